Background: an optimization exercise with open tools, aiming at small area. Do not read the settings as production practice. RTL that was checked went through simulation tests only; none was proved equivalent to the original. The runs stand in the order in which they began. Some may have run side by side, so a run need not build on the results above it, and the first need not be the original design. Some runs may be left out. An edit can pass the tests and still lose a function that they never use. Function not checked in runs 3 and 4: the RTL went through the layout flow alone. The clock cells of runs 9, 11, 12, 14 and 15 come from the design's own scripts or RTL, not from TritonCTS. No driver is modelled on the clock port, so clock power and skew are understated where the tree is cut down; a real chip needs a root buffer or a tree. No activity file was given, so power comes from the tool's default toggle rates.

==> flow/design.v <==
module LCDTestor
(
	clk,rst_n,key_in,
	vga_r,vga_g,vga_b,
	vga_hsy,vga_vsy,vga_clk,vga_de,
	led,led1
);
input clk;
input rst_n, key_in;
output [7:0] vga_r;
output [7:0] vga_g;
output [7:0] vga_b;
output vga_hsy, vga_vsy;
output vga_clk, vga_de;
output reg led;
output reg led1;
reg [23:0] cyc;
wire cyc_z = ~|cyc[22:0];
always @(posedge clk or negedge rst_n)
	if (!rst_n) begin
		cyc  <= 24'd1;
		led1 <= 1'b0;
	end else begin
		cyc  <= {cyc[22:0], cyc[23]^cyc[22]^cyc[21]^cyc[16]^cyc_z};
		if (cyc_z & ~cyc[23]) led1 <= ~led1;
	end
localparam [31:0] T0  = 32'hc6f68ac0;
localparam [31:0] POL = 32'haaaaaaaa;
reg key_now, key_pre;
wire key_neg = ~key_now & key_pre;
reg [31:0] tq;
wire [31:0] tb = tq ^ POL;
wire t_z = ~|tb[30:0];
wire t_fb = tb[31]^tb[21]^tb[1]^tb[0]^t_z;
reg ko, ko_d;
reg [3:0] sw;		 
always @(posedge clk or negedge rst_n)
	if (!rst_n) begin
		key_now <= 1'b1;
		key_pre <= 1'b1;
		tq <= T0 ^ POL;
		ko <= 1'b0;
		ko_d <= 1'b0;
		led <= 1'b1;
		sw <= 4'd15;
	end else begin
		key_now <= key_in;
		key_pre <= key_now;
		tq <= key_neg ? (T0 ^ POL) : ({tb[30:0], t_fb} ^ POL);
		ko <= t_z & ~tb[31] & ~key_in;
		ko_d <= ko;
		if (ko) led <= ~led;
		if (ko_d | (&sw)) sw <= (sw == 4'd8) ? 4'd0 : sw + 4'd1;
	end
reg [11:0] r;
reg [9:0] v;
reg [1:0] band;		 
wire [12:0] r_inc = {1'b0, r} + 13'd1;
wire line_end = (r == 12'd1454);
wire v_last = v[9] & v[8] & v[5] & v[2] & v[0];	 
wire v_act = (v >= 10'd35) && (v < 10'd635);
wire [1:0] v_band = (v < 10'd185) ? 2'd0 : (v < 10'd335) ? 2'd1 : (v < 10'd485) ? 2'd2 : 2'd3;
always @(posedge clk or negedge rst_n)
	if (!rst_n) begin
		r <= 12'd1454;
		v <= 10'd805;
	end else begin
		r <= r_inc[11:0] | (r_inc[12] ? 12'd1408 : 12'd0);
		if (line_end) v <= v_last ? 10'd0 : v + 10'd1;
	end
always @(posedge clk)
	if (r == 12'd2047 && v_act) band <= v_band;
assign vga_clk = r[0];
assign vga_hsy = (r >= 12'd1455) && (r <= 12'd1726);
assign vga_vsy = (v < 10'd6);
assign vga_de  = r_inc[11] & v_act;
wire ld = r[11] & v_act;
wire [7:0] xv = ld ? r[10:3] : 8'hff;
wire [7:0] gv = {band, (ld ? r[10:8] : 3'b111), 3'b000};
reg [7:0] vr, vg, vb;
always @* begin
	case (sw)
	4'd0: begin vr = 8'hff; vg = 8'h00; vb = 8'h00; end
	4'd1: begin vr = 8'h00; vg = 8'hff; vb = 8'h00; end
	4'd2: begin vr = 8'h00; vg = 8'h00; vb = 8'hff; end
	4'd4: begin vr = 8'hff; vg = 8'hff; vb = 8'hff; end
	4'd5: begin vr = xv;    vg = 8'h00; vb = 8'h00; end
	4'd6: begin vr = 8'h00; vg = xv;    vb = 8'h00; end
	4'd7: begin vr = 8'h00; vg = 8'h00; vb = xv;    end
	4'd8: begin vr = gv;    vg = gv;    vb = gv;    end
	default: begin vr = 8'h00; vg = 8'h00; vb = 8'h00; end
	endcase
end
assign vga_r = vr;
assign vga_g = vg;
assign vga_b = vb;
endmodule
==> flow/run.sh <==
#!/bin/bash
# synth_recipe.tcl (not shown) runs the flow's synth.tcl, then flattens the netlist and writes it again
# the make line also repeats each setting of config.mk as NAME=value (left out here)
make -C /OpenROAD-flow-scripts/flow DESIGN_CONFIG=/design/flow/config.mk WORK_HOME=/design/flow/orfs CLKGATE_MAP_FILE= SYNTH_SCRIPT=/design/flow/synth_recipe.tcl finish
==> flow/config.mk <==
export PLATFORM = sky130hd
export DESIGN_NAME = LCDTestor
export DESIGN_NICKNAME = LCDTestor
export VERILOG_FILES = /design/flow/design.v
export SDC_FILE = /design/flow/constraint.sdc
export NUM_CORES = 4
export LEC_CHECK = 0
export CAP_MARGIN = 20
export CORE_MARGIN = 2
export CORE_UTILIZATION = 40
export SLEW_MARGIN = 20
==> flow/constraint.sdc <==
create_clock -name core_clock -period 8.0 [get_ports {clk}]
set_input_delay 1.6000 -clock core_clock [delete_from_list [all_inputs] [get_ports {clk}]]
set_output_delay 1.6000 -clock core_clock [all_outputs]
set_load 0.01 [all_outputs]
==> reports/results.txt, run 1 <==
Status: timing/DRC/antenna clean
Post-synth EDFFs: 2
Unrepaired setup endpoints after global routing: no
Fin cells: 545
Largest net degree at the start of global routing: 82
Crit-path max cell delay: 0.57 ns
CTS root buffer: clkbuf_8
First-pass GRT wire length: 13320 um
Post-layout util: 47.88%
Worst hold stages: 0
Sink Count: 90
Post-CTS Hold Fix Bufs: 0
Global route overflow: 0
Critical R2R Launch: v[0]
Leading area contributor after synthesis: dfrtp_1
Max cap viols: 0
Grt met1 use: 20.39%
RD Place Congestion: 0.8224
Worst setup SP type: flip-flop
Overall die height: 105.0 um
DR vias: 2895
Initial Util: 41.54%
Post-synthesis instance total: 382
Ys async rst share: 97.78%
DR DRC count: 0
Max Clock Freq: 213.7 MHz
Vias in the first global route: 2777
Final Slew Violations: 0
Worst-skew pair later-pin latency: 0.35 ns
Multi-input logic area: 1637 sq um
Fill cells: 912
FF/Latch Area: 2303 sq um
Final hold vios: 0
Worst setup endpoint: vga_b[4]
Port buffer count: 32
Post-Syn Area: 4079 sq um
CP Cell Sequence: ha_1 > o41a_1 > o221ai_2 > o21ai_0 > o21ai_1 > clkdlybuf4s50_1
WP buf/inv: 1
Post-synth top area share: 33.74%
Met2 usage: 22.36%
HPWL Detailed: 5240 um
IO Pins: 33
Final setup fails: 0
TNS Setup: 0 ns
CP Capture Type: output pin
Die area: 11020 sq um
Aggregate global-route resource usage: 14.75%
Critical path class: flip-flop to output pin
Area delta synth->final: 15.28%
Final Instance Area: 4702 sq um
CP Launch Point: v[1]
Critical-path top delay cell: o221ai_2
Rows: 36
DR WL/cell: 14.06 um
Number of CTS-inserted buffers: 9
Max Root-Sink Buffers: 2
Syn_nets: 393
Routed Antenna Nets: 0
P_leak: 1.858 nW
Reg2Reg Capture Point: band[0]
1st-iter DRT viols: 99
Period utilization: 58.50%
Initial antenna violation count: 0
Hold Worst Slack: 0.3772 ns
Inst Count DP: 529
Post-layout min period: 4.680 ns
Routed wire length: 7663 um
Top Usage Layer GRT: met2
VDD IR max: 91.18 uV
Clk_skew: 0.01353 ns
Number of diodes: 0
Worst min path class: flip-flop to flip-flop
Avg Cell Area, Syn: 10.68 sq um
H-tree lvl count: 3
Clock-pin slew on the worst setup and hold paths: 0.09 ns
Post-synthesis sequential element count: 90
Req. time, crit path: 6.40 ns
Yosys cell types: 54
Seq/Total Area, Yosys: 56.47%
Worst rel slew slack: 51.77%
Clock tree from TritonCTS: done
Fin nets: 418
Synth Flop Type: dfrtp_1
Crit path max fanout: 17
Reg2Reg Setup Slack: 5.72 ns
Worst path depth: 6
Postcts setup bufs: 0
Area after DPL: 4473 sq um
Synth area leaders: dfrtp_1, dfstp_2, a21oi_1
Share of cells above drive strength 1: 15.05%
Core area: 9819 sq um
Met3 GRT Util: 3.743%
Pwr Density: 189.3 nW/um^2
Drt first pass iters: 4
R2r worst-path depth: 4
YS warnings: 1
Die Wd: 105.0 um
Post-cts repair resize count: 0
Arrival time worst endpoint: 3.08 ns
Vias per cell: 5.312
Critical path's top delay family: compound AO/OA/AOI/OAI gates
Worst slew pin tran: 0.7180 ns
==> cell type report <==
type	instances	share of cell area, %
well taps	133	3.539
repair buffers	34	7.158
flip-flops and latches	90	48.99
clock buffers	10	2.927
clock inverters	6	1.863
multi-input cells	263	34.81
inverters	9	0.7185
==> power by group <==
group,switching (mW),internal (mW)
sequential,0.0146,0.488
combinational,0.0245,0.0192
clock,0.158,0.186
total,0.197,0.693
==> cell usage after synthesis, types with 6 or more instances <==
| cell | instances |
|---|---|
| nand3_1 | 16 |
| o21ai_1 | 8 |
| nand2b_1 | 7 |
| nor2b_1 | 9 |
| clkbuf_1 | 14 |
| and3_1 | 6 |
| nor2_1 | 30 |
| ha_1 | 8 |
| nor4_1 | 7 |
| xor2_1 | 7 |
| xnor2_1 | 11 |
| nand2_1 | 30 |
| nor4bb_1 | 6 |
| nand4_1 | 6 |
| o21ai_0 | 16 |
| inv_1 | 9 |
| a21oi_1 | 27 |
| dfrtp_1 | 55 |
| nor3_1 | 14 |
| dfstp_2 | 33 |
==> layer usage <==
| layer | vias up | part of all wire (%) |
|---|---|---|
| met5 | - | 0 |
| met4 | 0 | 1.7 |
| met3 | 12 | 4.3 |
| met2 | 65 | 45 |
| met1 | 1416 | 48 |
| li1 | 1402 | - |
==> stage by stage <==
stage	power, mW	setup WS, ns
6_report	0.8900	3.320
3_5_place_dp	0.5557	3.699
3_3_place_gp	0.5541	3.785
5_1_grt	0.9314	3.056
4_1_cts	0.9030	3.301
2_1_floorplan	0.5359	4.580
==> registers in the layout (all words and copies together), names as in the netlist <==
signal / flops
band: 2
cyc: 24
key_now: 1
key_pre: 1
ko: 1
ko_d: 1
led: 1
led1: 1
r: 12
sw: 4
tq: 32
v: 10
==> cells in the final DEF (no fill, tap or decap), types with 9 or more instances in the layout <==
cell type	netlist	routed
xnor2_1	11	11
o21ai_0	16	16
inv_1	9	9
dfrtp_1	55	55
nor2_1	30	30
nor3_1	14	14
dfstp_2	33	33
clkbuf_8	0	10
nand3_1	16	16
clkdlybuf4s50_1	0	31
nand2_1	30	30
nor2b_1	9	9
a21oi_1	27	27
==> kinds of logic (layout without fill, tap and decap cells) <==
family	Yosys count	count (layout)	share of synthesized area (%)
adders and majority gates	8	8	2.454
muxes	6	6	1.534
AOI/OAI and AO/OA	76	76	11.38
xor gates and xnor gates	18	18	3.865
DFF	90	90	56.47
buffers and inverters	29	59	3.405
and+or+nand+nor	155	155	20.89
==> worst min path at each step <==
| stage | from | endpoint | slack [ns] |
|---|---|---|---|
| 2_1_floorplan | cyc[10] | cyc[11] | 0.35 |
| 3_3_place_gp | cyc[20] | cyc[21] | 0.36 |
| 3_5_place_dp | cyc[7] | cyc[8] | 0.36 |
| 4_1_cts | key_now | key_pre | 0.38 |
| 5_1_grt | key_now | key_pre | 0.39 |
| 6_report | key_now | key_pre | 0.38 |
==> run 2, diff against run 1 <==
--- a/flow/config.mk
+++ b/flow/config.mk
@@ -8,4 +8,6 @@
 export CAP_MARGIN = 20
 export CORE_MARGIN = 2
 export CORE_UTILIZATION = 40
+export CTS_CLUSTER_DIAMETER = 400
+export CTS_CLUSTER_SIZE = 100
 export SLEW_MARGIN = 20
==> reports/results.txt, run 2 <==
Status: timing/DRC/antenna clean
Worst-skew pair later-pin latency: 0.35 ns (about the same)
Ys async rst share: 97.78% (unchanged)
Routed Antenna Nets: 0 (unchanged)
Final setup fails: 0 (unchanged)
Number of diodes: 0 (unchanged)
Vias per cell: 5.312 (unchanged)
Worst slew pin tran: 0.7180 ns (unchanged)
Vias in the first global route: 2777 (unchanged)
Power share of the clock group: 38.6% (about the same)
Fill cells: 912 (unchanged)
Worst rel slew slack: 51.77% (unchanged)
Drt first pass iters: 4 (unchanged)
DR WL/cell: 14.06 um (unchanged)
Syn_nets: 393 (unchanged)
Synth top cells by count: dfrtp_1, dfstp_2, nand2_1, nor2_1, a21oi_1
Unrepaired setup endpoints after global routing: no
Largest Register: tq
Internal: 692.8 uW (unchanged)
RD Place Congestion: 0.8224 (unchanged)
Port buffer count: 32 (unchanged)
Area delta synth->final: 15.28% (unchanged)
Critical-path top delay cell: o221ai_2
Compound-Gate Fraction of Synth Area: 11.38% (unchanged)
Final hold vios: 0 (unchanged)
TNS Setup: 0 ns (unchanged)
Post-synth EDFFs: 2 (unchanged)
First-pass GRT wire length: 13320 um (unchanged)
Post-Synth Adder-Cell Area: 2.454% (unchanged)
Die Wd: 105.0 um (unchanged)
CTS root buffer: clkbuf_8
Crit-path max cell delay: 0.57 ns (about the same)
Crit path max fanout: 17 (unchanged)
Hold Worst Slack: 0.3772 ns (unchanged)
WP buf/inv: 1 (unchanged)
Avg Cell Area, Syn: 10.68 sq um (unchanged)
Post-synthesis sequential element count: 90 (unchanged)
Yosys cell types: 54 (unchanged)
Routed wire length: 7663 um (unchanged)
Critical path's top delay family: compound AO/OA/AOI/OAI gates
Final worst slack: 3.320 ns (unchanged)
DR DRC count: 0 (unchanged)
Most frequent cells in the layout: dfrtp_1, dfstp_2, clkdlybuf4s50_1
1st-iter DRT viols: 99 (unchanged)
Share of cells above drive strength 1: 15.05% (unchanged)
XOR/XNOR share of the synthesized area: 3.865% (unchanged)
Top Registers: tq (32), cyc (24), r (12)
YS warnings: 1 (unchanged)
Synth area leaders: dfrtp_1, dfstp_2, a21oi_1
Max Root-Sink Buffers: 2 (unchanged)
Combinational power share: 4.9% (about the same)
Synth Flop Type: dfrtp_1
Arrival time worst endpoint: 3.08 ns (about the same)
P_leak: 1.858 nW (unchanged)
Largest net degree at the start of global routing: 82 (unchanged)
VDD IR max: 91.18 uV (unchanged)
Power share of the sequential group: 56.5% (about the same)
Switch share: 22.16% (unchanged)
DR vias: 2895 (unchanged)
Clock tree from TritonCTS: done
Initial Util: 41.54% (unchanged)
CP Cell Sequence: ha_1 > o41a_1 > o221ai_2 > o21ai_0 > o21ai_1 > clkdlybuf4s50_1
HPWL Detailed: 5240 um (unchanged)
Simple-gate share of the synthesized area: 20.89% (unchanged)
Max Clock Freq: 213.7 MHz (unchanged)
Worst slack, placed: 3.699 ns (unchanged)
Post-synthesis instance total: 382 (unchanged)
Final Slew Violations: 0 (unchanged)
Seq/Total Area, Yosys: 56.47% (unchanged)
Multi-input logic area: 1637 sq um (unchanged)
Fin nets: 418 (unchanged)
Switching power: 197.2 uW (unchanged)
Clk_skew: 0.01353 ns (unchanged)
Postcts setup bufs: 0 (unchanged)
Post-synth top area share: 33.74% (unchanged)
Initial antenna violation count: 0 (unchanged)
Post-layout min period: 4.680 ns (unchanged)
Most common cell after layout, fill and taps aside: dfrtp_1
Clock-pin slew on the worst setup and hold paths: 0.09 ns (about the same)
Post-synthesis mux area share: 1.534% (unchanged)
Aggregate global-route resource usage: 14.75% (unchanged)
Post-Syn Area: 4079 sq um (unchanged)
IO Pins: 33 (unchanged)
Overall die height: 105.0 um (unchanged)
Most frequent cell after synthesis: dfrtp_1
Core area: 9819 sq um (unchanged)
Post-layout util: 47.88% (unchanged)
Post-CTS Hold Fix Bufs: 0 (unchanged)
Worst setup SP type: flip-flop
Global route overflow: 0 (unchanged)
Worst min path class: flip-flop to flip-flop
CP Capture Type: output pin
Req. time, crit path: 6.40 ns (about the same)
Critical path class: flip-flop to output pin
Pwr Density: 189.3 nW/um^2 (unchanged)
Rows: 36 (unchanged)
Sink Count: 90 (unchanged)
Largest family of logic cells by synthesized area: simple AND/OR/NAND/NOR gates
Number of CTS-inserted buffers: 9 (unchanged)
Post-cts repair resize count: 0 (unchanged)
Max FFs per register: 32 (unchanged)
Period utilization: 58.50% (unchanged)
Max cap viols: 0 (unchanged)
Die area: 11020 sq um (unchanged)
FF/Latch Area: 2303 sq um (unchanged)
H-tree lvl count: 3 (unchanged)
Leading area contributor after synthesis: dfrtp_1
[run 2: cell counts in the layout (fill, tap and decap cells not counted)]
Identical to the previous run, type by type.
[run 2: final timing paths]
check / endpoint / slack (ns) / start / depth (start not counted)
hold reg to reg: key_pre / 0.38 / key_now / 0
setup / recovery: vga_b[4] / 3.32 / v[1] / 6
hold / removal: key_pre / 0.38 / key_now / 0
setup reg to reg: band[0] / 5.72 / v[0] / 4
min in group asynchronous: cyc[17] / 1.05 / rst_n / 1
max in group asynchronous: r[9] / 6.06 / rst_n / 2
[run 2: power by group through the flow]
stage          Combinational (mW)  Clock (mW)  Sequential, mW
2_1_floorplan              0.0295           0           0.506
3_3_place_gp               0.0437           0           0.510
3_5_place_dp               0.0446           0           0.511
4_1_cts                    0.0450       0.355           0.503
5_1_grt                    0.0511       0.374           0.506
6_report                   0.0436       0.344           0.502
[run 2: logic make-up (layout without fill, tap and decap cells)]
| family | after synthesis | after routing |
|---|---|---|
| fa+ha+maj | 8 | 8 |
| mux | 6 | 6 |
| xor+xnor | 18 | 18 |
| compound gates | 76 | 76 |
| buf+inv | 29 | 59 |
| simple gates | 155 | 155 |
| flops | 90 | 90 |
[run 2: layout make-up]
type | count | share of cell area (%)
clock buffers | 10 | 2.927
multi-input cells | 263 | 34.81
well taps | 133 | 3.539
clock inverters | 6 | 1.863
flip-flops and latches | 90 | 48.99
inverters | 9 | 0.7185
repair buffers | 34 | 7.158
[run 2: worst register-to-register path, cell delays in order, from the launching register on]
cell,delay (ns)
dfstp_2,0.60
ha_1,0.29
o41a_1,0.20
o221ai_2,0.29
nor4_1,0.54
[run 2: through the flow]
step                      std cells  total power, mW  area, sq um
after floorplan                 382           0.5359         4079
after global placement          529           0.5541         4473
after detailed placement        529           0.5557         4473
after CTS                       545           0.9030         4698
after global routing            545           0.9314         4702
final                           545           0.8900         4702
[run 2: routing by layer]
layer / track usage, % / part of all wire [%]
met2: 22.36 / 45
met4: 5.524 / 1.7
met5: 0 / 0
met1: 20.39 / 48
met3: 3.743 / 4.3
==> run 3, diff against run 2 <==
==> flow/design.v (replaced) <==
module LCDTestor
(
	clk,rst_n,key_in,
	vga_r,vga_g,vga_b,
	vga_hsy,vga_vsy,vga_clk,vga_de,
	led,led1
);
input clk;
input rst_n, key_in;
output [7:0] vga_r;
output [7:0] vga_g;
output [7:0] vga_b;
output vga_hsy, vga_vsy;
output vga_clk, vga_de;
output reg led;
output reg led1;
reg run;
reg [23:0] cq;		 
localparam [23:0] CPOL = 24'haaaaaa;
wire [23:0] cyc = run ? (cq ^ CPOL) : 24'd1;
wire cyc_z = ~|cyc[22:0];
always @(posedge clk)
	cq <= {cyc[22:0], cyc[23]^cyc[22]^cyc[21]^cyc[16]^cyc_z} ^ CPOL;
always @(posedge clk or negedge rst_n)
	if (!rst_n) led1 <= 1'b0;
	else if (cyc_z & ~cyc[23]) led1 <= ~led1;
localparam [31:0] T0  = 32'hc6f68ac0;
localparam [31:0] POL = 32'haaaaaaaa;
reg key_now, key_pre;
wire key_neg = ~key_now & key_pre;
reg [31:0] tq;
wire [31:0] tb = run ? (tq ^ POL) : T0;
wire t_z = ~|tb[30:0];
wire t_fb = tb[31]^tb[21]^tb[1]^tb[0]^t_z;
reg ko, ko_d;
reg [3:0] sw;		 
always @(posedge clk)
	tq <= key_neg ? (T0 ^ POL) : ({tb[30:0], t_fb} ^ POL);
always @(posedge clk or negedge rst_n)
	if (!rst_n) begin
		run <= 1'b0;
		key_now <= 1'b1;
		key_pre <= 1'b1;
		ko <= 1'b0;
		ko_d <= 1'b0;
		led <= 1'b1;
		sw <= 4'd15;
	end else begin
		run <= 1'b1;
		key_now <= key_in;
		key_pre <= key_now;
		ko <= t_z & ~tb[31] & ~key_in;
		ko_d <= ko;
		if (ko) led <= ~led;
		if (ko_d | (&sw)) sw <= (sw == 4'd8) ? 4'd0 : sw + 4'd1;
	end
reg [11:0] r;
reg [9:0] v;
reg [1:0] band;		 
wire [12:0] r_inc = {1'b0, r} + 13'd1;
wire line_end = (r == 12'd1454);
wire v_last = v[9] & v[8] & v[5] & v[2] & v[0];	 
wire v_act = (v >= 10'd35) && (v < 10'd635);
wire [1:0] v_band = (v < 10'd185) ? 2'd0 : (v < 10'd335) ? 2'd1 : (v < 10'd485) ? 2'd2 : 2'd3;
always @(posedge clk or negedge rst_n)
	if (!rst_n) begin
		r <= 12'd1454;
		v <= 10'd805;
	end else begin
		r <= r_inc[11:0] | (r_inc[12] ? 12'd1408 : 12'd0);
		if (line_end) v <= v_last ? 10'd0 : v + 10'd1;
	end
always @(posedge clk)
	if (r == 12'd2047 && v_act) band <= v_band;
assign vga_clk = r[0];
assign vga_hsy = (r >= 12'd1455) && (r <= 12'd1726);
assign vga_vsy = (v < 10'd6);
assign vga_de  = r_inc[11] & v_act;
wire ld = r[11] & v_act;
wire [7:0] xv = ld ? r[10:3] : 8'hff;
wire s8 = (sw == 4'd8);
wire [7:0] m = s8 ? {band, xv[7:5], 3'b000} : xv;
wire a_r = (sw == 4'd0) | (sw == 4'd4);
wire a_g = (sw == 4'd1) | (sw == 4'd4);
wire a_b = (sw == 4'd2) | (sw == 4'd4);
wire y_r = (sw == 4'd5) | s8;
wire y_g = (sw == 4'd6) | s8;
wire y_b = (sw == 4'd7) | s8;
assign vga_r = {8{a_r}} | ({8{y_r}} & m);
assign vga_g = {8{a_g}} | ({8{y_g}} & m);
assign vga_b = {8{a_b}} | ({8{y_b}} & m);
endmodule
==> flow/flow/run.sh (new file) <==
#!/bin/bash
# The standard layout (standard.sh), with two changes:
#  - port buffers are buf_1 instead of the buffer buffer_ports picks;
#  - CTS inserts no dummy loads.
# make's output goes to standard.log; ORFS writes each step's log under orfs/logs.
set -euo pipefail
export BUFFER_PORTS_ARGS="-buffer_cell sky130_fd_sc_hd__buf_1"
export CTS_ARGS="-sink_clustering_enable -repair_clock_nets -dont_use_dummy_load"
bash standard.sh > standard.log 2>&1
==> flow/standard.sh (new file) <==
#!/bin/bash
# synth_recipe.tcl (not shown) runs the flow's synth.tcl, then flattens the netlist and writes it again
# the make line also repeats each setting of config.mk as NAME=value (left out here)
make -C /OpenROAD-flow-scripts/flow DESIGN_CONFIG=/design/flow/config.mk WORK_HOME=/design/flow/orfs CLKGATE_MAP_FILE= SYNTH_SCRIPT=/design/flow/synth_recipe.tcl "${@:-finish}"
--- a/flow/config.mk
+++ b/flow/config.mk
@@ -8,6 +8,4 @@
 export CAP_MARGIN = 20
 export CORE_MARGIN = 2
 export CORE_UTILIZATION = 40
-export CTS_CLUSTER_DIAMETER = 400
-export CTS_CLUSTER_SIZE = 100
 export SLEW_MARGIN = 20
removed: flow/run.sh
==> reports/results.txt, run 3 <==
Status: timing/DRC/antenna clean
Arrival time worst endpoint: 2.51 ns (-0.57 ns)
Worst hold stages: 0 (unchanged)
Critical path's top delay family: compound AO/OA/AOI/OAI gates
VDD IR max: 142.4 uV (+56%)
Critical R2R Launch: r[11]
Max FFs per register: 32 (unchanged)
Share of cells above drive strength 1: 8.969% (-6.1 points)
TNS Setup: 0 ns (unchanged)
Synth Flop Type: dfxtp_1
CP Cell Sequence: ha_1 > o41a_1 > o221ai_4 > or3_1 > a221o_1 > buf_1
Clk_skew: 0.02825 ns (+0.01472 ns)
H-tree lvl count: 3 (unchanged)
Final Slew Violations: 0 (unchanged)
First-pass GRT wire length: 14680 um (+10%)
Syn_nets: 436 (+11%)
Top Registers: tq (32), cq (24), r (12)
Fin cells: 579 (+6.2%)
Crit path max fanout: 9 (-8)
Worst path depth: 6 (unchanged)
Reg2Reg Setup Slack: 5.85 ns (+0.13 ns)
Post-route total power: 769.0 uW (-14%)
Area after DPL: 4220 sq um (-5.7%)
CP Launch Point: v[0]
Post-synthesis instance total: 425 (+11%)
Postcts setup bufs: 0 (unchanged)
RD Place Congestion: 0.8604 (+4.6%)
Area delta synth->final: 8.487%
Number of diodes: 0 (unchanged)
Post-Syn Area: 4010 sq um (-1.7%)
DR vias: 3170 (+9.5%)
Max Clock Freq: 243.4 MHz (+14%)
Post-cts repair resize count: 0 (unchanged)
Period utilization: 51.36% (-7.1 points)
Worst rel slew slack: 41.97% (-9.8 points)
Post-CTS Hold Fix Bufs: 0 (unchanged)
Largest net degree at the start of global routing: 34 (-59%)
Global route overflow: 0 (unchanged)
Vias per cell: 5.475 (+3.1%)
HPWL Detailed: 5987 um (+14%)
Post-layout util: 44.51% (-3.4 points)
Post-synth top area share: 27.96% (-5.8 points)
Final worst slack: 3.891 ns (+0.5711 ns)
Min-Delay Startpoint: key_now
Rows: 36 (unchanged)
Most common cell after layout, fill and taps aside: dfxtp_1
Final Instance Area: 4350 sq um (-7.5%)
Avg Cell Area, Syn: 9.436 sq um (-12%)
Die area: 10840 sq um (-1.6%)
Inst Count DP: 570 (+7.8%)
P_leak: 1.660 nW (-11%)
Reg2Reg Capture Point: v[6]
Initial antenna violation count: 0 (unchanged)
Number of CTS-inserted buffers: 9 (unchanged)
Drt first pass iters: 4 (unchanged)
Overall die height: 104.1 um (-0.81%)
Worst setup SP type: flip-flop
Worst slew pin tran: 0.8687 ns (+0.1507 ns)
Port buffer count: 32 (unchanged)
Post-synthesis sequential element count: 91 (+1.1%)
Sink Count: 91 (+1.1%)
CP Capture Type: output pin
Req. time, crit path: 6.40 ns (about the same)
DR DRC count: 0 (unchanged)
Final setup fails: 0 (unchanged)
Max cap viols: 0 (unchanged)
Seq/Total Area, Yosys: 50.64% (-5.8 points)
Routed wire length: 8564 um (+12%)
Worst slack, placed: 4.256 ns (+0.5570 ns)
WP buf/inv: 1 (unchanged)
Synth top cells by count: dfxtp_1, nand2_1, nor2_1
Initial Util: 41.03% (-0.51 points)
Clock tree from TritonCTS: done
Leading area contributor after synthesis: dfxtp_1
Critical-path top delay cell: dfstp_2
Worst setup endpoint: vga_b[7]
Unrepaired setup endpoints after global routing: no
Ys async rst share: 36.26% (-62 points)
Final hold vios: 0 (unchanged)
Most frequent cells in the layout: dfxtp_1, nand2_1, nor2_1
Core area: 9774 sq um (-0.46%)
Die Wd: 104.1 um (-0.81%)
Worst min path class: flip-flop to flip-flop
Pwr Density: 176.8 nW/um^2 (-6.6%)
YS warnings: 1 (unchanged)
Aggregate global-route resource usage: 16.29% (+1.5 points)
Fin nets: 459 (+9.8%)
Post-layout min period: 4.109 ns (-0.5711 ns)
IO Pins: 33 (unchanged)
Fill cells: 979 (+7.3%)
Largest Register: tq
1st-iter DRT viols: 132 (+33%)
Vias in the first global route: 3033 (+9.2%)
Max Root-Sink Buffers: 2 (unchanged)
Worst-skew pair later-pin latency: 0.35 ns (about the same)
Post-synth EDFFs: 2 (unchanged)
Crit-path max cell delay: 0.56 ns (about the same)
DR WL/cell: 14.79 um (+5.2%)
CTS root buffer: clkbuf_8
Hold Worst Slack: 0.3625 ns (-0.01476 ns)
Synth area leaders: dfxtp_1, dfstp_2, dfrtp_1
Routed Antenna Nets: 0 (unchanged)
Clock-pin slew on the worst setup and hold paths: 0.08 ns (about the same)
R2r worst-path depth: 4 (unchanged)
Yosys cell types: 64 (+19%)
Most frequent cell after synthesis: dfxtp_1
Critical path class: flip-flop to output pin
==> run 3: cell types whose count changed after synthesis, sizes merged, moves of 4 or more <==
cell / delta
a21o: +5
dfxtp: +56
a221o: +6
nand2: +16
o21ai: +6
inv: +4
nor4bb: -5
nor2b: -4
dfrtp: -41
nor3: -5
dfstp: -14
==> run 3: worst min path at each step <==
| stage | slack (ns) | end |
|---|---|---|
| 6_report | 0.36 | key_pre |
| 4_1_cts | 0.36 | key_pre |
| 2_1_floorplan | 0.35 | tq[29] |
| 3_5_place_dp | 0.36 | tq[29] |
| 5_1_grt | 0.37 | key_pre |
| 3_3_place_gp | 0.36 | key_pre |
==> run 3: kinds of logic (layout without fill, tap and decap cells) <==
logic type | after synthesis | after routing | synth area share, %
muxes | 2 | 2 | 0.5304
and+or+nand+nor | 173 | 173 | 22.75
other | 1 | 1 | 0.09351
xor gates and xnor gates | 17 | 17 | 3.713
adders and majority gates | 8 | 8 | 2.496
DFF | 91 | 91 | 50.64
AOI/OAI and AO/OA | 97 | 97 | 16.26
buffers and inverters | 36 | 57 | 3.526
==> run 3: layout make-up <==
type | instances | area [sq um] | share of cell area (%)
timing repair buffer | 33 | 128.9 | 2.962
multi-input combinational | 298 | 1844 | 42.39
tap | 133 | 166.4 | 3.825
clock buffer | 9 | 123.9 | 2.847
sequential | 91 | 2031 | 46.68
inverter | 15 | 56.30 | 1.294
==> run 3: power breakdown <==
group	internal [mW]	switching, mW	total [mW]
logic	0.0171	0.0279	0.0450
registers	0.475	0.00990	0.485
clock network	0.101	0.138	0.239
total	0.593	0.176	0.769
==> run 3: routing by layer <==
metal / up-vias / routed length, um / global-route usage [%]
met5: - / 0 / 0
met4: 0 / 80 / 5.019
li1: 1565 / - / -
met1: 1519 / 4096 / 22.08
met3: 7 / 385 / 3.509
met2: 79 / 4000 / 26.08
==> run 4, diff against run 3 <==
--- a/flow/config.mk
+++ b/flow/config.mk
@@ -5,6 +5,7 @@
 export SDC_FILE = /design/flow/constraint.sdc
 export NUM_CORES = 4
 export LEC_CHECK = 0
+export ABC_AREA = 1
 export CAP_MARGIN = 20
 export CORE_MARGIN = 2
 export CORE_UTILIZATION = 40
==> reports/results.txt, run 4 <==
Worst slack, placed: 4.533 ns (+0.2772 ns)
1st-iter DRT viols: 185 (+40%)
Yosys cell types: 38 (-41%)
Crit-path max cell delay: 0.57 ns (about the same)
R2r worst-path depth: 6 (+2)
Top Registers: tq (32), cq (24), r (12)
TNS Setup: 0 ns (unchanged)
Post-synthesis sequential element count: 91 (unchanged)
Postcts setup bufs: 0 (unchanged)
DR DRC count: 0 (unchanged)
Sink Count: 91 (unchanged)
Ys async rst share: 36.26% (unchanged)
Worst min path class: flip-flop to flip-flop
IO Pins: 33 (unchanged)
Most frequent cells in the layout: nand2_1, nor2_1, inv_1
H-tree lvl count: 3 (unchanged)
Initial antenna violation count: 0 (unchanged)
Largest net degree at the start of global routing: 34 (unchanged)
Clk_skew: 0.03112 ns (+0.002868 ns)
Max cap viols: 0 (unchanged)
Leading area contributor after synthesis: dfxtp_1
Most frequent CP cell: inv_1
Number of CTS-inserted buffers: 9 (unchanged)
Die Wd: 105.5 um (+1.3%)
Post-cts repair resize count: 0 (unchanged)
Fill cells: 1036 (+5.8%)
CP Cell Sequence: inv_1 > ha_1 > nand3_2 > inv_1 > nor2_1 > nand4_1 > nand3_1 > nand2_1 > buf_1
Vias per cell: 4.851 (-11%)
Final Slew Violations: 0 (unchanged)
Power share of the clock group: 30.8% (-0.3 points)
DR WL/cell: 11.84 um (-20%)
Post-route total power: 761.0 uW (-1.0%)
VDD IR max: 83.56 uV (-41%)
Period utilization: 48.16% (-3.2 points)
P_leak: 2.013 nW (+21%)
Post-layout min period: 3.853 ns (-0.2556 ns)
Combinational power share: 5.3% (-0.6 points)
Status: timing/DRC/antenna clean
Worst slew pin tran: 0.9973 ns (+0.1286 ns)
DR vias: 3299 (+4.1%)
Critical-path top delay cell: dfstp_2
Initial Util: 40.64% (-0.39 points)
Clock tree from TritonCTS: done
Area delta synth->final: 8.078%
Most frequent cell after synthesis: nand2_1
Hold Worst Slack: 0.3721 ns (+0.009662 ns)
Multi-input logic area: 1778 sq um (-3.6%)
CTS root buffer: clkbuf_8
Unrepaired setup endpoints after global routing: no
Inst Count DP: 671 (+18%)
Max FFs per register: 32 (unchanged)
FF/Latch Area: 2031 sq um (unchanged)
Most common cell after layout, fill and taps aside: nand2_1
HPWL Detailed: 5881 um (-1.8%)
Reg2Reg Setup Slack: 5.78 ns (-0.07 ns)
Switching power: 171.3 uW (-2.6%)
Worst rel slew slack: 33.27% (-8.7 points)
Vias in the first global route: 3140 (+3.5%)
Routed Antenna Nets: 0 (unchanged)
Post-synth EDFFs: 2 (unchanged)
Req. time, crit path: 6.40 ns (about the same)
Critical path class: flip-flop to output pin
Synth top cells by count: nand2_1, nor2_1, inv_1
Power share of the sequential group: 63.9% (+0.9 points)
Max Clock Freq: 259.5 MHz (+6.6%)
Final worst slack: 4.147 ns (+0.2556 ns)
Largest Register: tq
Fin cells: 680 (+17%)
Fin nets: 557 (+21%)
Syn_nets: 527 (+21%)
Worst-skew pair later-pin latency: 0.35 ns (about the same)
Synth Flop Type: dfxtp_1
Crit path max fanout: 23 (+14)
Post-synthesis instance total: 516 (+21%)
Post-Syn Area: 4120 sq um (+2.7%)
Worst setup SP type: flip-flop
Final setup fails: 0 (unchanged)
Pwr Density: 170.9 nW/um^2 (-3.3%)
Synth area leaders: dfxtp_1, dfstp_2, nand2_1
Final hold vios: 0 (unchanged)
Rows: 37 (+2.8%)
Share of cells above drive strength 1: 9.007% (+0.039 points)
YS warnings: 1 (unchanged)
Global route overflow: 0 (unchanged)
Worst hold stages: 0 (unchanged)
First-pass GRT wire length: 13990 um (-4.7%)
Aggregate global-route resource usage: 15.28% (-1.0 points)
Routed wire length: 8052 um (-6.0%)
CP Capture Type: output pin
Post-CTS Hold Fix Bufs: 0 (unchanged)
Avg Cell Area, Syn: 7.985 sq um (-15%)
Seq/Total Area, Yosys: 49.29% (-1.4 points)
Number of diodes: 0 (unchanged)
Post-synth top area share: 27.21% (-0.75 points)
Die area: 11130 sq um (+2.6%)
Overall die height: 105.5 um (+1.3%)
Clock-pin slew on the worst setup and hold paths: 0.09 ns (about the same)
Core area: 10140 sq um (+3.7%)
Port buffer count: 32 (unchanged)
Arrival time worst endpoint: 2.25 ns (-0.26 ns)
Drt first pass iters: 5 (+1)
Switch share: 22.52% (-0.37 points)
Internal: 589.6 uW (-0.57%)
RD Place Congestion: 0.9004 (+4.6%)
Max Root-Sink Buffers: 2 (unchanged)
==> run 4: changes by cell type after synthesis, sizes merged, moves of 6 or more <==
cell    change
buf         +6
a221o       -6
and3        -9
nand3      +25
nand4      +19
nor2       +31
nand2      +75
xor2        +6
clkbuf     -14
a21oi       -6
nor4        -9
inv        +48
or3         -7
==> run 4: per-layer routing <==
layer	GRT usage (%)	vias to the layer above	routed length [um]
met5	0	-	0
met4	4.699	0	94
met3	4.082	11	325
met2	25.02	77	3741
met1	19.76	1500	3891
li1	-	1711	-
==> run 4: critical path: cells and delay by family (launching register included) <==
| kind | cells | cell delay, ns |
|---|---|---|
| flops | 1 | 0.57 |
| fa+ha+maj | 1 | 0.24 |
| simple gates | 5 | 0.76 |
| buf+inv | 3 | 0.34 |
==> run 4: worst paths after layout <==
kind                          from       end
setup reg to reg               run     cq[0]
hold / removal             key_now   key_pre
min in group asynchronous    rst_n      ko_d
hold reg to reg            key_now   key_pre
max in group asynchronous    rst_n      r[0]
setup / recovery             sw[0]  vga_g[7]
==> run 4: area by class of cell <==
cell class	count	area share, %
sequential	91	45.60
multi-input combinational	351	39.93
tap	136	3.821
timing repair buffer	32	2.725
inverter	61	5.142
clock buffer	9	2.782
==> run 4: logic make-up (layout without fill, tap and decap cells) <==
logic type	Yosys count	after routing	synth area share [%]
AOI/OAI and AO/OA	53	53	6.924
other	1	1	0.09101
and+or+nand+nor	270	270	29.67
xor gates and xnor gates	19	19	4.039
DFF	91	91	49.29
adders and majority gates	8	8	2.429
buffers and inverters	74	102	7.562
==> run 4: power groups by stage <==
| stage | combinational [mW] | clock (mW) | sequential, mW |
|---|---|---|---|
| after floorplan | 0.0293 | 0 | 0.492 |
| after global placement | 0.0400 | 0 | 0.495 |
| after detailed placement | 0.0412 | 0 | 0.495 |
| after CTS | 0.0411 | 0.246 | 0.486 |
| after global routing | 0.0461 | 0.266 | 0.489 |
| final | 0.0402 | 0.234 | 0.486 |
==> run 4: through the flow <==
| step | util, % | instance area (sq um) |
|---|---|---|
| 5_1_grt | 43.92 | 4453 |
| 4_1_cts | 43.92 | 4453 |
| 2_1_floorplan | - | 4120 |
| 3_3_place_gp | 42.70 | 4329 |
| 6_report | 43.92 | 4453 |
| 3_5_place_dp | 42.70 | 4329 |
==> run 5, diff against run 4 <==
--- a/flow/design.v
+++ b/flow/design.v
@@ -78,15 +78,22 @@
 assign vga_de  = r_inc[11] & v_act;
 wire ld = r[11] & v_act;
 wire [7:0] xv = ld ? r[10:3] : 8'hff;
-wire s8 = (sw == 4'd8);
-wire [7:0] m = s8 ? {band, xv[7:5], 3'b000} : xv;
-wire a_r = (sw == 4'd0) | (sw == 4'd4);
-wire a_g = (sw == 4'd1) | (sw == 4'd4);
-wire a_b = (sw == 4'd2) | (sw == 4'd4);
-wire y_r = (sw == 4'd5) | s8;
-wire y_g = (sw == 4'd6) | s8;
-wire y_b = (sw == 4'd7) | s8;
-assign vga_r = {8{a_r}} | ({8{y_r}} & m);
-assign vga_g = {8{a_g}} | ({8{y_g}} & m);
-assign vga_b = {8{a_b}} | ({8{y_b}} & m);
+wire [7:0] gv = {band, (ld ? r[10:8] : 3'b111), 3'b000};
+reg [7:0] vr, vg, vb;
+always @* begin
+	case (sw)
+	4'd0: begin vr = 8'hff; vg = 8'h00; vb = 8'h00; end
+	4'd1: begin vr = 8'h00; vg = 8'hff; vb = 8'h00; end
+	4'd2: begin vr = 8'h00; vg = 8'h00; vb = 8'hff; end
+	4'd4: begin vr = 8'hff; vg = 8'hff; vb = 8'hff; end
+	4'd5: begin vr = xv;    vg = 8'h00; vb = 8'h00; end
+	4'd6: begin vr = 8'h00; vg = xv;    vb = 8'h00; end
+	4'd7: begin vr = 8'h00; vg = 8'h00; vb = xv;    end
+	4'd8: begin vr = gv;    vg = gv;    vb = gv;    end
+	default: begin vr = 8'h00; vg = 8'h00; vb = 8'h00; end
+	endcase
+end
+assign vga_r = vr;
+assign vga_g = vg;
+assign vga_b = vb;
 endmodule
--- a/flow/config.mk
+++ b/flow/config.mk
@@ -5,7 +5,6 @@
 export SDC_FILE = /design/flow/constraint.sdc
 export NUM_CORES = 4
 export LEC_CHECK = 0
-export ABC_AREA = 1
 export CAP_MARGIN = 20
 export CORE_MARGIN = 2
 export CORE_UTILIZATION = 40
==> reports/results.txt, run 5 <==
Post-route total power: 759.6 uW (-0.18%)
HPWL Detailed: 5530 um (-6.0%)
CP Launch Point: v[1]
Vias in the first global route: 2904 (-7.5%)
Initial antenna violation count: 0 (unchanged)
Fill cells: 953 (-8.0%)
Post-CTS Hold Fix Bufs: 0 (unchanged)
Yosys cell types: 58 (+53%)
Max FFs per register: 32 (unchanged)
Worst rel slew slack: 38.73% (+5.5 points)
CTS root buffer: clkbuf_8
Crit-path max cell delay: 0.54 ns (-0.03 ns)
Max Root-Sink Buffers: 2 (unchanged)
Initial Util: 40.58% (-0.055 points)
Inst Count DP: 547 (-18%)
Number of diodes: 0 (unchanged)
Avg Cell Area, Syn: 9.638 sq um (+21%)
Worst min path class: flip-flop to flip-flop
Leading area contributor after synthesis: dfxtp_1
Critical-path top delay cell: a32oi_2
Overall die height: 102.7 um (-2.7%)
Largest net degree at the start of global routing: 34 (unchanged)
Aggregate global-route resource usage: 15.96% (+0.68 points)
RD Place Congestion: 0.8319 (-7.6%)
Area delta synth->final: 8.001% (about the same)
VDD IR max: 62.91 uV (-25%)
Post-cts repair resize count: 0 (unchanged)
Worst hold stages: 0 (unchanged)
Most frequent cells in the layout: dfxtp_1, nand2_1, buf_1
Unrepaired setup endpoints after global routing: no
Rows: 36 (-2.7%)
R2r worst-path depth: 5 (-1)
Destination of the worst hold path: key_pre
Post-synthesis sequential element count: 91 (unchanged)
Most frequent cell after synthesis: dfxtp_1
Sink Count: 91 (unchanged)
DR DRC count: 0 (unchanged)
Period utilization: 53.60% (+5.4 points)
Reg2Reg Setup Slack: 5.61 ns (-0.17 ns)
Post-layout util: 43.83% (-0.090 points)
Synth area leaders: dfxtp_1, dfstp_2, dfrtp_1
Post-synth top area share: 28.79% (+1.6 points)
1st-iter DRT viols: 179 (-3.2%)
DR WL/cell: 14.02 um (+18%)
Seq/Total Area, Yosys: 52.15% (+2.9 points)
Routed Antenna Nets: 0 (unchanged)
Worst path depth: 6 (-3)
Worst slew pin tran: 0.9190 ns (-0.07827 ns)
Vias per cell: 5.338 (+10%)
Die Wd: 102.7 um (-2.7%)
Share of cells above drive strength 1: 8.511% (-0.50 points)
P_leak: 1.546 nW (-23%)
Post-synth EDFFs: 2 (unchanged)
First-pass GRT wire length: 13410 um (-4.1%)
CP Cell Sequence: ha_1 > or4_1 > a32oi_2 > nor3_1 > o211ai_1 > buf_1
Worst setup SP type: flip-flop
Postcts setup bufs: 0 (unchanged)
Reg2Reg Capture Point: band[1]
Clock-pin slew on the worst setup and hold paths: 0.08 ns (about the same)
IO Pins: 33 (unchanged)
Global route overflow: 0 (unchanged)
Post-synthesis instance total: 404 (-22%)
Fin cells: 556 (-18%)
Post-layout min period: 4.288 ns (+0.4350 ns)
YS warnings: 1 (unchanged)
Crit path max fanout: 13 (-43%)
Clock tree from TritonCTS: done
Max cap viols: 0 (unchanged)
Pwr Density: 180.6 nW/um^2 (+5.7%)
Critical path class: flip-flop to output pin
Ys async rst share: 36.26% (unchanged)
Synth Flop Type: dfxtp_1
Die area: 10540 sq um (-5.3%)
Min-Delay Startpoint: key_now
Status: timing/DRC/antenna clean
TNS Setup: 0 ns (unchanged)
Critical path's top delay family: compound AO/OA/AOI/OAI gates
Critical R2R Launch: v[0]
DR vias: 2968 (-10%)
Largest Register: tq
Syn_nets: 415 (-21%)
Synth top cells by count: dfxtp_1, nand2_1, nor2_1
Post-Syn Area: 3894 sq um (-5.5%)
Final hold vios: 0 (unchanged)
Port buffer count: 32 (unchanged)
Core area: 9594 sq um (-5.4%)
WP buf/inv: 1 (-2)
Final Slew Violations: 0 (unchanged)
Max Clock Freq: 233.2 MHz (-10%)
Final setup fails: 0 (unchanged)
Arrival time worst endpoint: 2.69 ns (+0.44 ns)
CP Capture Type: output pin
Number of CTS-inserted buffers: 9 (unchanged)
Routed wire length: 7796 um (-3.2%)
Most common cell after layout, fill and taps aside: dfxtp_1
Worst-skew pair later-pin latency: 0.34 ns (about the same)
Clk_skew: 0.02008 ns (-0.01104 ns)
H-tree lvl count: 3 (unchanged)
Fin nets: 436 (-22%)
Req. time, crit path: 6.40 ns (about the same)
Drt first pass iters: 5 (unchanged)
Top Registers: tq (32), cq (24), r (12)
[run 5: cells by family after synthesis]
family                   after synthesis  synth area share [%]
adder cells (fa/ha/maj)                8                 2.571
buffers and inverters                 35                 3.824
AO/OA/AOI/OAI                        101                 16.87
multiplexers                           3                0.8354
AND/OR/NAND/NOR                      148                 19.83
other                                  1               0.09631
XOR/XNOR                              17                 3.824
flip-flops                            91                 52.15
[run 5: how the worst max path moves through the flow]
stage | to | slack (ns)
6_report | vga_b[7] | 3.71
5_1_grt | vga_b[6] | 3.49
4_1_cts | vga_r[7] | 3.51
3_5_place_dp | vga_r[7] | 3.88
3_3_place_gp | vga_g[6] | 3.95
2_1_floorplan | vga_b[3] | 4.42
[run 5: power by group]
group          switching (mW)  internal, mW
Sequential             0.0131         0.475
Clock                   0.134         0.101
Combinational          0.0230        0.0141
Total                   0.170         0.590
[run 5: final cells by class]
class	count	area (sq um)	share of cell area, %
Multi-Input combinational cell	278	1714	40.76
Sequential cell	91	2031	48.29
Timing Repair Buffer	32	121.4	2.886
Clock buffer	9	123.9	2.946
Inverter	13	48.80	1.160
Tap cell	133	166.4	3.957
[run 5: stage by stage]
stage,hold WS [ns],instance area [sq um],setup slack (ns)
floorplan,0.3536,3894,4.415
global placement,0.3587,4081,3.952
detailed placement,0.3630,4081,3.879
CTS,0.3748,4205,3.509
global route,0.3787,4205,3.487
finish,0.3740,4205,3.712
[run 5: routing by layer]
metal	part of all wire, %	wire (um)	global-route usage (%)	vias up
met3	3.6	283	3.322	6
met4	0.94	73	5.949	0
met2	45	3528	25.54	55
met1	50	3911	21.38	1418
met5	0	0	0	-
li1	-	-	-	1489
==> run 6, diff against run 5 <==
==> flow/flow/run.sh (replaced) <==
#!/bin/bash
# The standard layout (standard.sh), with these changes:
#  - synthesis is synth_recipe.tcl unchanged, except that yosys's abc runs
#    flow/abc_deep.script (area-oriented) instead of ORFS's speed script;
#  - port buffers are buf_1 instead of the buffer buffer_ports picks;
#  - CTS inserts no dummy loads.
# make's output goes to standard.log; ORFS writes each step's log under orfs/logs.
set -euo pipefail
export FLOW_FLOW_DIR=$PWD/flow
cat flow/abc_override.tcl synth_recipe.tcl > my_synth.tcl
export BUFFER_PORTS_ARGS="-buffer_cell sky130_fd_sc_hd__buf_1"
export CTS_ARGS="-sink_clustering_enable -repair_clock_nets -dont_use_dummy_load"
bash standard.sh SYNTH_SCRIPT=$PWD/my_synth.tcl finish > standard.log 2>&1
==> flow/flow/abc_deep.script (new file) <==
strash
&get -n
&deepsyn -T 20
&put
dch -f
map -a
topo
==> flow/flow/abc_override.tcl (new file) <==
# Prepended to synth_recipe.tcl: run yosys's abc with flow/abc_deep.script
# (an area-oriented ABC script) in place of the script ORFS picks.
proc abc {args} {
  set i [lsearch -exact $args -script]
  if {$i >= 0} {
    set args [lreplace $args $i [expr {$i + 1}] -script $::env(FLOW_FLOW_DIR)/abc_deep.script]
  }
  yosys abc {*}$args
}
==> reports/results.txt, run 6 <==
Status: timing/DRC/antenna clean
Most frequent CP cell: nor2_1
Vias per cell: 4.958 (-7.1%)
Worst rel slew slack: 45.85% (+7.1 points)
Yosys cell types: 27 (-53%)
Final hold vios: 0 (unchanged)
Global route overflow: 0 (unchanged)
Post-synth top area share: 31.80% (+3.0 points)
Critical path's top delay family: compound AO/OA/AOI/OAI gates
DR DRC count: 0 (unchanged)
Synth top cells by count: nor2_1, dfxtp_1, nand2_1
Inst Count DP: 538 (-1.6%)
Post-cts repair resize count: 0 (unchanged)
Largest Register: tq
Worst min path class: flip-flop to flip-flop
RD Place Congestion: 0.8097 (-2.7%)
First-pass GRT wire length: 11630 um (-13%)
Rows: 34 (-5.6%)
Synth Flop Type: dfxtp_1
Port buffer count: 32 (unchanged)
Postcts setup bufs: 0 (unchanged)
Number of diodes: 0 (unchanged)
Critical-path top delay cell: dfstp_2
Final setup fails: 0 (unchanged)
R2r worst-path depth: 4 (-1)
Syn_nets: 409 (-1.4%)
Power share of the clock group: 31.4% (+0.5 points)
Max cap viols: 0 (unchanged)
Largest net degree at the start of global routing: 34 (unchanged)
Min-Delay Startpoint: key_now
Period utilization: 52.00% (-1.6 points)
Worst setup SP type: flip-flop
Clk_skew: 0.02228 ns (+0.002193 ns)
Synth area leaders: dfxtp_1, dfstp_2, dfrtp_1
Arrival time worst endpoint: 2.56 ns (-0.13 ns)
Max Clock Freq: 240.4 MHz (+3.1%)
Drt first pass iters: 4 (-1)
1st-iter DRT viols: 95 (-47%)
Ys async rst share: 36.26% (unchanged)
Post-synth EDFFs: 2 (unchanged)
Routed wire length: 6536 um (-16%)
Pwr Density: 190.2 nW/um^2 (+5.3%)
Worst slew pin tran: 0.8092 ns (-0.1098 ns)
Clock-pin slew on the worst setup and hold paths: 0.07 ns (about the same)
Fill cells: 857 (-10%)
Number of CTS-inserted buffers: 9 (unchanged)
Most frequent cell after synthesis: nor2_1
Final Slew Violations: 0 (unchanged)
Combinational power share: 3.4% (-1.5 points)
WP buf/inv: 1 (unchanged)
Post-Syn Area: 3526 sq um (-9.4%)
Unrepaired setup endpoints after global routing: no
Initial antenna violation count: 0 (unchanged)
Power share of the sequential group: 65.2% (+1.0 points)
Clock tree from TritonCTS: done
Seq/Total Area, Yosys: 57.59% (+5.4 points)
Vias in the first global route: 2682 (-7.6%)
Die area: 9581 sq um (-9.1%)
Avg Cell Area, Syn: 8.859 sq um (-8.1%)
Fin cells: 547 (-1.6%)
Critical path class: flip-flop to output pin
Top Registers: tq (32), cq (24), r (12)
Req. time, crit path: 6.40 ns (about the same)
Switch share: 21.44% (-0.89 points)
Most common cell after layout, fill and taps aside: nor2_1
Leading area contributor after synthesis: dfxtp_1
Internal: 583.6 uW (-1.1%)
Switching power: 159.2 uW (-6.1%)
Post-CTS Hold Fix Bufs: 0 (unchanged)
IO Pins: 33 (unchanged)
YS warnings: 1 (unchanged)
Hold Worst Slack: 0.3622 ns (-0.01177 ns)
Area delta synth->final: 10.79%
CP Cell Sequence: ha_1 > nor2_1 > o41ai_1 > nand2_1 > o21ai_0 > nor2_1 > nand2_1 > nor2_1 > o21ai_0 > buf_1
Share of cells above drive strength 1: 6.834% (-1.7 points)
Worst hold stages: 0 (unchanged)
TNS Setup: 0 ns (unchanged)
Initial Util: 40.83% (+0.24 points)
Most frequent cells in the layout: nor2_1, dfxtp_1, nand2_1
Core area: 8636 sq um (-10%)
Sink Count: 91 (unchanged)
Crit-path max cell delay: 0.55 ns (about the same)
Worst-skew pair later-pin latency: 0.36 ns (+0.02 ns)
Critical R2R Launch: run
DR vias: 2712 (-8.6%)
H-tree lvl count: 3 (unchanged)
CTS root buffer: clkbuf_8
Final Instance Area: 3906 sq um (-7.1%)
Worst path depth: 10 (+4)
Overall die height: 97.89 um (-4.7%)
Max FFs per register: 32 (unchanged)
Post-synthesis instance total: 398 (-1.5%)
CP Capture Type: output pin
Reg2Reg Capture Point: tq[0]
Crit path max fanout: 8 (-5)
Routed Antenna Nets: 0 (unchanged)
Reg2Reg Setup Slack: 5.02 ns (-0.59 ns)
Aggregate global-route resource usage: 14.54% (-1.4 points)
Fin nets: 452 (+3.7%)
VDD IR max: 105.8 uV (+68%)
Destination of the worst hold path: key_pre
Die Wd: 97.89 um (-4.7%)
Area after DPL: 3782 sq um (-7.3%)
DR WL/cell: 11.95 um (-15%)
P_leak: 1.490 nW (-3.7%)
Max Root-Sink Buffers: 2 (unchanged)
Post-layout min period: 4.160 ns (-0.1285 ns)
HPWL Detailed: 4775 um (-14%)
Post-synthesis sequential element count: 91 (unchanged)
[run 6: changes by cell type in the layout (fill, tap and decap cells not counted), moves of 7 or more]
cell      change
nand2b_1      -7
a21oi_1      +29
o31ai_1      -10
clkinv_1     +46
o211ai_1     -12
inv_1        -13
nor2_1       +50
nand2_1       +8
o21ai_1      -10
[run 6: cell families after synthesis]
group           share of synthesized area (%)
simple gates                            19.98
other cells                            0.1064
buf+inv                                 4.897
flops                                   57.59
compound gates                          11.85
xor+xnor                                2.732
fa+ha+maj                               2.839
[run 6: routing by layer]
| metal | vias up | track usage, % | wire length, um |
|---|---|---|---|
| met5 | - | 0 | 0 |
| met4 | 0 | 3.526 | 52 |
| met3 | 8 | 4.080 | 271 |
| met2 | 52 | 25.18 | 3021 |
| met1 | 1244 | 18.01 | 3191 |
| li1 | 1408 | - | - |
[run 6: how the worst max path moves through the flow]
stage / start / to / slack [ns]
floorplan: v[0] / vga_r[3] / 4.51
global placement: v[0] / vga_r[3] / 4.29
detailed placement: v[0] / vga_r[6] / 4.25
CTS: v[0] / vga_r[6] / 3.84
global route: v[0] / vga_r[6] / 3.56
finish: v[0] / vga_r[4] / 3.84
[run 6: power groups by stage]
stage / Clock (mW) / Combinational, mW / Sequential [mW]
detailed placement: 0 / 0.0262 / 0.493
finish: 0.233 / 0.0253 / 0.484
global placement: 0 / 0.0256 / 0.494
global route: 0.264 / 0.0299 / 0.486
floorplan: 0 / 0.0150 / 0.492
CTS: 0.245 / 0.0262 / 0.484
[run 6: per-stage QoR]
stage	total power [mW]	utilization (%)	setup WS [ns]
after detailed placement	0.5196	43.80	4.247
final	0.7428	45.23	3.840
after floorplan	0.5070	-	4.508
after global routing	0.7802	45.23	3.564
after global placement	0.5192	43.80	4.289
after CTS	0.7559	45.23	3.845
[run 6: cell type report]
type / instances / area [sq um] / area share, %
sequential: 91 / 2031 / 51.99
multi-input combinational: 261 / 1323 / 33.86
tap: 108 / 135.1 / 3.459
inverter: 46 / 172.7 / 4.420
timing repair buffer: 32 / 121.4 / 3.107
clock buffer: 9 / 123.9 / 3.171
==> run 7, diff against run 6 <==
==> flow/flow/abc_deep.script (replaced) <==
strash
&get -n
&deepsyn -J 200 -S 1
&put
dch -f
map -a
topo
==> reports/results.txt, run 7 <==
Hold Worst Slack: 0.3686 ns (+0.006363 ns)
TNS Setup: 0 ns (unchanged)
Synth top cells by count: nor2_1, dfxtp_1, nand2_1
IO Pins: 33 (unchanged)
Most frequent CP cell: nor2_1
Max FFs per register: 32 (unchanged)
Switch share: 21.45% (about the same)
CP Cell Sequence: clkinv_1 > nor2_1 > clkinv_1 > nor2_1 > clkinv_1 > o211ai_1 > nand2_1 > o21ai_0 > nor2_1 > nand2_1 > nor2_1 > o21ai_0 > buf_1
Status: timing/DRC/antenna clean
Period utilization: 51.83% (-0.17 points)
Post-Syn Area: 3535 sq um (+0.25%)
RD Place Congestion: 0.8583 (+6.0%)
First-pass GRT wire length: 12140 um (+4.5%)
Most frequent cell after synthesis: nor2_1
Crit path max fanout: 8 (unchanged)
Largest net degree at the start of global routing: 34 (unchanged)
Postcts setup bufs: 0 (unchanged)
Post-synthesis sequential element count: 91 (unchanged)
Fin cells: 550 (+0.55%)
Post-layout util: 45.33% (+0.10 points)
Number of diodes: 0 (unchanged)
Rows: 34 (unchanged)
Number of CTS-inserted buffers: 9 (unchanged)
Post-synth top area share: 31.72% (-0.079 points)
Clk_skew: 0.02712 ns (+0.004846 ns)
Max Clock Freq: 241.2 MHz (+0.33%)
Power share of the sequential group: 65.2% (about the same)
Aggregate global-route resource usage: 15.33% (+0.79 points)
Destination of the worst hold path: key_pre
Final hold vios: 0 (unchanged)
Clock-pin slew on the worst setup and hold paths: 0.08 ns (about the same)
Avg Cell Area, Syn: 8.815 sq um (-0.50%)
Top Registers: tq (32), cq (24), r (12)
Final setup fails: 0 (unchanged)
Reg2Reg Setup Slack: 5.11 ns (+0.09 ns)
Leading area contributor after synthesis: dfxtp_1
Initial antenna violation count: 0 (unchanged)
Critical path's top delay family: simple AND/OR/NAND/NOR gates
Inst Count DP: 541 (+0.56%)
Worst setup SP type: flip-flop
Worst slack, placed: 4.219 ns (-0.02763 ns)
Area delta synth->final: 10.76% (about the same)
Area after DPL: 3791 sq um (+0.23%)
Worst min path class: flip-flop to flip-flop
DR DRC count: 0 (unchanged)
Vias per cell: 5.076 (+2.4%)
1st-iter DRT viols: 113 (+19%)
Arrival time worst endpoint: 2.55 ns (about the same)
Crit-path max cell delay: 0.39 ns (-0.16 ns)
Max cap viols: 0 (unchanged)
Most common cell after layout, fill and taps aside: nor2_1
Seq/Total Area, Yosys: 57.45% (-0.14 points)
Switching power: 159.1 uW (about the same)
Drt first pass iters: 4 (unchanged)
Post-route total power: 741.8 uW (-0.14%)
Final Instance Area: 3915 sq um (+0.22%)
Sink Count: 91 (unchanged)
Synth area leaders: dfxtp_1, dfstp_2, dfrtp_1
Routed Antenna Nets: 0 (unchanged)
Critical-path top delay cell: dfrtp_1
Combinational power share: 3.3% (about the same)
Vias in the first global route: 2723 (+1.5%)
Largest Register: tq
P_leak: 1.485 nW (-0.30%)
Critical path class: flip-flop to output pin
Final Slew Violations: 0 (unchanged)
Ys async rst share: 36.26% (unchanged)
Share of cells above drive strength 1: 7.466% (+0.63 points)
Post-synth EDFFs: 2 (unchanged)
Routed wire length: 6845 um (+4.7%)
HPWL Detailed: 5061 um (+6.0%)
Worst hold stages: 0 (unchanged)
Die area: 9605 sq um (+0.25%)
Internal: 582.7 uW (-0.15%)
Post-cts repair resize count: 0 (unchanged)
Post-synthesis instance total: 401 (+0.75%)
Synth Flop Type: dfxtp_1
YS warnings: 1 (unchanged)
Initial Util: 40.93% (+0.10 points)
Worst path depth: 13 (+3)
Syn_nets: 412 (+0.73%)
Reg2Reg Capture Point: tq[7]
Fin nets: 455 (+0.66%)
Worst slew pin tran: 0.8474 ns (+0.03814 ns)
VDD IR max: 95.15 uV (-10%)
Req. time, crit path: 6.40 ns (about the same)
Unrepaired setup endpoints after global routing: no
Final worst slack: 3.854 ns (+0.01357 ns)
Critical R2R Launch: run
Fill cells: 852 (-0.58%)
Post-CTS Hold Fix Bufs: 0 (unchanged)
Overall die height: 98.01 um (+0.12%)
Pwr Density: 189.5 nW/um^2 (-0.36%)
Clock tree from TritonCTS: done
CTS root buffer: clkbuf_8
DR vias: 2792 (+2.9%)
Power share of the clock group: 31.5% (about the same)
DR WL/cell: 12.45 um (+4.2%)
R2r worst-path depth: 4 (unchanged)
Most frequent cells in the layout: nor2_1, dfxtp_1, nand2_1
H-tree lvl count: 3 (unchanged)
Worst-skew pair later-pin latency: 0.34 ns (-0.02 ns)
Yosys cell types: 32 (+19%)
Worst rel slew slack: 43.30% (-2.6 points)
Core area: 8636 sq um (unchanged)
Min-Delay Startpoint: key_now
Post-layout min period: 4.146 ns (-0.01357 ns)
Port buffer count: 32 (unchanged)
Die Wd: 98.01 um (+0.12%)
Max Root-Sink Buffers: 2 (unchanged)
Global route overflow: 0 (unchanged)
CP Capture Type: output pin
WP buf/inv: 4 (+3)
run 7: area by class of cell:
cell class	count	area (sq um)	area share [%]
inverters	42	157.7	4.027
flip-flops and latches	91	2031	51.87
repair buffers	32	121.4	3.100
well taps	108	135.1	3.452
clock buffers	9	123.9	3.164
multi-input cells	268	1346	34.39
run 7: routing by layer:
metal	up-vias	GRT usage, %	routed length, um
met1	1302	19.70	3264
met3	4	3.508	254
met5	-	0	0
met4	0	5.556	45
met2	52	25.40	3279
li1	1434	-	-
run 7: worst reg2reg max path, stage by stage, from the launching register on:
cell and delay [ns]:
dfrtp_1 0.86, clkinv_1 0.64, nor2_1 0.69, clkinv_1 0.44
nor2_1 0.20
run 7: cell families after synthesis:
| family | count (synthesis) | synth area share, % |
|---|---|---|
| fa+ha+maj | 8 | 2.832 |
| xor+xnor | 8 | 1.982 |
| other cells | 1 | 0.1061 |
| buf+inv | 42 | 4.460 |
| flops | 91 | 57.45 |
| compound gates | 80 | 12.25 |
| simple gates | 171 | 20.92 |
run 7: worst max-delay path by stage:
stage / slack (ns) / from / to
6_report: 3.85 / v[3] / vga_r[6]
5_1_grt: 3.52 / v[3] / vga_r[4]
3_5_place_dp: 4.22 / v[3] / vga_r[7]
3_3_place_gp: 4.28 / v[3] / vga_r[6]
2_1_floorplan: 4.49 / v[5] / vga_r[6]
4_1_cts: 3.82 / v[3] / vga_r[6]
run 7: power groups by stage:
stage          Sequential, mW  Combinational [mW]  Clock [mW]
3_3_place_gp            0.493              0.0245           0
6_report                0.484              0.0242       0.234
4_1_cts                 0.484              0.0250       0.245
5_1_grt                 0.486              0.0274       0.264
3_5_place_dp            0.493              0.0250           0
2_1_floorplan           0.492              0.0140           0
==> run 8, diff against run 7 <==
--- a/flow/design.v
+++ b/flow/design.v
@@ -55,26 +55,35 @@
 		if (ko_d | (&sw)) sw <= (sw == 4'd8) ? 4'd0 : sw + 4'd1;
 	end
 reg [11:0] r;
-reg [9:0] v;
-reg [1:0] band;		 
 wire [12:0] r_inc = {1'b0, r} + 13'd1;
 wire line_end = (r == 12'd1454);
-wire v_last = v[9] & v[8] & v[5] & v[2] & v[0];	 
-wire v_act = (v >= 10'd35) && (v < 10'd635);
-wire [1:0] v_band = (v < 10'd185) ? 2'd0 : (v < 10'd335) ? 2'd1 : (v < 10'd485) ? 2'd2 : 2'd3;
+reg [2:0] s;
+reg [7:0] c;
+wire c_end = (c == 8'd149);
+wire [2:0] s_nx = (s == 3'd6) ? 3'd0 : s + 3'd1;
+wire [7:0] c_start = (s_nx == 3'd4) ? 8'd235 : (s_nx == 3'd5) ? 8'd144 :
+                     (s_nx == 3'd6) ? 8'd121 : 8'd0;
 always @(posedge clk or negedge rst_n)
 	if (!rst_n) begin
 		r <= 12'd1454;
-		v <= 10'd805;
+		s <= 3'd4;
+		c <= 8'd149;
 	end else begin
 		r <= r_inc[11:0] | (r_inc[12] ? 12'd1408 : 12'd0);
-		if (line_end) v <= v_last ? 10'd0 : v + 10'd1;
+		if (line_end) begin
+			if (c_end) begin
+				s <= s_nx;
+				c <= c_start;
+			end else
+				c <= c + 8'd1;
+		end
 	end
-always @(posedge clk)
-	if (r == 12'd2047 && v_act) band <= v_band;
+wire v_act = ~s[2];
+wire first = (c == 8'd0) & ~r[11] & (r >= 12'd1455);
+wire [1:0] band = s[2] ? 2'd3 : first ? s[1:0] - 2'd1 : s[1:0];
 assign vga_clk = r[0];
 assign vga_hsy = (r >= 12'd1455) && (r <= 12'd1726);
-assign vga_vsy = (v < 10'd6);
+assign vga_vsy = (s == 3'd5);
 assign vga_de  = r_inc[11] & v_act;
 wire ld = r[11] & v_act;
 wire [7:0] xv = ld ? r[10:3] : 8'hff;
==> reports/results.txt, run 8 <==
Switching power: 161.3 uW (+1.4%)
Clock-pin slew on the worst setup and hold paths: 0.08 ns (about the same)
Worst path depth: 10 (-3)
First-pass GRT wire length: 12270 um (+1.0%)
Most frequent CP cell: o21ai_0
Max FFs per register: 32 (unchanged)
Synth top cells by count: nor2_1, dfxtp_1, nand2_1
Area after DPL: 3804 sq um (+0.33%)
Largest Register: tq
Ys async rst share: 37.78% (+1.5 points)
Post-layout min period: 4.577 ns (+0.4310 ns)
Worst slew pin tran: 0.8339 ns (-0.01351 ns)
Die area: 9637 sq um (+0.34%)
DR DRC count: 0 (unchanged)
CP Cell Sequence: ha_1 > nand2_1 > o21ai_0 > a21oi_1 > o31ai_1 > a21boi_0 > o21ai_0 > o21ai_0 > a21oi_1 > buf_1
Worst-skew pair later-pin latency: 0.35 ns (about the same)
P_leak: 1.514 nW (+1.9%)
Power share of the sequential group: 64.7% (-0.5 points)
H-tree lvl count: 3 (unchanged)
HPWL Detailed: 5242 um (+3.6%)
Fin cells: 549 (-0.18%)
1st-iter DRT viols: 63 (-44%)
Seq/Total Area, Yosys: 56.26% (-1.2 points)
Aggregate global-route resource usage: 15.71% (+0.38 points)
DR WL/cell: 13.28 um (+6.7%)
Reg2Reg Setup Slack: 5.07 ns (-0.04 ns)
Leading area contributor after synthesis: dfxtp_1
Reg2Reg Capture Point: tq[31]
Final hold vios: 0 (unchanged)
Max Clock Freq: 218.5 MHz (-9.4%)
Routed wire length: 7293 um (+6.5%)
Number of diodes: 0 (unchanged)
WP buf/inv: 1 (-3)
Req. time, crit path: 6.40 ns (about the same)
Synth Flop Type: dfxtp_1
Initial antenna violation count: 0 (unchanged)
Critical-path top delay cell: dfstp_2
Clock tree from TritonCTS: done
Rows: 34 (unchanged)
Crit-path max cell delay: 0.56 ns (+0.17 ns)
YS warnings: 1 (unchanged)
Max cap viols: 0 (unchanged)
Combinational power share: 3.4% (about the same)
Arrival time worst endpoint: 2.98 ns (+0.43 ns)
Clk_skew: 0.03306 ns (+0.005936 ns)
Most common cell after layout, fill and taps aside: nor2_1
Port buffer count: 32 (unchanged)
Post-synth top area share: 31.60% (-0.11 points)
Overall die height: 98.17 um (+0.17%)
Internal: 577.0 uW (-0.97%)
Worst setup endpoint: vga_r[6]
Inst Count DP: 540 (-0.18%)
Yosys cell types: 28 (-13%)
Critical path class: flip-flop to output pin
Switch share: 21.85% (+0.40 points)
Status: timing/DRC/antenna clean
CP Capture Type: output pin
Syn_nets: 415 (+0.73%)
Unrepaired setup endpoints after global routing: no
Post-synthesis sequential element count: 90 (-1.1%)
Final worst slack: 3.423 ns (-0.4310 ns)
Critical path's top delay family: compound AO/OA/AOI/OAI gates
Post-Syn Area: 3547 sq um (+0.35%)
Postcts setup bufs: 0 (unchanged)
Crit path max fanout: 4 (-4)
Vias in the first global route: 2679 (-1.6%)
Final Instance Area: 3928 sq um (+0.32%)
Post-cts repair resize count: 0 (unchanged)
Top Registers: tq (32), cq (24), r (12)
Post-CTS Hold Fix Bufs: 0 (unchanged)
Worst rel slew slack: 44.41% (+1.1 points)
Die Wd: 98.17 um (+0.17%)
Post-synth EDFFs: 0 (-2)
Vias per cell: 5.120 (+0.86%)
TNS Setup: 0 ns (unchanged)
Fin nets: 458 (+0.66%)
Avg Cell Area, Syn: 8.868 sq um (+0.60%)
Global route overflow: 0 (unchanged)
Post-synthesis instance total: 400 (-0.25%)
R2r worst-path depth: 4 (unchanged)
VDD IR max: 138.6 uV (+46%)
Core area: 8678 sq um (+0.49%)
Routed Antenna Nets: 0 (unchanged)
Synth area leaders: dfxtp_1, dfstp_2, dfrtp_1
CTS root buffer: clkbuf_8
DR vias: 2811 (+0.68%)
Max Root-Sink Buffers: 2 (unchanged)
Worst min path class: flip-flop to flip-flop
Power share of the clock group: 31.9% (+0.4 points)
Largest net degree at the start of global routing: 35 (+2.9%)
Pwr Density: 188.0 nW/um^2 (-0.78%)
CP Launch Point: r[1]
Worst slack, placed: 3.848 ns (-0.3712 ns)
Drt first pass iters: 5 (+1)
Initial Util: 40.87% (-0.056 points)
Fill cells: 881 (+3.4%)
Most frequent cells in the layout: nor2_1, nand2_1, dfxtp_1
Sink Count: 90 (-1.1%)
Final setup fails: 0 (unchanged)
Area delta synth->final: 10.72% (about the same)
Number of CTS-inserted buffers: 9 (unchanged)
Final Slew Violations: 0 (unchanged)
Most frequent cell after synthesis: nor2_1
RD Place Congestion: 0.8413 (-2.0%)
IO Pins: 33 (unchanged)
Critical R2R Launch: run
Period utilization: 57.21% (+5.4 points)
Worst setup SP type: flip-flop
Share of cells above drive strength 1: 6.803% (-0.66 points)
[run 8: changes by cell type after synthesis, moves of 3 or more]
| cell | change |
|---|---|
| ha_1 | +4 |
| nor2_1 | -8 |
| xor2_1 | +3 |
| nand3_1 | +7 |
| nor4_1 | +6 |
| nor3_1 | -9 |
[run 8: worst min path at each step]
stage / from / endpoint / cells past startpoint
finish: key_now / key_pre / 0
global route: key_now / key_pre / 0
CTS: key_now / key_pre / 0
detailed placement: key_now / key_pre / 0
global placement: key_now / key_pre / 0
floorplan: key_now / key_pre / 0
[run 8: layout make-up]
cell class | instances | area (sq um) | share of cell area (%)
clock buffers | 9 | 123.9 | 3.154
inverters | 44 | 165.2 | 4.205
multi-input cells | 266 | 1386 | 35.30
flip-flops and latches | 90 | 1996 | 50.81
well taps | 108 | 135.1 | 3.441
repair buffers | 32 | 121.4 | 3.090
[run 8: power by group through the flow]
stage	registers [mW]	clock network (mW)	logic [mW]
2_1_floorplan	0.486	0	0.0146
5_1_grt	0.480	0.262	0.0291
6_report	0.478	0.236	0.0249
3_5_place_dp	0.487	0	0.0255
3_3_place_gp	0.487	0	0.0252
4_1_cts	0.478	0.248	0.0257
[run 8: cell families (layout without fill, tap and decap cells)]
logic type	Yosys count	in the layout	synth area share, %
and+or+nand+nor	163	163	19.79
DFF	90	90	56.26
AOI/OAI and AO/OA	77	77	11.75
buffers and inverters	44	85	4.656
xor gates and xnor gates	13	13	3.210
adders and majority gates	12	12	4.233
other	1	1	0.1057
[run 8: metrics by stage]
stage	hold WS (ns)	power (mW)	util (%)
global route	0.3752	0.7711	45.26
detailed placement	0.3568	0.5124	43.83
floorplan	0.3541	0.5002	-
CTS	0.3712	0.7513	45.26
global placement	0.3563	0.5123	43.83
finish	0.3726	0.7383	45.26
[run 8: routing by layer]
layer  vias to the layer above  GRT usage [%]  wire length (um)
met5                         -              0                 0
met4                         0          5.374               119
met3                        11          4.080               261
met2                        40          25.71              3508
met1                      1344          20.32              3404
li1                       1416              -                 -
[run 8: worst register-to-register path, stage by stage, from the launching register on]
cell      delay [ns]
dfrtp_1         0.86
clkinv_1        0.66
nor2_1          0.73
clkinv_1        0.45
nor2_1          0.19
==> run 9, diff against run 8 <==
--- a/flow/design.v
+++ b/flow/design.v
@@ -55,35 +55,26 @@
 		if (ko_d | (&sw)) sw <= (sw == 4'd8) ? 4'd0 : sw + 4'd1;
 	end
 reg [11:0] r;
+reg [9:0] v;
+reg [1:0] band;		 
 wire [12:0] r_inc = {1'b0, r} + 13'd1;
 wire line_end = (r == 12'd1454);
-reg [2:0] s;
-reg [7:0] c;
-wire c_end = (c == 8'd149);
-wire [2:0] s_nx = (s == 3'd6) ? 3'd0 : s + 3'd1;
-wire [7:0] c_start = (s_nx == 3'd4) ? 8'd235 : (s_nx == 3'd5) ? 8'd144 :
-                     (s_nx == 3'd6) ? 8'd121 : 8'd0;
+wire v_last = v[9] & v[8] & v[5] & v[2] & v[0];	 
+wire v_act = (v >= 10'd35) && (v < 10'd635);
+wire [1:0] v_band = (v < 10'd185) ? 2'd0 : (v < 10'd335) ? 2'd1 : (v < 10'd485) ? 2'd2 : 2'd3;
 always @(posedge clk or negedge rst_n)
 	if (!rst_n) begin
 		r <= 12'd1454;
-		s <= 3'd4;
-		c <= 8'd149;
+		v <= 10'd805;
 	end else begin
 		r <= r_inc[11:0] | (r_inc[12] ? 12'd1408 : 12'd0);
-		if (line_end) begin
-			if (c_end) begin
-				s <= s_nx;
-				c <= c_start;
-			end else
-				c <= c + 8'd1;
-		end
+		if (line_end) v <= v_last ? 10'd0 : v + 10'd1;
 	end
-wire v_act = ~s[2];
-wire first = (c == 8'd0) & ~r[11] & (r >= 12'd1455);
-wire [1:0] band = s[2] ? 2'd3 : first ? s[1:0] - 2'd1 : s[1:0];
+always @(posedge clk)
+	if (r == 12'd2047 && v_act) band <= v_band;
 assign vga_clk = r[0];
 assign vga_hsy = (r >= 12'd1455) && (r <= 12'd1726);
-assign vga_vsy = (s == 3'd5);
+assign vga_vsy = (v < 10'd6);
 assign vga_de  = r_inc[11] & v_act;
 wire ld = r[11] & v_act;
 wire [7:0] xv = ld ? r[10:3] : 8'hff;
--- a/flow/flow/run.sh
+++ b/flow/flow/run.sh
@@ -10,4 +10,7 @@
 cat flow/abc_override.tcl synth_recipe.tcl > my_synth.tcl
 export BUFFER_PORTS_ARGS="-buffer_cell sky130_fd_sc_hd__buf_1"
 export CTS_ARGS="-sink_clustering_enable -repair_clock_nets -dont_use_dummy_load"
+export POST_CTS_TCL=$PWD/flow/post_cts.tcl
+export CLK_LEAVES=4
+export CLK_LEAF_BUF=sky130_fd_sc_hd__clkbuf_16
 bash standard.sh SYNTH_SCRIPT=$PWD/my_synth.tcl finish > standard.log 2>&1
==> flow/flow/collapse.tcl (new file) <==
# Rebuild the clock network as nleaf buffers of type buf, each driven
# straight from the clock port and each driving one cluster of clock
# sinks (k-means on the sink locations); the buffers CTS made are removed.
proc collapse_clock_tree { nleaf buf } {
  set block [ord::get_db_block]
  set master [[ord::get_db] findMaster $buf]
  set clknet [$block findNet clk]
  # CTS's buffers and dummy loads
  set old {}
  foreach inst [$block getInsts] {
    set n [$inst getName]
    if {[string match "clkbuf_*" $n] || [string match "clkload*" $n]} { lappend old $inst }
  }
  # clock sinks: every CLK pin
  set sinks {}
  foreach inst [$block getInsts] {
    set it [$inst findITerm CLK]
    if {$it != "NULL" && [$it getNet] != "NULL"} {
      set bb [$inst getBBox]
      lappend sinks [list [expr {([$bb xMin] + [$bb xMax]) / 2.0}] [expr {([$bb yMin] + [$bb yMax]) / 2.0}] $it]
    }
  }
  foreach b $old {
    set onet "NULL"
    set x [$b findITerm X]
    if {$x != "NULL"} { set onet [$x getNet] }
    foreach it [$b getITerms] { if {[$it getNet] != "NULL"} { $it disconnect } }
    odb::dbInst_destroy $b
    if {$onet != "NULL" && $onet != $clknet} { odb::dbNet_destroy $onet }
  }
  # k-means, centers seeded along x
  set s [lsort -real -index 0 $sinks]
  set n [llength $s]
  set cx {}; set cy {}
  for {set k 0} {$k < $nleaf} {incr k} {
    set p [lindex $s [expr {int(($k + 0.5) * $n / $nleaf)}]]
    lappend cx [lindex $p 0]; lappend cy [lindex $p 1]
  }
  for {set iter 0} {$iter < 30} {incr iter} {
    set asg {}
    foreach p $s {
      set best 0; set bd 1e30
      for {set k 0} {$k < $nleaf} {incr k} {
        set d [expr {abs([lindex $p 0] - [lindex $cx $k]) + abs([lindex $p 1] - [lindex $cy $k])}]
        if {$d < $bd} { set bd $d; set best $k }
      }
      lappend asg $best
    }
    set ncx {}; set ncy {}
    for {set k 0} {$k < $nleaf} {incr k} {
      set sx 0; set sy 0; set m 0
      foreach p $s a $asg { if {$a == $k} { set sx [expr {$sx + [lindex $p 0]}]; set sy [expr {$sy + [lindex $p 1]}]; incr m } }
      if {$m > 0} { lappend ncx [expr {$sx / $m}]; lappend ncy [expr {$sy / $m}] } else { lappend ncx [lindex $cx $k]; lappend ncy [lindex $cy $k] }
    }
    set cx $ncx; set cy $ncy
  }
  for {set k 0} {$k < $nleaf} {incr k} {
    set net [odb::dbNet_create $block "clknet_leaf_$k"]
    $net setSigType CLOCK
    set inst [odb::dbInst_create $block $master "clkbuf_leaf_$k"]
    [$inst findITerm A] connect $clknet
    [$inst findITerm X] connect $net
    set m 0
    foreach p $s a $asg {
      if {$a == $k} {
        set it [lindex $p 2]
        $it disconnect
        $it connect $net
        incr m
      }
    }
    $inst setLocation [expr {int([lindex $cx $k])}] [expr {int([lindex $cy $k])}]
    $inst setPlacementStatus PLACED
    puts "clock leaf $k: $m sinks"
  }
}
==> flow/flow/post_cts.tcl (new file) <==
# POST_CTS hook: replace the CTS tree by a few leaf buffers fed from the
# clock port, then legalize and repair hold.
source $::env(FLOW_FLOW_DIR)/collapse.tcl
collapse_clock_tree $::env(CLK_LEAVES) $::env(CLK_LEAF_BUF)
detailed_placement
estimate_parasitics -placement
repair_timing -hold -hold_margin 0.05
detailed_placement
check_placement -verbose
report_clock_skew
==> reports/results.txt, run 9 <==
Status: timing/DRC/antenna clean
Initial antenna violation count: 0 (unchanged)
Die area: 9605 sq um (-0.34%)
Rows: 34 (unchanged)
Clk_skew: 0.03688 ns (+0.003822 ns)
CP Capture Type: output pin
Largest net degree at the start of global routing: 35 (unchanged)
Syn_nets: 412 (-0.72%)
Routed Antenna Nets: 0 (unchanged)
Critical R2R Launch: run
VDD IR max: 144.9 uV (+4.5%)
Final Slew Violations: 0 (unchanged)
WP buf/inv: 4 (+3)
Most frequent cell after synthesis: nor2_1
Worst slack, placed: 4.219 ns (+0.3712 ns)
Post-synthesis instance total: 401 (+0.25%)
Reg2Reg Capture Point: tq[7]
Die Wd: 98.01 um (-0.17%)
Avg Cell Area, Syn: 8.815 sq um (-0.60%)
Max cap viols: 0 (unchanged)
Fin nets: 450 (-1.7%)
RD Place Congestion: 0.8583 (+2.0%)
Worst setup SP type: flip-flop
Sink Count: 91 (+1.1%)
Critical-path top delay cell: dfrtp_1
HPWL Detailed: 5061 um (-3.4%)
Arrival time worst endpoint: 2.39 ns (-0.59 ns)
Crit-path max cell delay: 0.41 ns (-0.15 ns)
Critical path class: flip-flop to output pin
Worst min path class: flip-flop to flip-flop
Pwr Density: 182.4 nW/um^2 (-3.0%)
Synth area leaders: dfxtp_1, dfstp_2, dfrtp_1
R2r worst-path depth: 4 (unchanged)
Largest Register: tq
Period utilization: 49.93% (-7.3 points)
Core area: 8636 sq um (-0.49%)
CP Cell Sequence: clkinv_1 > nor2_1 > clkinv_1 > nor2_1 > clkinv_1 > o211ai_1 > nand2_1 > o21ai_0 > nor2_1 > nand2_1 > nor2_1 > o21ai_0 > buf_1
Final setup fails: 0 (unchanged)
Drt first pass iters: 4 (-1)
DR vias: 2784 (-0.96%)
Switch share: 19.25% (-2.6 points)
Yosys cell types: 32 (+14%)
Reg2Reg Setup Slack: 5.09 ns (+0.02 ns)
Most frequent CP cell: nor2_1
Post-Syn Area: 3535 sq um (-0.35%)
DR DRC count: 0 (unchanged)
Synth top cells by count: nor2_1, dfxtp_1, nand2_1
First-pass GRT wire length: 11990 um (-2.3%)
Ys async rst share: 36.26% (-1.5 points)
Final hold vios: 0 (unchanged)
Max Clock Freq: 250.3 MHz (+15%)
Final worst slack: 4.005 ns (+0.5825 ns)
Most frequent cells in the layout: nor2_1, dfxtp_1, nand2_1
Post-synth top area share: 31.72% (+0.11 points)
TNS Setup: 0 ns (unchanged)
Overall die height: 98.01 um (-0.17%)
IO Pins: 33 (unchanged)
Routed wire length: 6800 um (-6.8%)
Unrepaired setup endpoints after global routing: no
Post-layout min period: 3.995 ns (-0.5825 ns)
Power share of the clock group: 28.4% (-3.5 points)
Destination of the worst hold path: key_pre
Switching power: 136.6 uW (-15%)
Min-Delay Startpoint: key_now
Crit path max fanout: 8 (+4)
Initial Util: 40.93% (+0.056 points)
Worst slew pin tran: 0.8237 ns (-0.01020 ns)
P_leak: 1.470 nW (-2.9%)
DR WL/cell: 12.48 um (-6.1%)
Vias in the first global route: 2699 (+0.75%)
Aggregate global-route resource usage: 14.98% (-0.73 points)
Power share of the sequential group: 68.2% (+3.5 points)
Vias per cell: 5.108 (-0.23%)
Combinational power share: 3.4% (about the same)
Internal: 573.0 uW (-0.69%)
Worst-skew pair later-pin latency: 0.17 ns (-0.18 ns)
Max FFs per register: 32 (unchanged)
Share of cells above drive strength 1: 6.407% (-0.40 points)
Post-synthesis sequential element count: 91 (+1.1%)
Top Registers: tq (32), cq (24), r (12)
Clock-pin slew on the worst setup and hold paths: 0.11 ns (+0.03 ns)
YS warnings: 1 (unchanged)
Synth Flop Type: dfxtp_1
Leading area contributor after synthesis: dfxtp_1
Worst hold stages: 0 (unchanged)
Req. time, crit path: 6.40 ns (about the same)
Number of diodes: 0 (unchanged)
Critical path's top delay family: simple AND/OR/NAND/NOR gates
Most common cell after layout, fill and taps aside: nor2_1
Area delta synth->final: 10.09%
Post-synth EDFFs: 2 (+2)
Port buffer count: 32 (unchanged)
1st-iter DRT viols: 71 (+13%)
Seq/Total Area, Yosys: 57.45% (+1.2 points)
Worst rel slew slack: 44.89% (+0.48 points)
Global route overflow: 0 (unchanged)
==> run 9: cell count changes in the layout (fill, tap and decap cells not counted), moves of 3 or more <==
cell	before	now
nand3_1	14	7
nor2_1	62	70
nor3_1	8	17
nor4_1	11	5
ha_1	12	8
xor2_1	9	6
clkbuf_16	0	4
clkbuf_8	9	0
==> run 9: worst register-to-register path, stage by stage (launching register included) <==
cell and delay [ns]:
dfrtp_1 0.87, clkinv_1 0.64, nor2_1 0.69, clkinv_1 0.44, nor2_1 0.20
==> run 9: stage by stage <==
stage | hold WS, ns | cells | area (sq um) | total power, mW | util [%]
after floorplan | 0.3541 | 401 | 3535 | 0.5056 | -
after global placement | 0.3558 | 541 | 3791 | 0.5178 | 43.90
after detailed placement | 0.3571 | 541 | 3791 | 0.5184 | 43.90
after global routing | 0.3771 | 545 | 3891 | 0.7358 | 45.06
final | 0.3680 | 545 | 3891 | 0.7097 | 45.06
==> run 9: layout make-up <==
class,count,area (sq um)
buffer,4,100.1
fill,849,4745
inverter,42,157.7
multi-input combinational,268,1346
sequential,91,2031
tap,108,135.1
timing repair buffer,32,121.4
==> run 9: cells by family (layout without fill, tap and decap cells) <==
group,Yosys count,after routing,share of synthesized area [%]
buf+inv,42,78,4.460
flops,91,91,57.45
fa+ha+maj,8,8,2.832
xor+xnor,8,8,1.982
simple gates,171,171,20.92
other cells,1,1,0.1061
compound gates,80,80,12.25
==> run 9: worst max path at each step <==
stage          startpoint  endpoint  slack, ns  cells after the start
2_1_floorplan        v[5]  vga_r[6]       4.49                     10
3_5_place_dp         v[3]  vga_r[7]       4.22                     13
5_1_grt              v[3]  vga_r[4]       3.69                     13
3_3_place_gp         v[3]  vga_r[6]       4.28                     13
6_report             v[3]  vga_r[6]       4.01                     13
==> run 9: per-layer routing <==
layer	track usage, %	wire (um)
met5	0	0
met2	25.34	3248
met3	2.434	230
met4	5.876	125
met1	19.24	3197
==> run 9: power groups by stage <==
stage / sequential [mW] / combinational, mW / clock, mW
final: 0.484 / 0.0242 / 0.201
after global routing: 0.486 / 0.0275 / 0.222
after detailed placement: 0.493 / 0.0250 / 0
after global placement: 0.493 / 0.0245 / 0
after floorplan: 0.492 / 0.0140 / 0
==> run 10, diff against run 9 <==
--- a/flow/design.v
+++ b/flow/design.v
@@ -14,7 +14,8 @@
 output vga_clk, vga_de;
 output reg led;
 output reg led1;
-reg run;
+reg [3:0] sw;		 
+wire run = ~&sw;
 reg [23:0] cq;		 
 localparam [23:0] CPOL = 24'haaaaaa;
 wire [23:0] cyc = run ? (cq ^ CPOL) : 24'd1;
@@ -33,26 +34,23 @@
 wire t_z = ~|tb[30:0];
 wire t_fb = tb[31]^tb[21]^tb[1]^tb[0]^t_z;
 reg ko, ko_d;
-reg [3:0] sw;		 
+always @(posedge clk)
+	ko_d <= ko;
 always @(posedge clk)
 	tq <= key_neg ? (T0 ^ POL) : ({tb[30:0], t_fb} ^ POL);
 always @(posedge clk or negedge rst_n)
 	if (!rst_n) begin
-		run <= 1'b0;
 		key_now <= 1'b1;
 		key_pre <= 1'b1;
 		ko <= 1'b0;
-		ko_d <= 1'b0;
 		led <= 1'b1;
 		sw <= 4'd15;
 	end else begin
-		run <= 1'b1;
 		key_now <= key_in;
 		key_pre <= key_now;
 		ko <= t_z & ~tb[31] & ~key_in;
-		ko_d <= ko;
 		if (ko) led <= ~led;
-		if (ko_d | (&sw)) sw <= (sw == 4'd8) ? 4'd0 : sw + 4'd1;
+		if (ko_d | ~run) sw <= (sw == 4'd8) ? 4'd0 : sw + 4'd1;
 	end
 reg [11:0] r;
 reg [9:0] v;
--- a/flow/flow/run.sh
+++ b/flow/flow/run.sh
@@ -10,7 +10,4 @@
 cat flow/abc_override.tcl synth_recipe.tcl > my_synth.tcl
 export BUFFER_PORTS_ARGS="-buffer_cell sky130_fd_sc_hd__buf_1"
 export CTS_ARGS="-sink_clustering_enable -repair_clock_nets -dont_use_dummy_load"
-export POST_CTS_TCL=$PWD/flow/post_cts.tcl
-export CLK_LEAVES=4
-export CLK_LEAF_BUF=sky130_fd_sc_hd__clkbuf_16
 bash standard.sh SYNTH_SCRIPT=$PWD/my_synth.tcl finish > standard.log 2>&1
removed: flow/flow/collapse.tcl
removed: flow/flow/post_cts.tcl
==> reports/results.txt, run 10 <==
Unrepaired setup endpoints after global routing: no
Synth area leaders: dfxtp_1, dfstp_2, dfrtp_1
Global route overflow: 0 (unchanged)
Max Clock Freq: 225.4 MHz (-10%)
Fill cells: 868 (+2.2%)
Status: timing/DRC/antenna clean
Reg2Reg Setup Slack: 5.33 ns (+0.24 ns)
VDD IR max: 120.5 uV (-17%)
Most frequent cells in the layout: nor2_1, dfxtp_1, clkinv_1
H-tree lvl count: 3
Power share of the sequential group: 64.9% (-3.3 points)
Crit path max fanout: 7 (-1)
Req. time, crit path: 6.40 ns (about the same)
Post-synthesis instance total: 399 (-0.50%)
Hold Worst Slack: 0.3762 ns (+0.008176 ns)
Most frequent cell after synthesis: nor2_1
Critical R2R Launch: sw[2]
Most common cell after layout, fill and taps aside: nor2_1
Fin nets: 454 (+0.89%)
Post-synth EDFFs: 2 (unchanged)
Overall die height: 97.71 um (-0.31%)
Number of diodes: 0 (unchanged)
Clock tree from TritonCTS: done
DR vias: 2758 (-0.93%)
Max FFs per register: 32 (unchanged)
DR DRC count: 0 (unchanged)
DR WL/cell: 12.76 um (+2.3%)
Met1 wire length: 3535 um (+11%)
Period utilization: 55.45% (+5.5 points)
Avg Cell Area, Syn: 8.802 sq um (-0.14%)
Final Slew Violations: 0 (unchanged)
Max cap viols: 0 (unchanged)
CTS root buffer: clkbuf_8
R2r worst-path depth: 9 (+5)
Worst-skew pair later-pin latency: 0.36 ns (+0.19 ns)
Initial antenna violation count: 0 (unchanged)
Ys async rst share: 34.44% (-1.8 points)
Syn_nets: 410 (-0.49%)
Arrival time worst endpoint: 2.84 ns (+0.45 ns)
P_leak: 1.560 nW (+6.1%)
Die Wd: 97.71 um (-0.31%)
Vias per cell: 5.024 (-1.7%)
Number of CTS-inserted buffers: 9
CP Cell Sequence: ha_1 > nor2_1 > a21oi_1 > nor2_1 > a21oi_1 > clkinv_1 > nor2_1 > nand2_1 > nor2_1 > clkinv_1 > nor2_1 > o21ai_0 > buf_1
Post-synth top area share: 32.49% (+0.77 points)
Pwr Density: 195.1 nW/um^2 (+7.0%)
Final setup fails: 0 (unchanged)
Drt first pass iters: 4 (unchanged)
Switching power: 168.3 uW (+23%)
Seq/Total Area, Yosys: 56.96% (-0.49 points)
Postcts setup bufs: 0
Post-synthesis sequential element count: 90 (-1.1%)
Rows: 34 (unchanged)
Worst slew pin tran: 0.8049 ns (-0.01873 ns)
Destination of the worst hold path: cq[9]
YS warnings: 1 (unchanged)
Power share of the clock group: 31.0% (+2.6 points)
Largest net degree at the start of global routing: 32 (-8.6%)
Met2 WL: 3152 um (-3.0%)
Post-cts repair resize count: 0
Critical path class: flip-flop to output pin
1st-iter DRT viols: 93 (+31%)
IO Pins: 33 (unchanged)
TNS Setup: 0 ns (unchanged)
Final hold vios: 0 (unchanged)
WL met3: 250 um (+8.7%)
CP Capture Type: output pin
Max Root-Sink Buffers: 2
Sink Count: 90 (-1.1%)
Top Registers: tq (32), cq (24), r (12)
Post-layout min period: 4.436 ns (+0.4416 ns)
Most frequent CP cell: nor2_1
Critical-path top delay cell: dfstp_2
Yosys cell types: 26 (-19%)
Worst rel slew slack: 45.93% (+1.0 points)
Leading area contributor after synthesis: dfxtp_1
Worst setup SP type: flip-flop
Largest Register: tq
Post-Syn Area: 3512 sq um (-0.64%)
Crit-path max cell delay: 0.54 ns (+0.13 ns)
First-pass GRT wire length: 11990 um (about the same)
Post-CTS Hold Fix Bufs: 0
Reg2Reg Capture Point: tq[0]
Routed wire length: 7007 um (+3.0%)
Port buffer count: 32 (unchanged)
Worst slack, placed: 3.894 ns (-0.3249 ns)
Internal: 593.4 uW (+3.6%)
Synth Flop Type: dfxtp_1
Switch share: 22.10% (+2.8 points)
Min-Delay Startpoint: cq[8]
Area delta synth->final: 11.19%
Top Layer Used: met4
Worst hold stages: 1 (+1)
Combinational power share: 4.1% (+0.7 points)
RD Place Congestion: 0.9235 (+7.6%)
Die area: 9546 sq um (-0.61%)
Clk_skew: 0.02753 ns (-0.009355 ns)
HPWL Detailed: 5104 um (+0.85%)
Clock-pin slew on the worst setup and hold paths: 0.09 ns (-0.02 ns)
Share of cells above drive strength 1: 7.256% (+0.85 points)
Vias in the first global route: 2559 (-5.2%)
Final worst slack: 3.564 ns (-0.4416 ns)
Worst min path class: flip-flop to flip-flop
Aggregate global-route resource usage: 15.38% (+0.40 points)
Routed Antenna Nets: 0 (unchanged)
Synth top cells by count: nor2_1, dfxtp_1, clkinv_1
Core area: 8636 sq um (unchanged)
Initial Util: 40.67% (-0.26 points)
## run 10: cell count changes after synthesis, moves of 4 or more
cell / change
a21oi_1: +8
clkinv_1: +10
nand2_1: -12
nor3_1: -4
nor4_1: +6
o21a_1: +4
## run 10: cell type report
cell class	instances	area (sq um)	area share, %
Timing Repair Buffer	33	128.9	3.300
Clock buffer	9	123.9	3.172
Multi-Input combinational cell	257	1321	33.84
Tap cell	108	135.1	3.460
Sequential cell	90	2001	51.23
Inverter	52	195.2	4.998
## run 10: per-layer routing
| metal | GRT usage [%] | vias up |
|---|---|---|
| met4 | 5.128 | 0 |
| met5 | 0 | - |
| li1 | - | 1423 |
| met3 | 3.597 | 6 |
| met1 | 21.37 | 1276 |
| met2 | 23.82 | 53 |
## run 10: kinds of logic after synthesis
logic type,count (synthesis),share of synthesized area [%]
buf+inv,52,5.558
compound gates,84,13.00
flops,90,56.96
simple gates,155,19.13
fa+ha+maj,8,2.850
xor+xnor,10,2.494
## run 10: power groups by stage
stage                     registers, mW  logic (mW)  clock network (mW)
final                             0.494      0.0316               0.236
after global placement            0.503      0.0311                   0
after detailed placement          0.503      0.0326                   0
after global routing              0.497      0.0383               0.265
after floorplan                   0.499      0.0232                   0
after CTS                         0.494      0.0325               0.246
## run 10: worst max-delay path by stage
stage,slack (ns),from,endpoint,depth (start not counted)
global route,3.18,v[0],vga_g[4],13
global placement,4.00,v[0],vga_r[3],13
finish,3.56,v[0],vga_g[7],13
CTS,3.52,v[0],vga_g[6],13
floorplan,4.30,v[0],vga_g[6],12
detailed placement,3.89,v[0],vga_g[6],13
## run 10: metrics by stage
stage | cell area [sq um] | instances | utilization (%) | total power [mW]
2_1_floorplan | 3512 | 399 | - | 0.5224
3_3_place_gp | 3781 | 540 | 43.78 | 0.5346
3_5_place_dp | 3781 | 540 | 43.78 | 0.5359
4_1_cts | 3905 | 549 | 45.22 | 0.7726
5_1_grt | 3905 | 549 | 45.22 | 0.8008
6_report | 3905 | 549 | 45.22 | 0.7617
## run 10: worst max-delay path: cells and delay by family, from the launching register on
family | cells | cell delay, ns
compound gates | 3 | 0.36
fa+ha+maj | 1 | 0.19
buf+inv | 3 | 0.52
flops | 1 | 0.54
simple gates | 6 | 0.89
==> run 11, diff against run 10 <==
--- a/flow/flow/run.sh
+++ b/flow/flow/run.sh
@@ -10,4 +10,7 @@
 cat flow/abc_override.tcl synth_recipe.tcl > my_synth.tcl
 export BUFFER_PORTS_ARGS="-buffer_cell sky130_fd_sc_hd__buf_1"
 export CTS_ARGS="-sink_clustering_enable -repair_clock_nets -dont_use_dummy_load"
+export POST_CTS_TCL=$PWD/flow/post_cts.tcl
+export CLK_LEAVES=4
+export CLK_LEAF_BUF=sky130_fd_sc_hd__clkbuf_16
 bash standard.sh SYNTH_SCRIPT=$PWD/my_synth.tcl finish > standard.log 2>&1
==> flow/flow/collapse.tcl (new file) <==
# Rebuild the clock network as nleaf buffers of type buf, each driven
# straight from the clock port and each driving one cluster of clock
# sinks (k-means on the sink locations); the buffers CTS made are removed.
proc collapse_clock_tree { nleaf buf } {
  set block [ord::get_db_block]
  set master [[ord::get_db] findMaster $buf]
  set clknet [$block findNet clk]
  # CTS's buffers and dummy loads
  set old {}
  foreach inst [$block getInsts] {
    set n [$inst getName]
    if {[string match "clkbuf_*" $n] || [string match "clkload*" $n]} { lappend old $inst }
  }
  # clock sinks: every CLK pin
  set sinks {}
  foreach inst [$block getInsts] {
    set it [$inst findITerm CLK]
    if {$it != "NULL" && [$it getNet] != "NULL"} {
      set bb [$inst getBBox]
      lappend sinks [list [expr {([$bb xMin] + [$bb xMax]) / 2.0}] [expr {([$bb yMin] + [$bb yMax]) / 2.0}] $it]
    }
  }
  foreach b $old {
    set onet "NULL"
    set x [$b findITerm X]
    if {$x != "NULL"} { set onet [$x getNet] }
    foreach it [$b getITerms] { if {[$it getNet] != "NULL"} { $it disconnect } }
    odb::dbInst_destroy $b
    if {$onet != "NULL" && $onet != $clknet} { odb::dbNet_destroy $onet }
  }
  # k-means, centers seeded along x
  set s [lsort -real -index 0 $sinks]
  set n [llength $s]
  set cx {}; set cy {}
  for {set k 0} {$k < $nleaf} {incr k} {
    set p [lindex $s [expr {int(($k + 0.5) * $n / $nleaf)}]]
    lappend cx [lindex $p 0]; lappend cy [lindex $p 1]
  }
  for {set iter 0} {$iter < 30} {incr iter} {
    set asg {}
    foreach p $s {
      set best 0; set bd 1e30
      for {set k 0} {$k < $nleaf} {incr k} {
        set d [expr {abs([lindex $p 0] - [lindex $cx $k]) + abs([lindex $p 1] - [lindex $cy $k])}]
        if {$d < $bd} { set bd $d; set best $k }
      }
      lappend asg $best
    }
    set ncx {}; set ncy {}
    for {set k 0} {$k < $nleaf} {incr k} {
      set sx 0; set sy 0; set m 0
      foreach p $s a $asg { if {$a == $k} { set sx [expr {$sx + [lindex $p 0]}]; set sy [expr {$sy + [lindex $p 1]}]; incr m } }
      if {$m > 0} { lappend ncx [expr {$sx / $m}]; lappend ncy [expr {$sy / $m}] } else { lappend ncx [lindex $cx $k]; lappend ncy [lindex $cy $k] }
    }
    set cx $ncx; set cy $ncy
  }
  # balance: capacity-limited greedy assignment to the k-means centers,
  # most constrained sinks (largest regret) first
  set cap [expr {($n + $nleaf - 1) / $nleaf}]
  set order {}
  set idx 0
  foreach p $s {
    set ds {}
    for {set k 0} {$k < $nleaf} {incr k} {
      lappend ds [expr {abs([lindex $p 0] - [lindex $cx $k]) + abs([lindex $p 1] - [lindex $cy $k])}]
    }
    set sd [lsort -real $ds]
    lappend order [list $idx [expr {[lindex $sd 1] - [lindex $sd 0]}] $ds]
    incr idx
  }
  set order [lsort -real -decreasing -index 1 $order]
  for {set k 0} {$k < $nleaf} {incr k} { set cnt($k) 0 }
  set asg [lrepeat $n 0]
  foreach o $order {
    set ds [lindex $o 2]
    set best -1; set bd 1e30
    for {set k 0} {$k < $nleaf} {incr k} {
      if {$cnt($k) < $cap && [lindex $ds $k] < $bd} { set bd [lindex $ds $k]; set best $k }
    }
    lset asg [lindex $o 0] $best
    incr cnt($best)
  }
  # buffer at the centroid of its sinks
  for {set k 0} {$k < $nleaf} {incr k} {
    set sx 0; set sy 0; set m 0
    foreach p $s a $asg { if {$a == $k} { set sx [expr {$sx + [lindex $p 0]}]; set sy [expr {$sy + [lindex $p 1]}]; incr m } }
    if {$m > 0} { lset cx $k [expr {$sx / $m}]; lset cy $k [expr {$sy / $m}] }
  }
  for {set k 0} {$k < $nleaf} {incr k} {
    set net [odb::dbNet_create $block "clknet_leaf_$k"]
    $net setSigType CLOCK
    set inst [odb::dbInst_create $block $master "clkbuf_leaf_$k"]
    [$inst findITerm A] connect $clknet
    [$inst findITerm X] connect $net
    set m 0
    foreach p $s a $asg {
      if {$a == $k} {
        set it [lindex $p 2]
        $it disconnect
        $it connect $net
        incr m
      }
    }
    $inst setLocation [expr {int([lindex $cx $k])}] [expr {int([lindex $cy $k])}]
    $inst setPlacementStatus PLACED
    puts "clock leaf $k: $m sinks"
  }
}
==> flow/flow/post_cts.tcl (new file) <==
# POST_CTS hook: replace the CTS tree by a few leaf buffers fed from the
# clock port, then legalize and repair hold.
source $::env(FLOW_FLOW_DIR)/collapse.tcl
collapse_clock_tree $::env(CLK_LEAVES) $::env(CLK_LEAF_BUF)
detailed_placement
estimate_parasitics -placement
repair_timing -hold -hold_margin 0.05
detailed_placement
check_placement -verbose
report_clock_skew
==> reports/results.txt, run 11 <==
Status: timing/DRC/antenna clean
Most frequent cells in the layout: nor2_1, dfxtp_1, clkinv_1
Number of diodes: 0 (unchanged)
Req. time, crit path: 6.40 ns (about the same)
Worst hold stages: 0 (-1)
Vias per cell: 5.070 (+0.92%)
Routed Antenna Nets: 0 (unchanged)
Initial antenna violation count: 0 (unchanged)
Critical-path top delay cell: dfstp_2
Worst slack, placed: 3.894 ns (unchanged)
YS warnings: 1 (unchanged)
Ys async rst share: 34.44% (unchanged)
Post-synthesis sequential element count: 90 (unchanged)
HPWL Detailed: 5104 um (unchanged)
Arrival time worst endpoint: 2.68 ns (-0.16 ns)
Synth top cells by count: nor2_1, dfxtp_1, clkinv_1
Fin nets: 449 (-1.1%)
Worst min path class: flip-flop to flip-flop
Top Registers: tq (32), cq (24), r (12)
CP Cell Sequence: ha_1 > nor2_1 > a21oi_1 > nor2_1 > a21oi_1 > clkinv_1 > nor2_1 > nand2_1 > nor2_1 > clkinv_1 > nor2_1 > o21ai_0 > buf_1
Critical path class: flip-flop to output pin
Post-layout min period: 4.275 ns (-0.1611 ns)
Simple-gate share of the synthesized area: 19.13% (unchanged)
Largest family of logic cells by synthesized area: simple AND/OR/NAND/NOR gates
Die area: 9546 sq um (unchanged)
Worst rel slew slack: 46.07% (+0.14 points)
Synth Flop Type: dfxtp_1
Post-route total power: 728.7 uW (-4.3%)
Unrepaired setup endpoints after global routing: no
Clk_skew: 0.009122 ns (-0.01840 ns)
DR DRC count: 0 (unchanged)
XOR/XNOR share of the synthesized area: 2.494% (unchanged)
Min-Delay Startpoint: key_now
Seq/Total Area, Yosys: 56.96% (unchanged)
Worst setup SP type: flip-flop
Critical path's top delay family: simple AND/OR/NAND/NOR gates
Share of cells above drive strength 1: 6.193% (-1.1 points)
RD Place Congestion: 0.9235 (unchanged)
Worst-skew pair later-pin latency: 0.15 ns (-0.21 ns)
Destination of the worst hold path: key_pre
Die Wd: 97.71 um (unchanged)
Sink Count: 90 (unchanged)
Post-Syn Area: 3512 sq um (unchanged)
DR WL/cell: 12.81 um (+0.33%)
Compound-Gate Fraction of Synth Area: 13.00% (unchanged)
Overall die height: 97.71 um (unchanged)
Most frequent cell after synthesis: nor2_1
Post-Synth Adder-Cell Area: 2.850% (unchanged)
Worst slew pin tran: 0.8028 ns (-0.002131 ns)
Area delta synth->final: 10.51%
Final worst slack: 3.725 ns (+0.1611 ns)
Routed wire length: 6966 um (-0.59%)
Port buffer count: 32 (unchanged)
P_leak: 1.545 nW (-0.99%)
First-pass GRT wire length: 11930 um (-0.52%)
Post-synthesis instance total: 399 (unchanged)
Leading area contributor after synthesis: dfxtp_1
Pwr Density: 187.7 nW/um^2 (-3.8%)
Worst path depth: 13 (unchanged)
Synth area leaders: dfxtp_1, dfstp_2, dfrtp_1
CP Capture Type: output pin
R2r worst-path depth: 9 (unchanged)
Fill cells: 865 (-0.35%)
Crit path max fanout: 7 (unchanged)
1st-iter DRT viols: 105 (+13%)
Max cap viols: 0 (unchanged)
Post-synthesis mux area share: 0% (unchanged)
Most frequent CP cell: nor2_1
WP buf/inv: 3 (unchanged)
Final Instance Area: 3881 sq um (-0.61%)
Post-synth EDFFs: 2 (unchanged)
TNS Setup: 0 ns (unchanged)
Yosys cell types: 26 (unchanged)
VDD IR max: 233.3 uV (+94%)
Final hold vios: 0 (unchanged)
Final Slew Violations: 0 (unchanged)
Global route overflow: 0 (unchanged)
Most common cell after layout, fill and taps aside: nor2_1
Crit-path max cell delay: 0.56 ns (+0.02 ns)
Aggregate global-route resource usage: 15.14% (-0.24 points)
Syn_nets: 410 (unchanged)
Max FFs per register: 32 (unchanged)
Clock-pin slew on the worst setup and hold paths: 0.09 ns (about the same)
Rows: 34 (unchanged)
DR vias: 2758 (unchanged)
Max Clock Freq: 233.9 MHz (+3.8%)
Area after DPL: 3781 sq um (unchanged)
Post-synth top area share: 32.49% (unchanged)
IO Pins: 33 (unchanged)
Initial Util: 40.67% (unchanged)
Reg2Reg Setup Slack: 5.37 ns (+0.04 ns)
Vias in the first global route: 2533 (-1.0%)
Period utilization: 53.44% (-2.0 points)
Reg2Reg Capture Point: tq[0]
Largest net degree at the start of global routing: 32 (unchanged)
Final setup fails: 0 (unchanged)
Critical R2R Launch: sw[2]
Drt first pass iters: 4 (unchanged)
Avg Cell Area, Syn: 8.802 sq um (unchanged)
Largest Register: tq
Core area: 8636 sq um (unchanged)
-- run 11: cell counts after synthesis --
No cell type changed its count.
-- run 11: worst max-delay path by stage --
stage / from / endpoint / slack, ns
2_1_floorplan: v[0] / vga_g[6] / 4.30
3_3_place_gp: v[0] / vga_r[3] / 4.00
3_5_place_dp: v[0] / vga_g[6] / 3.89
5_1_grt: v[0] / vga_g[4] / 3.35
6_report: v[0] / vga_r[3] / 3.72
-- run 11: per-stage QoR --
step | cells | hold slack, ns | util (%)
finish | 544 | 0.3802 | 44.94
global route | 544 | 0.3861 | 44.94
detailed placement | 540 | 0.3578 | 43.78
global placement | 540 | 0.3565 | 43.78
floorplan | 399 | 0.3541 | -
-- run 11: power by group --
| part | switching [mW] | internal, mW | leakage [nW] | total (mW) |
|---|---|---|---|---|
| logic | 0.0179 | 0.0137 | 0.652 | 0.0316 |
| clock network | 0.112 | 0.0914 | 0.0493 | 0.203 |
| registers | 0.0155 | 0.479 | 0.843 | 0.494 |
| total | 0.145 | 0.584 | 1.54 | 0.729 |
-- run 11: logic make-up after synthesis --
group                    Yosys count
AO/OA/AOI/OAI                     84
XOR/XNOR                          10
adder cells (fa/ha/maj)            8
buffers and inverters             52
flip-flops                        90
AND/OR/NAND/NOR                  155
-- run 11: final cells by class --
cell class / instances / area [sq um] / share of cell area, %
inverters: 52 / 195.2 / 5.029
multi-input cells: 257 / 1321 / 34.04
repair buffers: 33 / 128.9 / 3.320
well taps: 108 / 135.1 / 3.482
plain buffers: 4 / 100.1 / 2.579
flip-flops and latches: 90 / 2001 / 51.55
-- run 11: layer usage --
layer	GRT usage (%)	vias to the layer above	share of wire [%]
li1	-	1419	-
met1	21.06	1284	51
met2	24.30	51	44
met3	3.597	4	3.9
met4	3.205	0	0.98
met5	0	-	0
==> run 12, diff against run 11 <==
--- a/flow/flow/run.sh
+++ b/flow/flow/run.sh
@@ -11,6 +11,6 @@
 export BUFFER_PORTS_ARGS="-buffer_cell sky130_fd_sc_hd__buf_1"
 export CTS_ARGS="-sink_clustering_enable -repair_clock_nets -dont_use_dummy_load"
 export POST_CTS_TCL=$PWD/flow/post_cts.tcl
-export CLK_LEAVES=4
+export CLK_LEAVES=3
 export CLK_LEAF_BUF=sky130_fd_sc_hd__clkbuf_16
 bash standard.sh SYNTH_SCRIPT=$PWD/my_synth.tcl finish > standard.log 2>&1
--- a/flow/config.mk
+++ b/flow/config.mk
@@ -7,5 +7,6 @@
 export LEC_CHECK = 0
 export CAP_MARGIN = 20
 export CORE_MARGIN = 2
-export CORE_UTILIZATION = 40
+export CORE_UTILIZATION = 65
+export PLACE_DENSITY = 0.8
 export SLEW_MARGIN = 20
==> reports/results.txt, run 12 <==
Post-layout min period: 4.405 ns (+0.1297 ns)
IO Pins: 33 (unchanged)
Vias per cell: 5.638 (+11%)
Avg Cell Area, Syn: 8.802 sq um (unchanged)
Pwr Density: 184.2 nW/um^2 (-1.9%)
Top Registers: tq (32), cq (24), r (12)
Status: timing/DRC/antenna clean
Post-Syn Area: 3512 sq um (unchanged)
Largest net degree at the start of global routing: 32 (unchanged)
TNS Setup: 0 ns (unchanged)
Crit path max fanout: 7 (unchanged)
Routed wire length: 6905 um (-0.88%)
1st-iter DRT viols: 203 (+93%)
Crit-path max cell delay: 0.56 ns (about the same)
DR WL/cell: 13.67 um (+6.8%)
Seq/Total Area, Yosys: 56.96% (unchanged)
YS warnings: 1 (unchanged)
Worst slack, placed: 3.889 ns (-0.005450 ns)
Drt first pass iters: 5 (+1)
CP Capture Type: output pin
Synth top cells by count: nor2_1, dfxtp_1, clkinv_1
Ys async rst share: 34.44% (unchanged)
Period utilization: 55.06% (+1.6 points)
Worst path depth: 13 (unchanged)
Area after DPL: 3734 sq um (-1.3%)
Most common cell after layout, fill and taps aside: nor2_1
Power share of the sequential group: 70.6% (+2.8 points)
Worst hold stages: 0 (unchanged)
Share of cells above drive strength 1: 5.977% (-0.22 points)
Most frequent cell after synthesis: nor2_1
Destination of the worst hold path: key_pre
Max cap viols: 0 (unchanged)
Global route overflow: 0 (unchanged)
Most frequent cells in the layout: nor2_1, dfxtp_1, clkinv_1
Synth Flop Type: dfxtp_1
Multi-input logic area: 1321 sq um (unchanged)
Post-synth top area share: 32.49% (unchanged)
Fill cells: 386 (-55%)
Final setup fails: 0 (unchanged)
Clk_skew: 0.01155 ns (+0.002428 ns)
Final hold vios: 0 (unchanged)
Area delta synth->final: 8.443%
Synth area leaders: dfxtp_1, dfstp_2, dfrtp_1
Max Clock Freq: 227.0 MHz (-2.9%)
Final Slew Violations: 0 (unchanged)
Vias in the first global route: 2697 (+6.5%)
Initial Util: 67.90% (+27 points)
R2r worst-path depth: 10 (+1)
Clock-pin slew on the worst setup and hold paths: 0.11 ns (+0.02 ns)
Combinational power share: 4.5% (+0.2 points)
Post-synthesis sequential element count: 90 (unchanged)
Worst slew pin tran: 0.7727 ns (-0.03012 ns)
Yosys cell types: 26 (unchanged)
Worst-skew pair later-pin latency: 0.17 ns (+0.02 ns)
Initial antenna violation count: 0 (unchanged)
First-pass GRT wire length: 11960 um (+0.28%)
WP buf/inv: 3 (unchanged)
Reg2Reg Capture Point: tq[0]
Hold Worst Slack: 0.3755 ns (-0.004785 ns)
Die Wd: 77.51 um (-21%)
Critical path's top delay family: simple AND/OR/NAND/NOR gates
Port buffer count: 32 (unchanged)
RD Place Congestion: 0.9083 (-1.6%)
Post-synth EDFFs: 2 (unchanged)
CP Cell Sequence: ha_1 > nor2_1 > a21oi_1 > nor2_1 > a21oi_1 > clkinv_1 > nor2_1 > nand2_1 > nor2_1 > clkinv_1 > nor2_1 > o21ai_0 > buf_1
Post-layout util: 73.63% (+29 points)
Aggregate global-route resource usage: 24.54% (+9.4 points)
Reg2Reg Setup Slack: 5.33 ns (-0.04 ns)
Power share of the clock group: 24.9% (-3.0 points)
Critical R2R Launch: sw[0]
Switching power: 139.7 uW (-3.6%)
Unrepaired setup endpoints after global routing: no
Routed Antenna Nets: 0 (unchanged)
Post-synthesis instance total: 399 (unchanged)
Worst rel slew slack: 48.49% (+2.4 points)
Arrival time worst endpoint: 2.80 ns (+0.12 ns)
DR vias: 2847 (+3.2%)
DR DRC count: 0 (unchanged)
Min-Delay Startpoint: key_now
Number of diodes: 0 (unchanged)
Sink Count: 90 (unchanged)
Switch share: 19.92% (about the same)
Rows: 26 (-24%)
Syn_nets: 410 (unchanged)
FF/Latch Area: 2001 sq um (unchanged)
Die area: 6007 sq um (-37%)
P_leak: 1.532 nW (-0.80%)
Most frequent CP cell: nor2_1
Critical-path top delay cell: dfstp_2
Core area: 5172 sq um (-40%)
Overall die height: 77.51 um (-21%)
Worst min path class: flip-flop to flip-flop
HPWL Detailed: 4949 um (-3.0%)
Critical path class: flip-flop to output pin
Largest Register: tq
Max FFs per register: 32 (unchanged)
Worst setup SP type: flip-flop
VDD IR max: 240.8 uV (+3.2%)
Internal: 561.9 uW (-3.7%)
Leading area contributor after synthesis: dfxtp_1
Req. time, crit path: 6.40 ns (about the same)
Final worst slack: 3.595 ns (-0.1297 ns)
Final Instance Area: 3809 sq um (-1.9%)
Fin nets: 448 (-0.22%)
## run 12: cell counts after synthesis
Identical to the previous run, type by type.
## run 12: cells by family (layout without fill, tap and decap cells)
kind of cell | count (synthesis) | count (layout) | share of synthesized area [%]
xor+xnor | 10 | 10 | 2.494
buf+inv | 52 | 88 | 5.558
simple gates | 155 | 155 | 19.13
flops | 90 | 90 | 56.96
compound gates | 84 | 84 | 13.00
fa+ha+maj | 8 | 8 | 2.850
## run 12: metrics by stage
stage	cells	power, mW
after floorplan	399	0.5224
after global placement	502	0.5335
after detailed placement	502	0.5364
after global routing	505	0.7283
final	505	0.7016
## run 12: worst max path at each step
stage | to | start
global placement | vga_r[3] | v[0]
detailed placement | vga_r[4] | v[0]
global route | vga_b[7] | v[0]
finish | vga_r[4] | v[0]
floorplan | vga_g[6] | v[0]
## run 12: layout make-up
type / instances / area share (%)
inverter: 52 / 5.125
tap: 70 / 2.300
sequential: 90 / 52.53
timing repair buffer: 33 / 3.384
multi-input combinational: 257 / 34.69
buffer: 3 / 1.971
## run 12: power by group through the flow
| stage | registers (mW) | logic [mW] | clock network, mW |
|---|---|---|---|
| after global placement | 0.504 | 0.0296 | 0 |
| final | 0.496 | 0.0315 | 0.174 |
| after floorplan | 0.499 | 0.0232 | 0 |
| after global routing | 0.499 | 0.0359 | 0.193 |
| after detailed placement | 0.504 | 0.0321 | 0 |
## run 12: layer usage
metal	up-vias	GRT usage, %	wire length (um)
li1	1414	-	-
met1	1325	33.44	3223
met2	99	41.04	3267
met3	9	4.070	318
met4	0	6.429	95
met5	-	0	0
==> run 13, diff against run 12 <==
--- a/flow/flow/run.sh
+++ b/flow/flow/run.sh
@@ -10,7 +10,4 @@
 cat flow/abc_override.tcl synth_recipe.tcl > my_synth.tcl
 export BUFFER_PORTS_ARGS="-buffer_cell sky130_fd_sc_hd__buf_1"
 export CTS_ARGS="-sink_clustering_enable -repair_clock_nets -dont_use_dummy_load"
-export POST_CTS_TCL=$PWD/flow/post_cts.tcl
-export CLK_LEAVES=3
-export CLK_LEAF_BUF=sky130_fd_sc_hd__clkbuf_16
 bash standard.sh SYNTH_SCRIPT=$PWD/my_synth.tcl finish > standard.log 2>&1
==> flow/flow/abc_deep.script (replaced) <==
strash
&get -n
&deepsyn -J 200 -S 1
&dch -f
&nf -R 1000
&put
topo
removed: flow/flow/collapse.tcl
removed: flow/flow/post_cts.tcl
==> reports/results.txt, run 13 <==
Pwr Density: 198.0 nW/um^2 (+7.5%)
Post-layout min period: 4.267 ns (-0.1374 ns)
Arrival time worst endpoint: 2.67 ns (-0.13 ns)
Post-Syn Area: 3458 sq um (-1.5%)
Leading area contributor after synthesis: dfxtp_1
Post-synthesis instance total: 362 (-9.3%)
Global route overflow: 0 (unchanged)
Area delta synth->final: 9.841%
Crit path max fanout: 8 (+1)
Port buffer count: 32 (unchanged)
IO Pins: 33 (unchanged)
Worst slew pin tran: 0.8600 ns (+0.08735 ns)
1st-iter DRT viols: 105 (-48%)
Number of CTS-inserted buffers: 9
Routed Antenna Nets: 0 (unchanged)
Post-layout util: 74.38% (+0.74 points)
Postcts setup bufs: 0
Most frequent cell after synthesis: nor2_1
Overall die height: 76.94 um (-0.73%)
Post-synthesis sequential element count: 90 (unchanged)
Post-cts repair resize count: 0
Seq/Total Area, Yosys: 57.85% (+0.89 points)
CP Cell Sequence: clkinv_1 > ha_1 > clkinv_1 > nor3b_1 > a21boi_0 > nor2_1 > o21ai_0 > buf_1
Post-synth EDFFs: 2 (unchanged)
Critical-path top delay cell: nor3b_1
Die Wd: 76.94 um (-0.73%)
HPWL Detailed: 4590 um (-7.3%)
DR DRC count: 0 (unchanged)
Avg Cell Area, Syn: 9.553 sq um (+8.5%)
Core area: 5107 sq um (-1.3%)
Top Registers: tq (32), cq (24), r (12)
Final setup fails: 0 (unchanged)
RD Place Congestion: 0.9108 (+0.28%)
Vias per cell: 5.667 (+0.52%)
Clock tree from TritonCTS: done
Initial antenna violation count: 0 (unchanged)
Max FFs per register: 32 (unchanged)
Max Root-Sink Buffers: 2
Clock-pin slew on the worst setup and hold paths: 0.10 ns (about the same)
Aggregate global-route resource usage: 24.04% (-0.50 points)
Ys async rst share: 34.44% (unchanged)
Post-CTS Hold Fix Bufs: 0
Synth Flop Type: dfxtp_1
Routed wire length: 6480 um (-6.2%)
TNS Setup: 0 ns (unchanged)
Rows: 26 (unchanged)
Synth area leaders: dfxtp_1, dfstp_2, dfrtp_1
Synth top cells by count: nor2_1, dfxtp_1, nand2_1
Drt first pass iters: 5 (unchanged)
Final Slew Violations: 0 (unchanged)
Largest net degree at the start of global routing: 32 (unchanged)
Sink Count: 90 (unchanged)
Max Clock Freq: 234.3 MHz (+3.2%)
Status: timing/DRC/antenna clean
CTS root buffer: clkbuf_8
Initial Util: 67.71% (-0.19 points)
First-pass GRT wire length: 11270 um (-5.8%)
Max cap viols: 0 (unchanged)
Worst rel slew slack: 42.50% (-6.0 points)
Fin nets: 417 (-6.9%)
YS warnings: 1 (unchanged)
Yosys cell types: 40 (+54%)
DR WL/cell: 13.67 um (about the same)
VDD IR max: 130.6 uV (-46%)
H-tree lvl count: 3
Critical path class: flip-flop to output pin
Unrepaired setup endpoints after global routing: no
Vias in the first global route: 2407 (-11%)
Die area: 5920 sq um (-1.5%)
DR vias: 2686 (-5.7%)
Crit-path max cell delay: 0.69 ns (+0.13 ns)
Worst setup SP type: flip-flop
Syn_nets: 373 (-9.0%)
Period utilization: 53.34% (-1.7 points)
CP Capture Type: output pin
Share of cells above drive strength 1: 7.426% (+1.4 points)
Post-synth top area share: 33.00% (+0.51 points)
Final hold vios: 0 (unchanged)
Worst min path class: flip-flop to flip-flop
Number of diodes: 0 (unchanged)
Clk_skew: 0.03889 ns (+0.02734 ns)
Req. time, crit path: 6.40 ns (about the same)
P_leak: 1.531 nW (about the same)
Largest Register: tq
Worst-skew pair later-pin latency: 0.36 ns (+0.19 ns)
Most frequent CP cell: clkinv_1
Most frequent cells in the layout: nor2_1, dfxtp_1, nand2_1
Most common cell after layout, fill and taps aside: nor2_1
[run 13: changes by cell type in the layout (fill, tap and decap cells not counted), moves of 4 or more]
cell      previous run  this run
clkinv_1            52        12
a21oi_1             49        31
nand2_1             42        35
nand2b_1             0         6
clkbuf_8             0         9
xnor2_1              2         7
nand3_1              8        12
nor3_1              12         7
and3_1               0         7
o21ai_0             21        26
[run 13: path summary, 6_finish.rpt]
kind	from	end	slack [ns]	cells after the start
max	sw[1]	vga_g[5]	3.73	8
min	cq[10]	cq[11]	0.37	1
max reg2reg	sw[1]	tq[0]	5.66	7
max in group asynchronous	rst_n	v[1]	6.20	1
min in group asynchronous	rst_n	ko	1.32	1
min reg2reg	cq[10]	cq[11]	0.37	1
[run 13: cell families after synthesis]
logic type,Yosys count,share of synthesized area [%]
DFF,90,57.85
and+or+nand+nor,165,22.47
buffers and inverters,12,1.302
adders and majority gates,8,2.894
xor gates and xnor gates,12,3.039
muxes,2,0.6150
AOI/OAI and AO/OA,73,11.83
[run 13: metrics by stage]
step	worst slack (ns)	cells	cell area [sq um]	hold WS, ns	total power, mW
finish	3.733	474	3799	0.3694	0.7522
global route	3.464	474	3799	0.3830	0.7839
CTS	3.730	474	3799	0.3697	0.7603
detailed placement	4.118	465	3675	0.3640	0.5323
global placement	4.249	465	3675	0.3612	0.5304
floorplan	4.440	362	3458	0.3576	0.5196
[run 13: cell type report]
| type | count | area (sq um) |
|---|---|---|
| Sequential cell | 90 | 2001 |
| Fill cell | 382 | 1309 |
| Multi-Input combinational cell | 260 | 1413 |
| Inverter | 12 | 45.04 |
| Tap cell | 70 | 87.58 |
| Clock buffer | 9 | 123.9 |
| Timing Repair Buffer | 33 | 128.9 |
[run 13: metal layers]
layer,global-route usage (%),vias to the layer above,routed length [um]
li1,-,1361,-
met1,33.57,1235,3092
met2,35.53,84,2983
met3,7.294,6,317
met4,8.909,0,86
met5,0,-,0
[run 13: critical path, delay by kind of cell, from the launching register on]
kind	cells	cell delay, ns
adder cells (fa/ha/maj)	1	0.16
buffers and inverters	3	0.37
AND/OR/NAND/NOR	2	0.81
AO/OA/AOI/OAI	2	0.58
flip-flops	1	0.40
[run 13: report_power, final]
group / internal (mW) / total [mW] / switching, mW / leakage [nW]
clock network: 0.101 / 0.229 / 0.129 / 0.0647
logic: 0.0119 / 0.0284 / 0.0165 / 0.623
registers: 0.479 / 0.495 / 0.0157 / 0.843
==> run 14, diff against run 13 <==
--- a/flow/flow/run.sh
+++ b/flow/flow/run.sh
@@ -10,4 +10,7 @@
 cat flow/abc_override.tcl synth_recipe.tcl > my_synth.tcl
 export BUFFER_PORTS_ARGS="-buffer_cell sky130_fd_sc_hd__buf_1"
 export CTS_ARGS="-sink_clustering_enable -repair_clock_nets -dont_use_dummy_load"
+export POST_CTS_TCL=$PWD/flow/post_cts.tcl
+export CLK_LEAVES=3
+export CLK_LEAF_BUF=sky130_fd_sc_hd__clkbuf_16
 bash standard.sh SYNTH_SCRIPT=$PWD/my_synth.tcl finish > standard.log 2>&1
==> flow/flow/collapse.tcl: back to that of run 11 <==
==> flow/flow/post_cts.tcl (new file) <==
# POST_CTS hook: replace the CTS tree by a few leaf buffers fed from the
# clock port, then legalize and repair hold.
source $::env(FLOW_FLOW_DIR)/collapse.tcl
collapse_clock_tree $::env(CLK_LEAVES) $::env(CLK_LEAF_BUF)
detailed_placement
estimate_parasitics -placement
repair_timing -hold -hold_margin 0.05
detailed_placement
check_placement -verbose
report_clock_skew
--- a/flow/config.mk
+++ b/flow/config.mk
@@ -7,6 +7,6 @@
 export LEC_CHECK = 0
 export CAP_MARGIN = 20
 export CORE_MARGIN = 2
-export CORE_UTILIZATION = 65
-export PLACE_DENSITY = 0.8
+export CORE_UTILIZATION = 80
+export PLACE_DENSITY = 0.9
 export SLEW_MARGIN = 20
==> reports/results.txt, run 14 <==
Initial antenna violation count: 0 (unchanged)
Yosys cell types: 40 (unchanged)
Aggregate global-route resource usage: 35.50% (+11 points)
Post-synth EDFFs: 2 (unchanged)
Power share of the clock group: 24.7% (-5.8 points)
Ys async rst share: 34.44% (unchanged)
Critical path class: flip-flop to output pin
Most frequent cells in the layout: nor2_1, dfxtp_1, nand2_1
Vias per cell: 6.683 (+18%)
Final hold vios: 0 (unchanged)
Final Instance Area: 3725 sq um (-1.9%)
Power share of the sequential group: 70.8% (+5.1 points)
Sink Count: 90 (unchanged)
First-pass GRT wire length: 13570 um (+20%)
Top Registers: tq (32), cq (24), r (12)
Core area: 4086 sq um (-20%)
Hold Worst Slack: 0.3965 ns (+0.02703 ns)
Clk_skew: 0.004583 ns (-0.03431 ns)
DR WL/cell: 18.68 um (+37%)
Post-synthesis sequential element count: 90 (unchanged)
RD Place Congestion: 0.9141 (+0.36%)
Worst slew pin tran: 0.9389 ns (+0.07885 ns)
Largest Register: tq
Final Slew Violations: 0 (unchanged)
Initial Util: 84.63% (+17 points)
Area delta synth->final: 7.706%
Post-synthesis instance total: 362 (unchanged)
Routed Antenna Nets: 0 (unchanged)
Seq/Total Area, Yosys: 57.85% (unchanged)
Max Clock Freq: 239.7 MHz (+2.3%)
IO Pins: 33 (unchanged)
Routed wire length: 8370 um (+29%)
Synth Flop Type: dfxtp_1
P_leak: 1.503 nW (-1.8%)
Period utilization: 52.15% (-1.2 points)
Fin nets: 411 (-1.4%)
DR DRC count: 0 (unchanged)
Synth top cells by count: nor2_1, dfxtp_1, nand2_1
Leading area contributor after synthesis: dfxtp_1
Max cap viols: 0 (unchanged)
YS warnings: 1 (unchanged)
DR vias: 2994 (+11%)
CP Capture Type: output pin
Port buffer count: 32 (unchanged)
Internal: 560.1 uW (-5.3%)
Die area: 4865 sq um (-18%)
Switching power: 143.5 uW (-11%)
Largest net degree at the start of global routing: 32 (unchanged)
Drt first pass iters: 7 (+2)
Pwr Density: 188.9 nW/um^2 (-4.6%)
HPWL Detailed: 5329 um (+16%)
TNS Setup: 0 ns (unchanged)
Arrival time worst endpoint: 2.57 ns (-0.10 ns)
Overall die height: 69.75 um (-9.3%)
Clock-pin slew on the worst setup and hold paths: 0.10 ns (about the same)
Worst setup SP type: flip-flop
Final setup fails: 0 (unchanged)
Max FFs per register: 32 (unchanged)
Share of cells above drive strength 1: 6.030% (-1.4 points)
Post-Syn Area: 3458 sq um (unchanged)
Most frequent cell after synthesis: nor2_1
Avg Cell Area, Syn: 9.553 sq um (unchanged)
Combinational power share: 4.5% (+0.7 points)
Synth area leaders: dfxtp_1, dfstp_2, dfrtp_1
Post-synth top area share: 33.00% (unchanged)
Most common cell after layout, fill and taps aside: nor2_1
Worst rel slew slack: 37.23% (-5.3 points)
Crit path max fanout: 8 (unchanged)
Area after DPL: 3650 sq um (-0.68%)
Worst min path class: flip-flop to flip-flop
Unrepaired setup endpoints after global routing: no
Rows: 23 (-12%)
Switch share: 20.40% (-0.97 points)
VDD IR max: 215.0 uV (+65%)
Status: timing/DRC/antenna clean
1st-iter DRT viols: 273 (+160%)
Global route overflow: 0 (unchanged)
Post-layout util: 91.15% (+17 points)
Vias in the first global route: 2832 (+18%)
Worst-skew pair later-pin latency: 0.16 ns (-0.20 ns)
Post-layout min period: 4.172 ns (-0.09575 ns)
Number of diodes: 0 (unchanged)
Req. time, crit path: 6.40 ns (about the same)
Syn_nets: 373 (unchanged)
Die Wd: 69.75 um (-9.3%)
run 14: cell types whose count changed in the layout (fill, tap and decap cells not counted), sizes merged:
cell    change
clkbuf      -6
run 14: cell families (layout without fill, tap and decap cells):
logic type                 Yosys count  count (layout)  share of synthesized area (%)
xor gates and xnor gates            12              12                          3.039
adders and majority gates            8               8                          2.894
DFF                                 90              90                          57.85
and+or+nand+nor                    165             165                          22.47
buffers and inverters               12              48                          1.302
AOI/OAI and AO/OA                   73              73                          11.83
muxes                                2               2                         0.6150
run 14: worst max-delay path, stage by stage, from the launching register on:
cell and delay [ns]:
dfstp_2 0.42, clkinv_1 0.08, ha_1 0.18, clkinv_1 0.14, nor3b_1 0.72, a21boi_0 0.40, nor2_1 0.12, o21ai_0 0.18
buf_1 0.17
run 14: layout make-up:
type | instances | area (sq um)
multi-input cells | 260 | 1413
repair buffers | 33 | 128.9
plain buffers | 3 | 75.07
inverters | 12 | 45.04
flip-flops and latches | 90 | 2001
fillers | 167 | 361.6
well taps | 50 | 62.56
run 14: metal layers:
| metal | GRT usage (%) | vias up | wire, um |
|---|---|---|---|
| met1 | 43.52 | 1422 | 3273 |
| met2 | 62.82 | 188 | 4168 |
| met3 | 6.831 | 43 | 612 |
| met4 | 12.39 | 0 | 316 |
| li1 | - | 1341 | - |
| met5 | 0 | - | 0 |
run 14: stage by stage:
step / instances / setup WS (ns) / total power [mW]
after global routing: 448 / 3.606 / 0.7208
after global placement: 445 / 4.257 / 0.5296
after floorplan: 362 / 4.440 / 0.5196
final: 448 / 3.828 / 0.7037
after detailed placement: 445 / 4.087 / 0.5342
run 14: power groups by stage:
stage / registers (mW) / clock network (mW) / logic, mW
global route: 0.500 / 0.186 / 0.0352
global placement: 0.503 / 0 / 0.0270
detailed placement: 0.504 / 0 / 0.0299
finish: 0.498 / 0.174 / 0.0319
floorplan: 0.499 / 0 / 0.0204
run 14: worst paths after layout:
path | from | end | slack (ns) | cells after the start
setup / recovery | sw[0] | vga_g[5] | 3.83 | 8
hold / removal | tq[12] | tq[13] | 0.40 | 1
setup reg to reg | sw[0] | tq[0] | 5.41 | 7
hold reg to reg | tq[12] | tq[13] | 0.40 | 1
max in group asynchronous | rst_n | v[6] | 6.02 | 1
min in group asynchronous | rst_n | led1 | 1.49 | 1
==> run 15, diff against run 14 <==
--- a/flow/config.mk
+++ b/flow/config.mk
@@ -7,6 +7,6 @@
 export LEC_CHECK = 0
 export CAP_MARGIN = 20
 export CORE_MARGIN = 2
-export CORE_UTILIZATION = 80
-export PLACE_DENSITY = 0.9
+export CORE_UTILIZATION = 65
+export PLACE_DENSITY = 0.8
 export SLEW_MARGIN = 20
==> reports/results.txt, run 15 <==
Top Registers: tq (32), cq (24), r (12)
Post-layout min period: 4.102 ns (-0.06983 ns)
Fin nets: 411 (unchanged)
Req. time, crit path: 6.40 ns (about the same)
Most frequent cell after synthesis: nor2_1
Final hold vios: 0 (unchanged)
Max FFs per register: 32 (unchanged)
Critical path class: flip-flop to output pin
TNS Setup: 0 ns (unchanged)
Reg2Reg Setup Slack: 5.60 ns (+0.19 ns)
Most common cell after layout, fill and taps aside: nor2_1
Post-layout util: 73.42% (-18 points)
Seq/Total Area, Yosys: 57.85% (unchanged)
Worst slew pin tran: 0.9131 ns (-0.02574 ns)
Vias per cell: 5.763 (-14%)
Synth area leaders: dfxtp_1, dfstp_2, dfrtp_1
Crit path max fanout: 8 (unchanged)
YS warnings: 1 (unchanged)
1st-iter DRT viols: 147 (-46%)
Post-Syn Area: 3458 sq um (unchanged)
Drt first pass iters: 5 (-2)
Avg Cell Area, Syn: 9.553 sq um (unchanged)
Unrepaired setup endpoints after global routing: no
Rows: 26 (+13%)
Largest Register: tq
Reg2Reg Capture Point: tq[0]
Ys async rst share: 34.44% (unchanged)
Aggregate global-route resource usage: 22.87% (-13 points)
HPWL Detailed: 4590 um (-14%)
DR WL/cell: 13.87 um (-26%)
DR DRC count: 0 (unchanged)
IO Pins: 33 (unchanged)
Most frequent CP cell: clkinv_1
Worst setup endpoint: vga_g[5]
Clk_skew: 0.005965 ns (+0.001383 ns)
VDD IR max: 154.2 uV (-28%)
RD Place Congestion: 0.9108 (-0.36%)
Clock-pin slew on the worst setup and hold paths: 0.10 ns (about the same)
Largest net degree at the start of global routing: 32 (unchanged)
Die area: 5920 sq um (+22%)
Initial Util: 67.71% (-17 points)
Fill cells: 375 (+120%)
Arrival time worst endpoint: 2.50 ns (-0.07 ns)
Overall die height: 76.94 um (+10%)
R2r worst-path depth: 7 (unchanged)
Status: timing/DRC/antenna clean
Number of diodes: 0 (unchanged)
Post-synth top area share: 33.00% (unchanged)
Final setup fails: 0 (unchanged)
Global route overflow: 0 (unchanged)
Worst-skew pair later-pin latency: 0.17 ns (about the same)
Critical R2R Launch: sw[0]
CP Capture Type: output pin
Yosys cell types: 40 (unchanged)
Post-synth EDFFs: 2 (unchanged)
Sink Count: 90 (unchanged)
Initial antenna violation count: 0 (unchanged)
DR vias: 2697 (-9.9%)
Pwr Density: 185.9 nW/um^2 (-1.6%)
Syn_nets: 373 (unchanged)
Period utilization: 51.27% (-0.87 points)
P_leak: 1.503 nW (unchanged)
CP Launch Point: sw[1]
CP Cell Sequence: clkinv_1 > ha_1 > clkinv_1 > nor3b_1 > a21boi_0 > nor2_1 > o21ai_0 > buf_1
Critical-path top delay cell: nor3b_1
Vias in the first global route: 2389 (-16%)
Final Slew Violations: 0 (unchanged)
Leading area contributor after synthesis: dfxtp_1
Core area: 5107 sq um (+25%)
Max cap viols: 0 (unchanged)
Area delta synth->final: 8.430%
Die Wd: 76.94 um (+10%)
Synth top cells by count: nor2_1, dfxtp_1, nand2_1
Post-synthesis sequential element count: 90 (unchanged)
Worst setup SP type: flip-flop
Routed wire length: 6491 um (-22%)
Worst min path class: flip-flop to flip-flop
Crit-path max cell delay: 0.70 ns (-0.02 ns)
First-pass GRT wire length: 11190 um (-18%)
Share of cells above drive strength 1: 6.030% (unchanged)
Most frequent cells in the layout: nor2_1, dfxtp_1, nand2_1
Post-synthesis instance total: 362 (unchanged)
Routed Antenna Nets: 0 (unchanged)
Synth Flop Type: dfxtp_1
Port buffer count: 32 (unchanged)
Max Clock Freq: 243.8 MHz (+1.7%)
Worst rel slew slack: 38.95% (+1.7 points)
==> run 15: cell counts in the layout (fill, tap and decap cells not counted) <==
Identical to the previous run, type by type.
==> run 15: worst min-delay path by stage <==
stage / from / endpoint / slack [ns] / cells past startpoint
3_5_place_dp: key_now / key_pre / 0.36 / 0
2_1_floorplan: cq[8] / cq[9] / 0.36 / 1
5_1_grt: key_now / key_pre / 0.39 / 0
3_3_place_gp: key_now / key_pre / 0.36 / 0
6_report: key_now / key_pre / 0.38 / 0
==> run 15: through the flow <==
step           total power, mW  setup slack [ns]  cell area (sq um)  hold WS, ns  instances
2_1_floorplan           0.5196             4.440               3458       0.3576        362
3_3_place_gp            0.5304             4.249               3675       0.3612        465
3_5_place_dp            0.5323             4.118               3675       0.3640        465
5_1_grt                 0.7242             3.656               3750       0.3896        468
6_report                0.6972             3.898               3750       0.3776        468
==> run 15: kinds of logic (layout without fill, tap and decap cells) <==
logic type	after synthesis	in the layout	synth area share [%]
simple gates	165	165	22.47
flops	90	90	57.85
compound gates	73	73	11.83
xor+xnor	12	12	3.039
buf+inv	12	48	1.302
fa+ha+maj	8	8	2.894
mux	2	2	0.6150
==> run 15: worst max-delay path, delay by kind of cell (launching register included) <==
family | cells | cell delay, ns
AOI/OAI and AO/OA | 2 | 0.58
DFF | 1 | 0.41
buffers and inverters | 3 | 0.37
and+or+nand+nor | 2 | 0.82
adders and majority gates | 1 | 0.16
==> run 15: final cells by class <==
| class | count | area [sq um] | share of cell area (%) |
|---|---|---|---|
| Buffer | 3 | 75.07 | 2.002 |
| Timing Repair Buffer | 33 | 128.9 | 3.437 |
| Inverter | 12 | 45.04 | 1.201 |
| Sequential cell | 90 | 2001 | 53.35 |
| Multi-Input combinational cell | 260 | 1413 | 37.67 |
| Tap cell | 70 | 87.58 | 2.336 |
==> run 15: power by group <==
| group | internal [mW] | switching, mW | leakage (nW) |
|---|---|---|---|
| registers | 0.479 | 0.0155 | 0.843 |
| clock network | 0.0695 | 0.105 | 0.0370 |
| logic | 0.0119 | 0.0164 | 0.623 |
| total | 0.560 | 0.137 | 1.50 |
==> run 15: per-layer routing <==
layer,part of all wire (%),global-route usage (%)
met1,47,33.41
met2,47,36.84
met3,4.4,2.941
met4,1.0,4.909
met5,0,0

port drivers added, routing unchanged:
How much do the figures lean on ideal ports? The routed layouts below were timed once more, with nothing changed but the port constraints.
Step 1 assumes that a clkbuf_16 drives the clock port and a buf_2 every other input.
Step 2 also shifts input and output timing later by t, the mid clock arrival at the registers, as if the neighbouring blocks saw the same clock.
Three values: no drivers, after step 1, after step 2; two values: the first two.
| run | t (ns) | setup WS [ns] | worst register clock-pin slew, ns |
|---|---|---|---|
| run 1 | 0.375 | 3.320 / 3.289 / 3.664 | 0.09 / 0.09 |
| run 2 | 0.375 | 3.320 / 3.289 / 3.664 | 0.09 / 0.09 |
| run 3 | 0.368 | 3.891 / 3.860 / 4.229 | 0.10 / 0.10 |
| run 4 | 0.367 | 4.147 / 4.113 / 4.480 | 0.10 / 0.10 |
| run 5 | 0.368 | 3.712 / 3.681 / 4.049 | 0.10 / 0.10 |
| run 6 | 0.363 | 3.840 / 3.813 / 4.176 | 0.10 / 0.10 |
| run 7 | 0.361 | 3.854 / 3.824 / 4.185 | 0.11 / 0.11 |
| run 8 | 0.367 | 3.423 / 3.393 / 3.760 | 0.09 / 0.09 |
| run 9 | 0.237 | 4.005 / 3.922 / 4.160 | 0.12 / 0.12 |
| run 10 | 0.371 | 3.564 / 3.533 / 3.905 | 0.10 / 0.10 |
| run 11 | 0.228 | 3.725 / 3.647 / 3.874 | 0.09 / 0.09 |
| run 12 | 0.227 | 3.595 / 3.532 / 3.759 | 0.11 / 0.11 |
| run 13 | 0.371 | 3.733 / 3.703 / 4.075 | 0.10 / 0.10 |
| run 14 | 0.221 | 3.828 / 3.769 / 3.990 | 0.10 / 0.10 |
| run 15 | 0.223 | 3.898 / 3.840 / 4.062 | 0.11 / 0.11 |
After both steps every run listed still meets setup and hold.
